What follows belongs to an exercise in optimizing a design on an open flow for small area, a short achievable clock period and few clock cycles per item; a production flow would make more cautious choices.
In this exercise RTL edits were held to simulation tests only and were not proved equivalent to the original.
Runs are listed by start time; runs that overlapped did not see each other's results, and the first one shown may already differ from the original design.
Some runs may be left out. An edit can pass the tests and still lose a function that they never use.
Power is estimated from default activity; no workload was simulated.

### config.mk
export PLATFORM = sky130hd
export DESIGN_NAME = gan_v3
export DESIGN_NICKNAME = gan_v3
export VERILOG_FILES = /design/flow/design.v
export SDC_FILE = /design/flow/constraint.sdc
export NUM_CORES = 4
export LEC_CHECK = 0
export CAP_MARGIN = 20
export CORE_MARGIN = 2
export CORE_UTILIZATION = 40
export SLEW_MARGIN = 20
### constraint.sdc
create_clock -name core_clock -period 10.0 [get_ports {clk}]
set_input_delay 2.0000 -clock core_clock [delete_from_list [all_inputs] [get_ports {clk}]]
set_output_delay 2.0000 -clock core_clock [all_outputs]
set_load 0.01 [all_outputs]
### design.v
module gan_v3 #(parameter WIDTH=32)
(
    input wire clk,
    input wire rst,
    input wire signed [WIDTH-1:0] data_in,
    input wire [7:0] addr,
    input wire we,
    input wire start,
    output reg signed [WIDTH-1:0] data_out,
    output reg data_valid
);
    reg signed [WIDTH-1:0] X1, X2, X3, X4;
    reg signed [WIDTH-1:0] Y [0:3];
    reg signed [WIDTH-1:0] W1, W2, W3, W4;
    reg signed [WIDTH-1:0] B;
    reg signed [WIDTH-1:0] mult_result [0:3];
    reg [2:0] y_key;
    reg [4:0] neuron_key;
    reg [2:0] output_key;
    reg signed [WIDTH-1:0] temp, temp_add1, temp_add2;
     parameter n_x = 4;
    parameter n_w = 54;
    parameter n_b = 19;
    reg signed [WIDTH-1:0] x [0: n_x-1];
    reg signed [WIDTH-1:0] w [0: n_w-1];
    reg signed [WIDTH-1:0] b [0: n_b-1];
    reg done_loading;
    reg [3:0] STATE;
    parameter LOAD_DATA = 4'b0001, ASSIGN   = 4'b0010,
              MULTIPLY = 4'b0011, ADD_1      = 4'b0111, ADD_2      = 4'b1000,
                ADD_BIAS = 4'b0100, RELU       = 4'b0101, FINISH     = 4'b0110;
    always @(posedge clk ) begin
    if (rst) begin
        X1 <= 0; X2 <= 0; X3 <= 0; X4 <= 0;
        Y[0] <= 0; Y[1] <= 0; Y[2] <= 0; Y[3] <= 0;
        W1 <= 0; W2 <= 0; W3 <= 0; W4 <= 0;
        B <= 0;
        done_loading <= 1'b0;
        data_valid <= 1'b0;
        STATE <= LOAD_DATA;
    end  
    else begin
        case (STATE)
            LOAD_DATA : begin
                if (we) begin
                    if (addr < n_x) begin
                        x[addr] <= data_in;
                    end  
                    else if (addr < n_x + n_w) begin
                        w[addr - n_x] <= data_in;
                    end  
                    else if (addr < n_x + n_w + n_b ) begin
                        b[addr - n_x - n_w] <= data_in;
                    end  
                    if (addr == n_x + n_w + n_b - 1) begin
                        STATE <= ASSIGN;
                        done_loading <= 1'b1;
                        neuron_key <= 0;
                    end
                end  
            end  
            ASSIGN : begin
                case (neuron_key) 
                    0: begin
                        X1 <= x[0];
                        X2 <= x[1];
                        X3 <= x[2];
                        X4 <= x[3];
                        W1 <= w[0];
                        W2 <= w[1];
                        W3 <= w[2];
                        W4 <= w[3];
                        B  <= b[0];
                        y_key <= 0;
                        neuron_key <= neuron_key + 1;
                    end  
                    1: begin
                        W1 <= w[4];
                        W2 <= w[5];
                        W3 <= w[6];
                        W4 <= w[7];
                        B  <= b[1];
                        y_key <= 1;
                        neuron_key <= neuron_key + 1;
                    end  
                    2: begin
                        W1 <= w[8];
                        W2 <= w[9];
                        W3 <= w[10];
                        W4 <= w[11];
                        B  <= b[2];
                        y_key <= 2;
                        neuron_key <= neuron_key + 1;
                    end  
                    3: begin
                        W1 <= w[12];
                        W2 <= w[13];
                        W3 <= w[14];
                        W4 <= w[15];
                        B  <= b[3];
                        y_key <= 3;
                        STATE <= MULTIPLY;
                        neuron_key <= neuron_key + 1;
                    end  
                    4 : begin 
                        X1 <= Y[0];
                        X2 <= Y[1];
                        X3 <= Y[2];
                        X4 <= Y[3];
                        W1 <= w[16];
                        W2 <= w[17];
                        W3 <= w[18];
                        W4 <= w[19];
                        B  <= b[4];
                        y_key <= 0;
                        neuron_key <= neuron_key + 1;
                    end  
                    5 : begin 
                        W1 <= w[20];
                        W2 <= w[21];
                        W3 <= w[22];
                        W4 <= w[23];
                        B  <= b[5];
                        y_key <= 1;
                        neuron_key <= neuron_key + 1;
                    end  
                    6 : begin
                        X1 <= Y[0];
                        X2 <= Y[1];
                        X3 <= 0;
                        X4 <= 0;
                        W1 <= w[24];
                        W2 <= w[25];
                        W3 <= 0;
                        W4 <= 0;
                        B  <= b[6];
                        y_key <= 0;
                        neuron_key <= neuron_key + 1;
                    end  
                    7 : begin
                        X1 <= Y[0];
                        X2 <= 0;
                        X3 <= 0;
                        X4 <= 0;
                        W1 <= w[26];
                        W2 <= 0;
                        W3 <= 0;
                        W4 <= 0;
                        B  <= b[7];
                        y_key <= 0;
                        neuron_key <= neuron_key + 1;
                    end  
                    8 : begin
                        X1 <= Y[0];
                        X2 <= 0;
                        X3 <= 0;
                        X4 <= 0;
                        W1 <= w[27];
                        W2 <= 0;
                        W3 <= 0;
                        W4 <= 0;
                        B  <= b[8];
                        y_key <= 0;
                        neuron_key <= neuron_key + 1;
                    end  
                    9 : begin
                        X1 <= Y[0];
                        X2 <= 0;
                        X3 <= 0;
                        X4 <= 0;
                        W1 <= w[28];
                        W2 <= 0;
                        W3 <= 0;
                        W4 <= 0;
                        B  <= b[9];
                        y_key <= 0;
                        neuron_key <= neuron_key + 1;
                    end  
                    10 : begin
                        W1 <= w[29];
                        W2 <= 0;
                        W3 <= 0;
                        W4 <= 0;
                        B  <= b[10];
                        y_key <= 1;
                        neuron_key <= neuron_key + 1;
                    end  
                    11 : begin
                        X1 <= Y[0];
                        X2 <= Y[1];
                        X3 <= 0;
                        X4 <= 0;
                        W1 <= w[30];
                        W2 <= w[31];
                        W3 <= 0;
                        W4 <= 0;
                        B  <= b[11];
                        y_key <= 0;
                        neuron_key <= neuron_key + 1;
                    end  
                    12 : begin
                        W1 <= w[32];
                        W2 <= w[33];
                        W3 <= 0;
                        W4 <= 0;
                        B  <= b[12];
                        y_key <= 1;
                        neuron_key <= neuron_key + 1;
                    end  
                    13 : begin
                        W1 <= w[34];
                        W2 <= w[35];
                        W3 <= 0;
                        W4 <= 0;
                        B  <= b[13];
                        y_key <= 2;
                        neuron_key <= neuron_key + 1;
                    end  
                    14 : begin
                        W1 <= w[36];
                        W2 <= w[37];
                        W3 <= 0;
                        W4 <= 0;
                        B  <= b[14];
                        y_key <= 3;
                        neuron_key <= neuron_key + 1;
                    end  
                    15 : begin
                        X1 <= Y[0];
                        X2 <= Y[1];
                        X3 <= Y[2];
                        X4 <= Y[3];
                        W1 <= w[38];
                        W2 <= w[39];
                        W3 <= w[40];
                        W4 <= w[41];
                        B  <= b[15];
                        y_key <= 0;
                        neuron_key <= neuron_key + 1;
                    end  
                    16 : begin
                        W1 <= w[42];
                        W2 <= w[43];
                        W3 <= w[44];
                        W4 <= w[45];
                        B  <= b[16];
                        y_key <= 1;
                        neuron_key <= neuron_key + 1;
                    end  
                    17 : begin
                        W1 <= w[46];
                        W2 <= w[47];
                        W3 <= w[48];
                        W4 <= w[49];
                        B  <= b[17];
                        y_key <= 2;
                        neuron_key <= neuron_key + 1;
                    end  
                    18 : begin
                        W1 <= w[50];
                        W2 <= w[51];
                        W3 <= w[52];
                        W4 <= w[53];
                        B  <= b[18];
                        y_key <= 3;
                        neuron_key <= neuron_key + 1;
                    end  
                    default: ;
                endcase  
                STATE <= MULTIPLY;
                end  
            MULTIPLY : begin
                mult_result[0] <= X1*W1;
                mult_result[1] <= X2*W2;
                mult_result[2] <= X3*W3;
                mult_result[3] <= X4*W4;
                STATE <= ADD_1;
            end  
            ADD_1 : begin
                temp_add1 <= mult_result[0] + mult_result[1];
                temp_add2 <= mult_result[2] + mult_result[3];
                STATE <= ADD_2;
            end  
            ADD_2 : begin
                Y[y_key] <= temp_add1 + temp_add2;
                STATE <= ADD_BIAS;
            end  
            ADD_BIAS : begin
                Y[y_key] <= Y[y_key] + B;
                STATE <= RELU;
            end  
            RELU : begin
                temp = Y[y_key];
                if (temp < 0)
                    Y[y_key] <= 0;
                else
                    Y[y_key] <= temp;
                if (neuron_key < 19) begin
                    STATE <= ASSIGN;
                end else begin
                    STATE <= FINISH;
                    output_key <= 0;
                end
            end  
            FINISH : begin
                case (output_key)
                    0: begin
                        data_out <= Y[0];
                        output_key <= output_key + 1;
                    end
                    1: begin
                        data_out <= Y[1];
                        output_key <= output_key + 1;
                    end
                    2: begin
                        data_out <= Y[2];
                        output_key <= output_key + 1;
                    end
                    3: begin
                        data_out <= Y[3];
                        output_key <= output_key + 1;
                        data_valid <= 1'b1;
                    end
                    default: ;
                endcase  
            end  
            default: ;
        endcase  
    end  
    end  
endmodule
### run.sh
#!/bin/bash
# synth_recipe.tcl (not shown) runs the flow's synth.tcl, then flattens the netlist and writes it again
# the make line also repeats each setting of config.mk as NAME=value (left out here)
make -C /OpenROAD-flow-scripts/flow DESIGN_CONFIG=/design/flow/config.mk WORK_HOME=/design/flow/orfs CLKGATE_MAP_FILE= SYNTH_SCRIPT=/design/flow/synth_recipe.tcl finish
==> results of run 1 <==
## how the worst max path moves through the flow
stage / start / slack, ns / depth (start not counted) / endpoint
global route: W3[8] / 1.36 / 24 / mult_result[2][30]
detailed placement: W3[3] / 1.82 / 23 / mult_result[2][30]
finish: X3[12] / 1.95 / 24 / mult_result[2][30]
floorplan: rst / 1.48 / 4 / mult_result[0][0]
global placement: W2[3] / 1.91 / 20 / mult_result[1][30]
CTS: W3[3] / 1.83 / 23 / mult_result[2][30]
## synth_stat cells, drive strengths merged (78+ instances only)
cell type | n | area [um2]
nand3 | 144 | 721
ha | 740 | 9260
clkbuf | 731 | 2740
nand2 | 970 | 3640
xnor2 | 344 | 3010
a21o | 78 | 586
nand4 | 92 | 576
a222oi | 287 | 2870
fa | 1636 | 32800
xor2 | 103 | 902
a21oi | 352 | 1760
buf | 91 | 410
nor2 | 672 | 2520
a22oi | 377 | 2830
inv | 1809 | 6790
o21ai | 167 | 836
edfxtp | 2826 | 84900
nor3 | 285 | 1430
a22o | 167 | 1460
and2 | 1392 | 8710
a221oi | 271 | 2370
dfxtp | 295 | 5910
## worst max-delay path, stage by stage (launching register included)
cell	delay, ns
sky130_fd_sc_hd__dfxtp_1	0.75
sky130_fd_sc_hd__buf_4	0.35
sky130_fd_sc_hd__and2_1	0.18
sky130_fd_sc_hd__fa_1	0.44
sky130_fd_sc_hd__fa_1	0.49
sky130_fd_sc_hd__fa_1	0.51
sky130_fd_sc_hd__inv_1	0.05
sky130_fd_sc_hd__fa_1	0.47
sky130_fd_sc_hd__inv_1	0.05
sky130_fd_sc_hd__fa_1	0.49
sky130_fd_sc_hd__inv_1	0.05
sky130_fd_sc_hd__fa_1	0.53
sky130_fd_sc_hd__inv_1	0.05
sky130_fd_sc_hd__fa_1	0.51
sky130_fd_sc_hd__fa_1	0.42
sky130_fd_sc_hd__ha_1	0.38
sky130_fd_sc_hd__nand4_1	0.18
sky130_fd_sc_hd__or3_1	0.40
sky130_fd_sc_hd__nor3_1	0.33
sky130_fd_sc_hd__o2111ai_1	0.18
sky130_fd_sc_hd__o21ai_0	0.20
sky130_fd_sc_hd__nor4_1	0.12
sky130_fd_sc_hd__o31ai_1	0.38
sky130_fd_sc_hd__o41a_1	0.19
sky130_fd_sc_hd__xor2_1	0.18
## flip-flops by register name (all words and copies together) (netlist names), 128 cells and up, named ones only
signal / flops
w: 1728
b: 608
Y: 128
mult_result: 128
x: 128
## placed cells by master, fill, tap and decap left out, types with 56 or more instances in the layout
master                      instances
sky130_fd_sc_hd__nand3_1          143
sky130_fd_sc_hd__buf_4            334
sky130_fd_sc_hd__a221oi_1         270
sky130_fd_sc_hd__ha_1             738
sky130_fd_sc_hd__inv_1           1809
sky130_fd_sc_hd__clkbuf_16        327
sky130_fd_sc_hd__and2_1          1392
sky130_fd_sc_hd__nand4_1           92
sky130_fd_sc_hd__nor3_1           275
sky130_fd_sc_hd__a21oi_1          352
sky130_fd_sc_hd__fa_1            1636
sky130_fd_sc_hd__a21o_1            78
sky130_fd_sc_hd__clkbuf_1          76
sky130_fd_sc_hd__xor2_1           103
sky130_fd_sc_hd__a222oi_1         287
sky130_fd_sc_hd__xnor2_1          344
sky130_fd_sc_hd__nor2_1           586
sky130_fd_sc_hd__nor2_4            83
sky130_fd_sc_hd__o21ai_0          153
sky130_fd_sc_hd__o211ai_1          56
sky130_fd_sc_hd__a22o_1           167
sky130_fd_sc_hd__dfxtp_1          283
sky130_fd_sc_hd__a22oi_1          377
sky130_fd_sc_hd__a41oi_1           68
sky130_fd_sc_hd__a211oi_1          76
sky130_fd_sc_hd__nand2_1          970
sky130_fd_sc_hd__edfxtp_1        2826
## final cells by class
| class | count | area, um2 |
|---|---|---|
| sequential | 3121 | 90800 |
| fill | 41400 | 254000 |
| timing repair buffer | 397 | 3310 |
| inverter | 1809 | 6790 |
| tap | 6000 | 7510 |
| antenna | 28 | 70.1 |
| multi-input combinational | 8762 | 82800 |
| clock inverter | 162 | 1560 |
| clock buffer | 417 | 8660 |
## through the flow
stage	utilization (%)	hold WS [ns]	instance area [um2]
2_1_floorplan	-	0.445	183000
3_3_place_gp	41.9	0.465	191000
3_5_place_dp	42.0	0.475	191000
4_1_cts	44.2	0.486	201000
5_1_grt	44.2	0.501	201000
6_report	44.2	0.480	202000
## metal layers
layer,wire length (um),global-route usage (%),share of wire [%]
met1,229000,33.6,41
met2,259000,38.4,46
met3,52000,3.79,9.2
met4,23800,8.90,4.2
met5,126,0,0.022
## power breakdown
part           total, mW  switching (mW)  internal [mW]
Sequential          15.0           0.462           14.5
Combinational       4.68            3.44           1.24
Clock               11.8            5.15           6.67
Total               31.5            9.05           22.4
## logic make-up (layout without fill, tap and decap cells)
logic type	after synthesis	count (layout)	synth area share (%)
other	0	28	0
AND/OR/NAND/NOR	3751	3751	10.4
AO/OA/AOI/OAI	2114	2114	8.76
XOR/XNOR	447	447	2.14
buffers and inverters	2631	2785	5.44
adder cells (fa/ha/maj)	2376	2376	23.0
multiplexers	74	74	0.621
flip-flops	3121	3121	49.7
==> out/results.md, run 1 <==
| Parameter | Reported |
|:---|:---|
| Combined global-route utilization of all metal layers | 24.2% |
| Headroom to the max-slew limit | 14.8% |
| Clock tree root driver cell | sky130_fd_sc_hd__clkbuf_16 |
| Top-Level Pins | 77 |
| Core area | 0.456 mm2 |
| Number of H-tree levels | 5 |
| Fraction of final layout cells sized beyond drive strength 1 | 6.76% |
| Worst reg-to-reg setup slack | 1.95 ns |
| Effective utilization at floorplan | 40.1% |
| Crit Path Class | register to register |
| Via count | 118000 |
| Final standard cell count with taps included and fillers excluded | 20700 |
| Overall power of the completed layout | 31.5 mW |
| Nature of the critical path startpoint | register |
| Vias per Instance | 5.70 |
| Maximum buffer depth of the clock tree | 4 |
| Hold Path Origin | W2[30] |
| Arr. time, crit path | 8.81 ns |
| Overall routed net length | 565000 um |
| Leakage dissipation | 77.2 nW |
| Share of the yosys chip area belonging to registers | 49.7% |
| Total count of hold-check failures in the final report | 0 |
| Portion of the clock cycle consumed by the worst path in the final layout | 80.5% |
| Outcome | no timing/DRC/antenna violations |
| PnR worst setup slack | 1.95 ns |
| Number of enable flip-flop cells after synthesis | 2826 |
| Cell count of the worst reg-to-reg path | 24 |
| Type of the most critical hold path | register to register |
| Actual slew at the worst max-slew pin | 1.26 ns |
| Number of warnings printed during yosys synthesis | 2 |
| Cell total after placement | 20100 |
| HPWL reported at the end of detailed placement | 362000 um |
| Post-CTS Setup Bufs | 0 |
| Via count of the first global-routing pass | 118000 |
| Final-report max-slew violation count | 0 |
| Gates resized, CTS repair | 0 |
| Clock latency reported for the late side of the worst-skew pair | 0.96 ns |
| Count of state elements after synthesis | 3121 |
| Die width | 680 um |
| Chip Height | 680 um |
| DP Worst Slack | 1.82 ns |
| Largest fanout on the critical path | 13 |
| Post-detailed-route count of antenna-violating nets | 0 |
| Clock-pin slew of the registers on the worst-case setup and hold paths | 0.06 ns |
| Setup TNS | 0 ns |
| FMAX | 124 MHz |
| Aggregate global routing overflow | 0 |
| Drt drc | 0 |
| Area growth from synthesis to layout | 10.3% |
| Hold bufs inserted after CTS | 0 |
| Kind of capture point of the worst setup path | register |
| Number of sinks driven by the clock tree | 3121 |
| Post-synthesis async set-or-reset flop share | 0% |
| Post-route minimum period | 8.05 ns |
| Cell row count | 248 |
| Worst VDD drop | 0.234 mV |
| Capture instance of the worst register-to-register path | mult_result[2][30] |
| Number of buffer cells added on primary ports | 75 |
| Pin count of the biggest net entering global routing | 161 |
| Mapped Area | 0.183 mm2 |
| Net count reported at finish | 16800 |
| Startpoint of the worst register-to-register path | X3[12] |
| Final routed wire length divided by cell count | 27.3 um |
| Worst Path Required | 10.76 ns |
| Number of clock buffers inserted by TritonCTS | 317 |
| Max-capacitance violation count | 0 |
| RSZ-0062 raised after global routing | no |
| Most used flip-flop cell after synthesis | sky130_fd_sc_hd__edfxtp_1 |
| DRT Pass-1 Iters | 10 |
| Hold worst-path end | W2[30] |
| Distinct cell type count of the synthesized netlist | 74 |
| Global-route wire length before repair | 822000 um |
| Routability-driven placement congestion ratio | 0.934 |
| Mean post-synth cell area | 12.6 um2 |
| Cell count after synthesis | 14500 |
| Overall die area | 0.462 mm2 |
| Worst setup skew after layout | 0.0680 ns |
| Instance count along the most critical hold path | 2 |
| Total nets after synthesis | 16900 |
| Number of antenna violations at the first check in global routing | 56 |
| Clock tree from TritonCTS | done |
| Final number of setup-violating endpoints | 0 |
| Power density over cell area | 156 mW/mm2 |
| DRC violation total after the first TritonRoute iteration | 14300 |
Testbench counts, summed over its fixed seeds: cycles 18,816, inferences 96.
==> inputs of run 2 (changes only) <==
==> design.v (replaced) <==
module gan_v3 #(parameter WIDTH=32)
(
    input wire clk,
    input wire rst,
    input wire signed [WIDTH-1:0] data_in,
    input wire [7:0] addr,
    input wire we,
    input wire start,
    output reg signed [WIDTH-1:0] data_out,
    output reg data_valid
);
    reg        r_we;
    reg [7:0]  r_addr;
    reg [31:0] r_data;
    reg        r_rst;
    reg        loading;       
    reg        running;       
    reg [6:0]  step;
    reg [31:0] x [0:3];
    reg [31:0] w [0:53];
    reg [31:0] b [0:18];      
    reg        c0_v, c0_first, c0_last, c0_f0; reg [53:0] c0_wsel; reg [4:0] c0_src; reg [4:0] c0_b; reg [2:0] c0_oc;
    reg        c1_v, c1_first, c1_last; reg [4:0] c1_b; reg [2:0] c1_oc;
    reg        c2_first, c2_last; reg [4:0] c2_b; reg [2:0] c2_oc;
    reg        c3_last; reg [4:0] c3_b; reg [2:0] c3_oc;
    reg [31:0] opa;
    reg [31:0] br1;
    reg [31:0] acc_s, acc_c;
    wire [31:0] acc = acc_s + acc_c;
    wire [31:0] yfwd = acc[31] ? 32'd0 : acc;
    reg        m_v, m_first, m_last, m_f0; reg [5:0] m_w; reg [4:0] m_src; reg [4:0] m_b; reg [2:0] m_oc;
    always @(*) begin
        {m_v, m_w, m_src, m_f0, m_first, m_last, m_b, m_oc} = 0;
        case (step)
            7'd0: {m_v, m_w, m_src, m_f0, m_first, m_last, m_b, m_oc} = {1'b1, 6'd0, 5'd12, 1'b0, 1'b1, 1'b0, 5'd0, 3'd0};
            7'd1: {m_v, m_w, m_src, m_f0, m_first, m_last, m_b, m_oc} = {1'b1, 6'd1, 5'd13, 1'b0, 1'b0, 1'b0, 5'd0, 3'd0};
            7'd2: {m_v, m_w, m_src, m_f0, m_first, m_last, m_b, m_oc} = {1'b1, 6'd2, 5'd14, 1'b0, 1'b0, 1'b0, 5'd0, 3'd0};
            7'd3: {m_v, m_w, m_src, m_f0, m_first, m_last, m_b, m_oc} = {1'b1, 6'd3, 5'd15, 1'b0, 1'b0, 1'b1, 5'd0, 3'd0};
            7'd4: {m_v, m_w, m_src, m_f0, m_first, m_last, m_b, m_oc} = {1'b1, 6'd4, 5'd12, 1'b0, 1'b1, 1'b0, 5'd1, 3'd0};
            7'd5: {m_v, m_w, m_src, m_f0, m_first, m_last, m_b, m_oc} = {1'b1, 6'd5, 5'd13, 1'b0, 1'b0, 1'b0, 5'd1, 3'd0};
            7'd6: {m_v, m_w, m_src, m_f0, m_first, m_last, m_b, m_oc} = {1'b1, 6'd6, 5'd14, 1'b0, 1'b0, 1'b0, 5'd1, 3'd0};
            7'd7: {m_v, m_w, m_src, m_f0, m_first, m_last, m_b, m_oc} = {1'b1, 6'd7, 5'd15, 1'b0, 1'b0, 1'b1, 5'd1, 3'd0};
            7'd8: {m_v, m_w, m_src, m_f0, m_first, m_last, m_b, m_oc} = {1'b1, 6'd8, 5'd12, 1'b0, 1'b1, 1'b0, 5'd2, 3'd0};
            7'd9: {m_v, m_w, m_src, m_f0, m_first, m_last, m_b, m_oc} = {1'b1, 6'd9, 5'd13, 1'b0, 1'b0, 1'b0, 5'd2, 3'd0};
            7'd10: {m_v, m_w, m_src, m_f0, m_first, m_last, m_b, m_oc} = {1'b1, 6'd10, 5'd14, 1'b0, 1'b0, 1'b0, 5'd2, 3'd0};
            7'd11: {m_v, m_w, m_src, m_f0, m_first, m_last, m_b, m_oc} = {1'b1, 6'd11, 5'd15, 1'b0, 1'b0, 1'b1, 5'd2, 3'd0};
            7'd12: {m_v, m_w, m_src, m_f0, m_first, m_last, m_b, m_oc} = {1'b1, 6'd12, 5'd12, 1'b0, 1'b1, 1'b0, 5'd3, 3'd0};
            7'd13: {m_v, m_w, m_src, m_f0, m_first, m_last, m_b, m_oc} = {1'b1, 6'd13, 5'd13, 1'b0, 1'b0, 1'b0, 5'd3, 3'd0};
            7'd14: {m_v, m_w, m_src, m_f0, m_first, m_last, m_b, m_oc} = {1'b1, 6'd14, 5'd14, 1'b0, 1'b0, 1'b0, 5'd3, 3'd0};
            7'd15: {m_v, m_w, m_src, m_f0, m_first, m_last, m_b, m_oc} = {1'b1, 6'd15, 5'd15, 1'b0, 1'b0, 1'b1, 5'd3, 3'd0};
            7'd16: {m_v, m_w, m_src, m_f0, m_first, m_last, m_b, m_oc} = {1'b1, 6'd16, 5'd0, 1'b0, 1'b1, 1'b0, 5'd4, 3'd0};
            7'd17: {m_v, m_w, m_src, m_f0, m_first, m_last, m_b, m_oc} = {1'b1, 6'd17, 5'd1, 1'b0, 1'b0, 1'b0, 5'd4, 3'd0};
            7'd18: {m_v, m_w, m_src, m_f0, m_first, m_last, m_b, m_oc} = {1'b1, 6'd18, 5'd2, 1'b0, 1'b0, 1'b0, 5'd4, 3'd0};
            7'd19: {m_v, m_w, m_src, m_f0, m_first, m_last, m_b, m_oc} = {1'b1, 6'd19, 5'd11, 1'b0, 1'b0, 1'b1, 5'd4, 3'd0};
            7'd20: {m_v, m_w, m_src, m_f0, m_first, m_last, m_b, m_oc} = {1'b1, 6'd20, 5'd0, 1'b0, 1'b1, 1'b0, 5'd5, 3'd0};
            7'd21: {m_v, m_w, m_src, m_f0, m_first, m_last, m_b, m_oc} = {1'b1, 6'd21, 5'd1, 1'b0, 1'b0, 1'b0, 5'd5, 3'd0};
            7'd22: {m_v, m_w, m_src, m_f0, m_first, m_last, m_b, m_oc} = {1'b1, 6'd22, 5'd2, 1'b0, 1'b0, 1'b0, 5'd5, 3'd0};
            7'd23: {m_v, m_w, m_src, m_f0, m_first, m_last, m_b, m_oc} = {1'b1, 6'd23, 5'd3, 1'b0, 1'b0, 1'b1, 5'd5, 3'd0};
            7'd24: {m_v, m_w, m_src, m_f0, m_first, m_last, m_b, m_oc} = {1'b1, 6'd24, 5'd4, 1'b0, 1'b1, 1'b0, 5'd6, 3'd0};
            7'd26: {m_v, m_w, m_src, m_f0, m_first, m_last, m_b, m_oc} = {1'b1, 6'd25, 5'd0, 1'b1, 1'b0, 1'b1, 5'd6, 3'd0};
            7'd29: {m_v, m_w, m_src, m_f0, m_first, m_last, m_b, m_oc} = {1'b1, 6'd26, 5'd0, 1'b1, 1'b1, 1'b1, 5'd7, 3'd0};
            7'd32: {m_v, m_w, m_src, m_f0, m_first, m_last, m_b, m_oc} = {1'b1, 6'd27, 5'd0, 1'b1, 1'b1, 1'b1, 5'd8, 3'd0};
            7'd35: {m_v, m_w, m_src, m_f0, m_first, m_last, m_b, m_oc} = {1'b1, 6'd28, 5'd0, 1'b1, 1'b1, 1'b1, 5'd9, 3'd0};
            7'd36: {m_v, m_w, m_src, m_f0, m_first, m_last, m_b, m_oc} = {1'b1, 6'd29, 5'd11, 1'b0, 1'b1, 1'b1, 5'd10, 3'd0};
            7'd38: {m_v, m_w, m_src, m_f0, m_first, m_last, m_b, m_oc} = {1'b1, 6'd30, 5'd0, 1'b1, 1'b1, 1'b0, 5'd11, 3'd0};
            7'd39: {m_v, m_w, m_src, m_f0, m_first, m_last, m_b, m_oc} = {1'b1, 6'd31, 5'd0, 1'b1, 1'b0, 1'b1, 5'd11, 3'd0};
            7'd40: {m_v, m_w, m_src, m_f0, m_first, m_last, m_b, m_oc} = {1'b1, 6'd32, 5'd5, 1'b0, 1'b1, 1'b0, 5'd12, 3'd0};
            7'd41: {m_v, m_w, m_src, m_f0, m_first, m_last, m_b, m_oc} = {1'b1, 6'd33, 5'd6, 1'b0, 1'b0, 1'b1, 5'd12, 3'd0};
            7'd42: {m_v, m_w, m_src, m_f0, m_first, m_last, m_b, m_oc} = {1'b1, 6'd34, 5'd5, 1'b0, 1'b1, 1'b0, 5'd13, 3'd0};
            7'd43: {m_v, m_w, m_src, m_f0, m_first, m_last, m_b, m_oc} = {1'b1, 6'd35, 5'd6, 1'b0, 1'b0, 1'b1, 5'd13, 3'd0};
            7'd44: {m_v, m_w, m_src, m_f0, m_first, m_last, m_b, m_oc} = {1'b1, 6'd36, 5'd5, 1'b0, 1'b1, 1'b0, 5'd14, 3'd0};
            7'd45: {m_v, m_w, m_src, m_f0, m_first, m_last, m_b, m_oc} = {1'b1, 6'd37, 5'd6, 1'b0, 1'b0, 1'b1, 5'd14, 3'd0};
            7'd46: {m_v, m_w, m_src, m_f0, m_first, m_last, m_b, m_oc} = {1'b1, 6'd38, 5'd7, 1'b0, 1'b1, 1'b0, 5'd15, 3'd0};
            7'd47: {m_v, m_w, m_src, m_f0, m_first, m_last, m_b, m_oc} = {1'b1, 6'd39, 5'd8, 1'b0, 1'b0, 1'b0, 5'd15, 3'd0};
            7'd48: {m_v, m_w, m_src, m_f0, m_first, m_last, m_b, m_oc} = {1'b1, 6'd40, 5'd9, 1'b0, 1'b0, 1'b0, 5'd15, 3'd0};
            7'd49: {m_v, m_w, m_src, m_f0, m_first, m_last, m_b, m_oc} = {1'b1, 6'd41, 5'd11, 1'b0, 1'b0, 1'b1, 5'd15, 3'd0};
            7'd50: {m_v, m_w, m_src, m_f0, m_first, m_last, m_b, m_oc} = {1'b1, 6'd42, 5'd7, 1'b0, 1'b1, 1'b0, 5'd16, 3'd0};
            7'd51: {m_v, m_w, m_src, m_f0, m_first, m_last, m_b, m_oc} = {1'b1, 6'd43, 5'd8, 1'b0, 1'b0, 1'b0, 5'd16, 3'd0};
            7'd52: {m_v, m_w, m_src, m_f0, m_first, m_last, m_b, m_oc} = {1'b1, 6'd44, 5'd9, 1'b0, 1'b0, 1'b0, 5'd16, 3'd0};
            7'd53: {m_v, m_w, m_src, m_f0, m_first, m_last, m_b, m_oc} = {1'b1, 6'd45, 5'd10, 1'b0, 1'b0, 1'b1, 5'd16, 3'd0};
            7'd54: {m_v, m_w, m_src, m_f0, m_first, m_last, m_b, m_oc} = {1'b1, 6'd46, 5'd7, 1'b0, 1'b1, 1'b0, 5'd17, 3'd0};
            7'd55: {m_v, m_w, m_src, m_f0, m_first, m_last, m_b, m_oc} = {1'b1, 6'd47, 5'd8, 1'b0, 1'b0, 1'b0, 5'd17, 3'd0};
            7'd56: {m_v, m_w, m_src, m_f0, m_first, m_last, m_b, m_oc} = {1'b1, 6'd48, 5'd9, 1'b0, 1'b0, 1'b0, 5'd17, 3'd0};
            7'd57: {m_v, m_w, m_src, m_f0, m_first, m_last, m_b, m_oc} = {1'b1, 6'd49, 5'd10, 1'b0, 1'b0, 1'b1, 5'd17, 3'd0};
            7'd58: {m_v, m_w, m_src, m_f0, m_first, m_last, m_b, m_oc} = {1'b1, 6'd50, 5'd7, 1'b0, 1'b1, 1'b0, 5'd18, 3'd1};
            7'd59: {m_v, m_w, m_src, m_f0, m_first, m_last, m_b, m_oc} = {1'b1, 6'd51, 5'd8, 1'b0, 1'b0, 1'b0, 5'd18, 3'd2};
            7'd60: {m_v, m_w, m_src, m_f0, m_first, m_last, m_b, m_oc} = {1'b1, 6'd52, 5'd9, 1'b0, 1'b0, 1'b0, 5'd18, 3'd3};
            7'd61: {m_v, m_w, m_src, m_f0, m_first, m_last, m_b, m_oc} = {1'b1, 6'd53, 5'd10, 1'b0, 1'b0, 1'b1, 5'd18, 3'd4};
            7'd62: {m_v, m_w, m_src, m_f0, m_first, m_last, m_b, m_oc} = {1'b0, 6'd0, 5'd0, 1'b0, 1'b0, 1'b0, 5'd0, 3'd5};
            default: ;
        endcase
    end
    wire ld = loading | r_rst;
    wire trig = we & ~rst & ld & (addr == 8'd76);
    always @(posedge clk) begin
        r_rst <= rst;
        if (ld) begin
            r_data <= data_in;
            r_addr <= addr;
            r_we <= we & ~rst;
        end else begin
            r_data <= yfwd;
            r_addr <= {3'd0, c3_b} + 8'd58;
            r_we <= c3_last;
        end
        if (rst | r_rst) data_valid <= 1'b0;
        else if (c3_oc == 3'd4) data_valid <= 1'b1;
        {c0_src, c0_f0, c0_first, c0_b} <= {m_src, m_f0, m_first, m_b};
        c0_wsel <= m_v ? (54'd1 << m_w) : 54'd0;    
        {c1_first, c1_b} <= {c0_first, c0_b};
        {c2_first, c2_b} <= {c1_first, c1_b};
        c3_b <= c2_b;
        if (trig) step <= 7'd1;
        else if (rst | r_rst) step <= 7'd0;
        else if (running) step <= step + 7'd1;
        if (trig) begin
            loading <= 1'b0;
            running <= 1'b1;
        end else if (r_rst) begin
            loading <= 1'b1;
            running <= 1'b0;
        end else if (step == 7'd63) begin
            running <= 1'b0;
        end
        if ((running & ~r_rst) | trig) {c0_v, c0_last, c0_oc} <= {m_v, m_last, m_oc};
        else {c0_v, c0_last, c0_oc} <= 5'd0;
        if (r_rst) begin
            c1_v <= 1'b0; c1_last <= 1'b0; c1_oc <= 3'd0;
            c2_last <= 1'b0; c2_oc <= 3'd0;
            c3_last <= 1'b0; c3_oc <= 3'd0;
        end else begin
            {c1_v, c1_last, c1_oc} <= {c0_v, c0_last, c0_oc};
            {c2_last, c2_oc} <= {c1_last, c1_oc};
            {c3_last, c3_oc} <= {c2_last, c2_oc};
        end
    end
    integer i;
    always @(posedge clk) begin
        if (r_we) begin
            for (i = 0; i < 4; i = i + 1) if (r_addr == i) x[i] <= r_data;
            for (i = 0; i < 54; i = i + 1) if (r_addr == i + 4) w[i] <= r_data;
            for (i = 0; i < 19; i = i + 1) if (r_addr == i + 58) b[i] <= r_data;
        end
    end
    reg [31:0] asel, wsel;
    always @(*) begin
        case (c0_src)
            5'd0: asel = b[0];
            5'd1: asel = b[1];
            5'd2: asel = b[2];
            5'd3: asel = b[3];
            5'd4: asel = b[4];
            5'd5: asel = b[9];
            5'd6: asel = b[10];
            5'd7: asel = b[11];
            5'd8: asel = b[12];
            5'd9: asel = b[13];
            5'd10: asel = b[14];
            5'd11: asel = r_data;
            5'd12: asel = x[0];
            5'd13: asel = x[1];
            5'd14: asel = x[2];
            default: asel = x[3];
        endcase
        wsel = 32'd0;
        for (i = 0; i < 54; i = i + 1) wsel = wsel | (w[i] & {32{c0_wsel[i]}});
    end
    reg [15:0] bone, btwo, bneg;
    reg [2:0] dg;
    integer j;
    always @(*) begin
        for (j = 0; j < 16; j = j + 1) begin
            dg = {wsel[2*j+1], wsel[2*j], (j == 0) ? 1'b0 : wsel[2*j-1]};
            bone[j] = dg[1] ^ dg[0];
            btwo[j] = (dg == 3'b011) | (dg == 3'b100);
            bneg[j] = dg[2];
        end
    end
    reg [15:0] op_one, op_two, op_neg;
    always @(posedge clk) begin
        opa <= c0_f0 ? yfwd : asel;
        op_one <= bone;
        op_two <= btwo;
        op_neg <= bneg;
    end
    function [63:0] csa;   
        input [31:0] a, b2, c;
        begin
            csa[31:0]  = a ^ b2 ^ c;
            csa[63:32] = {((a & b2) | (a & c) | (b2 & c)), 1'b0};
        end
    endfunction
    function [63:0] red8to2;   
        input [255:0] r;
        reg [63:0] t0, t1, t2, t3, t4;
        begin
            t0 = csa(r[31:0], r[63:32], r[95:64]);
            t1 = csa(r[127:96], r[159:128], r[191:160]);
            t2 = csa(t0[31:0], t0[63:32], t1[31:0]);
            t3 = csa(t1[63:32], r[223:192], r[255:224]);
            t4 = csa(t2[31:0], t2[63:32], t3[31:0]);
            red8to2 = csa(t4[31:0], t4[63:32], t3[63:32]);
        end
    endfunction
    function [63:0] red8;   
        input [255:0] r;
        reg [63:0] t0, t1, t2, t3, t4;
        begin
            t0 = csa(r[95:64], r[127:96], r[159:128]);
            t1 = csa(r[191:160], r[223:192], r[255:224]);
            t2 = csa(t0[31:0], t0[63:32], t1[31:0]);
            t3 = csa(t1[63:32], r[31:0], r[63:32]);
            t4 = csa(t2[31:0], t2[63:32], t3[31:0]);
            red8 = csa(t4[31:0], t4[63:32], t3[63:32]);
        end
    endfunction
    reg [511:0] brow;
    reg [31:0] a2;
    reg [31:0] sel;
    always @(*) begin
        a2 = opa << 1;
        for (j = 0; j < 16; j = j + 1) begin
            sel = ({32{op_one[j]}} & opa) | ({32{op_two[j]}} & a2);
            if (op_neg[j]) sel = ~sel;
            brow[j*32 +: 32] = sel << (2*j);
        end
    end
    wire [63:0] g0 = red8to2(brow[255:0]);
    wire [63:0] g1 = red8to2(brow[511:256]);
    reg [63:0] s1a;           
    reg [31:0] s1b;           
    reg [15:0] s1n;           
    always @(posedge clk) begin
        s1a <= g0;
        s1b <= {g1[63:48], g1[31:16]};
        s1n <= op_neg;
        br1 <= c1_first ? b[c1_b] : 32'd0;
    end
    reg [31:0] nrow;
    always @(*) begin
        nrow = 32'd0;
        for (j = 0; j < 16; j = j + 1) nrow[2*j] = s1n[j];
    end
    wire [31:0] base_s = c2_first ? 32'd0 : acc_s;
    wire [31:0] base_c = c2_first ? 32'd0 : acc_c;
    wire [63:0] g2 = red8({br1, nrow, {s1b[31:16], 16'd0}, {s1b[15:0], 16'd0}, s1a[63:32], s1a[31:0],
                           base_c, base_s});
    always @(posedge clk) begin
        acc_s <= g2[31:0];
        acc_c <= g2[63:32];
    end
    always @(posedge clk) begin
        case (c3_oc)
            3'd1: data_out <= b[15];
            3'd2: data_out <= b[16];
            3'd3: data_out <= b[17];
            3'd4: data_out <= yfwd;
            3'd5: data_out <= r_data;
            default: data_out <= b[18];
        endcase
    end
endmodule
==> flow/run.sh (new file) <==
#!/bin/bash
set -euo pipefail
bash standard.sh SETUP_SLACK_MARGIN=6.6 finish > standard_flow.log 2>&1
==> standard.sh (new file) <==
#!/bin/bash
# synth_recipe.tcl (not shown) runs the flow's synth.tcl, then flattens the netlist and writes it again
# the make line also repeats each setting of config.mk as NAME=value (left out here)
make -C /OpenROAD-flow-scripts/flow DESIGN_CONFIG=/design/flow/config.mk WORK_HOME=/design/flow/orfs CLKGATE_MAP_FILE= SYNTH_SCRIPT=/design/flow/synth_recipe.tcl "${@:-finish}"
--- a/config.mk
+++ b/config.mk
@@ -7,5 +7,7 @@
 export LEC_CHECK = 0
+export ABC_CLOCK_PERIOD_IN_PS = 3000
 export CAP_MARGIN = 20
 export CORE_MARGIN = 2
-export CORE_UTILIZATION = 40
+export CORE_UTILIZATION = 45
+export SETUP_SLACK_MARGIN = 5
 export SLEW_MARGIN = 20
removed: run.sh
==> run 2 against run 1 <==
Compared with the run above: still clean; worst setup slack better by 4.6 ns; register-to-register slack better by 4.6 ns; sequential share of layout area increased by 16 points; die area down 42%; sequential power decreased by 11%; via count is 31% lower; largest cell class unchanged.
==> out/results.md, run 2 <==
| Parameter | Reported | Change |
|:---|:---|:---|
| Worst setup skew after layout | 0.0804 ns | was 0.0680 ns |
| Top-Level Pins | 77 | unchanged |
| Cell with the most instances after synthesis | sky130_fd_sc_hd__edfxtp_1 | unchanged |
| Outcome | no timing/DRC/antenna violations | unchanged |
| Final number of setup-violating endpoints | 0 | unchanged |
| Overall die area | 0.267 mm2 | was 0.462 mm2 |
| Post-route minimum period | 3.48 ns | was 8.05 ns |
| Number of fillers in the final layout | 21600 | was 41400 |
| Instance count along the most critical hold path | 0 | was 2 |
| Vias per Instance | 6.88 | was 5.70 |
| Worst Path Required | 10.71 ns | was 10.76 ns |
| Core area | 0.262 mm2 | was 0.456 mm2 |
| Largest fanout on the critical path | 5 | was 13 |
| Max-capacitance violation count | 0 | unchanged |
| Hold bufs inserted after CTS | 0 | unchanged |
| Number of antenna violations at the first check in global routing | 28 | was 56 |
| Worst VDD drop | 0.165 mV | was 0.234 mV |
| Share of the yosys chip area belonging to registers | 70.2% | was 49.7% |
| Net count reported at finish | 8515 | was 16800 |
| Area growth from synthesis to layout | 15.1% | was 10.3% |
| Startpoint of the worst register-to-register path | acc_c[9] | was X3[12] |
| Aggregate global routing overflow | 0 | unchanged |
| Hold Path Origin | c2_b[3] | was W2[30] |
| Most area-hungry cell type in the Yosys netlist | sky130_fd_sc_hd__edfxtp_1 | unchanged |
| Type of the most critical hold path | register to register | unchanged |
| Most flop-heavy register | w | unchanged |
| Mean post-synth cell area | 15.1 um2 | was 12.6 um2 |
| Post-synthesis async set-or-reset flop share | 0% | unchanged |
| Post-detailed-route count of antenna-violating nets | 0 | unchanged |
| Leading cell type in the layout, fill and taps excluded | sky130_fd_sc_hd__edfxtp_1 | unchanged |
| Combined global-route utilization of all metal layers | 34.2% | was 24.2% |
| Arr. time, crit path | 4.19 ns | was 8.81 ns |
| Total nets after synthesis | 8287 | was 16900 |
| Maximum buffer depth of the clock tree | 4 | unchanged |
| Cell row count | 188 | was 248 |
| HPWL reported at the end of detailed placement | 243000 um | was 362000 um |
| Number of H-tree levels | 5 | unchanged |
| Number of sinks driven by the clock tree | 2920 | was 3121 |
| Most used flip-flop cell after synthesis | sky130_fd_sc_hd__edfxtp_1 | unchanged |
| Number of buffer cells added on primary ports | 75 | unchanged |
| Share of the synthesized area in the top cell type | 62.5% | was 46.4% |
| Pin count of the biggest net entering global routing | 80 | was 161 |
| Worst reg-to-reg setup slack | 6.52 ns | was 1.95 ns |
| Mapped Area | 0.118 mm2 | was 0.183 mm2 |
| Clock tree root driver cell | sky130_fd_sc_hd__clkbuf_16 | unchanged |
| Power density over cell area | 199 mW/mm2 | was 156 mW/mm2 |
| Portion of the clock cycle consumed by the worst path in the final layout | 34.8% | was 80.5% |
| DRC violation total after the first TritonRoute iteration | 15800 | was 14300 |
| Die width | 517 um | was 680 um |
| Chip Height | 517 um | was 680 um |
| Routability-driven placement congestion ratio | 0.875 | was 0.934 |
| Kind of capture point of the worst setup path | register | unchanged |
| Effective utilization at floorplan | 45.2% | was 40.1% |
| DP Worst Slack | 5.05 ns | was 1.82 ns |
| Fraction of final layout cells sized beyond drive strength 1 | 14.6% | was 6.76% |
| Drt drc | 0 | unchanged |
| Count of state elements after synthesis | 2920 | was 3121 |
| Clock latency reported for the late side of the worst-skew pair | 0.90 ns | was 0.96 ns |
| Cells taking the most area after synthesis | sky130_fd_sc_hd__edfxtp_1 (63%), sky130_fd_sc_hd__a22oi_1 (8.7%), sky130_fd_sc_hd__dfxtp_1 (7.7%) | was sky130_fd_sc_hd__edfxtp_1 (46%), sky130_fd_sc_hd__fa_1 (18%), sky130_fd_sc_hd__ha_1 (5.1%) |
| Hold worst-path end | c3_b[3] | was W2[30] |
| DRT Pass-1 Iters | 8 | was 10 |
| Actual slew at the worst max-slew pin | 1.28 ns | was 1.26 ns |
| Most common library cells after synthesis | sky130_fd_sc_hd__edfxtp_1 (2464), sky130_fd_sc_hd__a22oi_1 (1377), sky130_fd_sc_hd__dfxtp_1 (456) | was sky130_fd_sc_hd__edfxtp_1 (2826), sky130_fd_sc_hd__inv_1 (1809), sky130_fd_sc_hd__fa_1 (1636) |
| RSZ-0062 raised after global routing | yes | was no |
| Final-report max-slew violation count | 0 | unchanged |
| Flip-flop count of the largest register after layout | 1728 | unchanged |
| Number of clock buffers inserted by TritonCTS | 306 | was 317 |
| Distinct cell type count of the synthesized netlist | 69 | was 74 |
| Registers with the most flip-flops | w: 1728 flops, b: 608 flops, x: 128 flops | was w: 1728 flops, b: 608 flops |
| Crit Path Class | register to register | unchanged |
| Clock-pin slew of the registers on the worst-case setup and hold paths | 0.06 ns | about the same |
| Global-route wire length before repair | 629000 um | was 822000 um |
| Setup TNS | 0 ns | unchanged |
| Capture instance of the worst register-to-register path | data_out[20] | was mult_result[2][30] |
| Total count of hold-check failures in the final report | 0 | unchanged |
| FMAX | 287 MHz | was 124 MHz |
| Cell count after synthesis | 7822 | was 14500 |
| Cell count of the worst reg-to-reg path | 14 | was 24 |
| Via count of the first global-routing pass | 77600 | was 118000 |
| Via count | 81400 | was 118000 |
| Number of enable flip-flop cells after synthesis | 2464 | was 2826 |
| Leakage dissipation | 44.7 nW | was 77.2 nW |
| Clock tree from TritonCTS | done | unchanged |
| Headroom to the max-slew limit | 14.8% | about the same |
| Overall routed net length | 468000 um | was 565000 um |
| Number of warnings printed during yosys synthesis | 4 | was 2 |
| PnR worst setup slack | 6.52 ns | was 1.95 ns |
| Nature of the critical path startpoint | register | unchanged |
| Most frequent cells in the layout | sky130_fd_sc_hd__edfxtp_1 (2464), sky130_fd_sc_hd__a22oi_1 (1364), sky130_fd_sc_hd__clkbuf_16 (322), sky130_fd_sc_hd__dfxtp_1 (304), sky130_fd_sc_hd__buf_4 (295) | was sky130_fd_sc_hd__edfxtp_1 (2826), sky130_fd_sc_hd__inv_1 (1809), sky130_fd_sc_hd__fa_1 (1636), sky130_fd_sc_hd__and2_1 (1392), sky130_fd_sc_hd__nand2_1 (970) |
| Final routed wire length divided by cell count | 39.6 um | was 27.3 um |
==> run 2: cell count changes after synthesis, moves of 176 or more <==
cell,before,now
sky130_fd_sc_hd__a22oi_1,377,1377
sky130_fd_sc_hd__and2_1,1392,9
sky130_fd_sc_hd__edfxtp_1,2826,2464
sky130_fd_sc_hd__a222oi_1,287,32
sky130_fd_sc_hd__nand2_1,970,251
sky130_fd_sc_hd__ha_1,740,135
sky130_fd_sc_hd__nor3_1,285,67
sky130_fd_sc_hd__inv_1,1809,269
sky130_fd_sc_hd__xnor2_1,344,168
sky130_fd_sc_hd__a21oi_1,352,159
sky130_fd_sc_hd__fa_1,1636,286
sky130_fd_sc_hd__clkbuf_1,731,431
sky130_fd_sc_hd__nor2_1,672,319
==> run 2: logic make-up (layout without fill, tap and decap cells) <==
kind of cell / Yosys count / after routing / synth area share [%]
mux: 12 / 12 / 0.136
other cells: 0 / 24 / 0
compound gates: 2079 / 2079 / 12.9
xor+xnor: 355 / 355 / 2.63
buf+inv: 777 / 1249 / 2.49
fa+ha+maj: 421 / 421 / 6.27
simple gates: 1258 / 1259 / 5.28
flops: 2920 / 2920 / 70.2
==> run 2: area by class of cell <==
class / count / area [um2] / share of cell area (%)
Sequential cell: 2920 / 83400 / 61.2
Multi-Input combinational cell: 4126 / 33900 / 24.9
Clock buffer: 405 / 8370 / 6.15
Tap cell: 3515 / 4400 / 3.23
Timing Repair Buffer: 425 / 3870 / 2.84
Clock inverter: 148 / 1200 / 0.883
Inverter: 271 / 1020 / 0.747
Antenna cell: 24 / 60.1 / 0.0441
==> run 2: worst max-delay path: stages (launching register included) <==
cell and delay, ns:
sky130_fd_sc_hd__dfxtp_2 0.33, sky130_fd_sc_hd__ha_4 0.25, sky130_fd_sc_hd__a21o_1 0.20, sky130_fd_sc_hd__a221oi_4 0.32, sky130_fd_sc_hd__nor2_2 0.08, sky130_fd_sc_hd__buf_4 0.15
sky130_fd_sc_hd__o31ai_4 0.24, sky130_fd_sc_hd__buf_6 0.17, sky130_fd_sc_hd__o21ai_4 0.06, sky130_fd_sc_hd__nor3b_4 0.29, sky130_fd_sc_hd__xnor2_4 0.18, sky130_fd_sc_hd__buf_6 0.19
sky130_fd_sc_hd__buf_8 0.14, sky130_fd_sc_hd__or3_4 0.40, sky130_fd_sc_hd__a31oi_4 0.36
==> run 2: metrics by stage <==
stage | std cells | hold WS [ns] | instance area (um2) | utilization, % | total power [mW]
2_1_floorplan | 7822 | 0.310 | 118000 | - | 14.8
3_3_place_gp | 11200 | 0.312 | 125000 | 47.6 | 15.6
3_5_place_dp | 11200 | 0.313 | 125000 | 47.6 | 15.6
4_1_cts | 11800 | 0.328 | 135000 | 51.6 | 26.9
5_1_grt | 11800 | 0.330 | 136000 | 52.0 | 27.7
6_report | 11800 | 0.327 | 136000 | 52.0 | 27.1
==> run 2: worst max-delay path by stage <==
stage | startpoint | endpoint | slack [ns]
after detailed placement | acc_s[9] | opa[0] | 5.05
after global placement | acc_s[3] | opa[0] | 5.02
after global routing | acc_c[9] | data_out[30] | 6.43
after CTS | acc_c[9] | opa[8] | 6.48
after floorplan | op_neg[1] | s1a[15] | 6.63
final | acc_c[9] | data_out[20] | 6.52
==> run 2: repair_timing <==
action	4_1_cts	5_1_grt
resized for setup	284	141
setup endpoints to repair	249	155
pin swaps	28	36
cloned	4	6
buffers inserted	28	27
==> run 2: where the power goes <==
group | internal, mW | switching (mW)
Sequential | 13.3 | 0.0999
Combinational | 0.941 | 1.64
Clock | 6.30 | 4.82
==> run 2: per-layer routing <==
metal  track usage (%)  up-vias  wire [um]
li1                  -    31200          -
met1              43.7    40900     157000
met2              51.5     7471     203000
met3              9.53     1852      70200
met4              21.9       12      37700
met5            0.0901        -         82
Testbench counts for the RTL of run 2, summed over its fixed seeds: cycles 13,728, inferences 96.
==> inputs of run 3 (changes only) <==
--- a/design.v
+++ b/design.v
@@ -13,3 +13,5 @@
     reg [7:0]  r_addr;
-    reg [31:0] r_data;
+    reg [31:0] r_data;        
+    reg        r_neg;         
+    wire [31:0] r_val = r_neg ? 32'd0 : r_data;
     reg        r_rst;
@@ -98,2 +100,3 @@
             r_data <= data_in;
+            r_neg <= 1'b0;
             r_addr <= addr;
@@ -101,3 +104,4 @@
         end else begin
-            r_data <= yfwd;
+            r_data <= acc;
+            r_neg <= acc[31];
             r_addr <= {3'd0, c3_b} + 8'd58;
@@ -139,5 +143,5 @@
         if (r_we) begin
-            for (i = 0; i < 4; i = i + 1) if (r_addr == i) x[i] <= r_data;
-            for (i = 0; i < 54; i = i + 1) if (r_addr == i + 4) w[i] <= r_data;
-            for (i = 0; i < 19; i = i + 1) if (r_addr == i + 58) b[i] <= r_data;
+            for (i = 0; i < 4; i = i + 1) if (r_addr == i) x[i] <= r_val;
+            for (i = 0; i < 54; i = i + 1) if (r_addr == i + 4) w[i] <= r_val;
+            for (i = 0; i < 19; i = i + 1) if (r_addr == i + 58) b[i] <= r_val;
         end
@@ -158,3 +162,3 @@
             5'd10: asel = b[14];
-            5'd11: asel = r_data;
+            5'd11: asel = r_val;
             5'd12: asel = x[0];
@@ -251,12 +255,15 @@
     end
-    always @(posedge clk) begin
+    reg [31:0] dsel;
+    always @(*) begin
         case (c3_oc)
-            3'd1: data_out <= b[15];
-            3'd2: data_out <= b[16];
-            3'd3: data_out <= b[17];
-            3'd4: data_out <= yfwd;
-            3'd5: data_out <= r_data;
-            default: data_out <= b[18];
+            3'd1: dsel = b[15];
+            3'd2: dsel = b[16];
+            3'd3: dsel = b[17];
+            3'd5: dsel = r_val;
+            default: dsel = b[18];
         endcase
     end
+    always @(posedge clk) begin
+        data_out <= (c3_oc == 3'd4) ? yfwd : dsel;
+    end
 endmodule
--- a/config.mk
+++ b/config.mk
@@ -10,3 +10,3 @@
 export CORE_MARGIN = 2
-export CORE_UTILIZATION = 45
+export CORE_UTILIZATION = 50
 export SETUP_SLACK_MARGIN = 5
==> run 3 against run 2 <==
Compared with the run above: core utilization rose by 5.4 points; worst setup slack improved by 0.017 ns; synthesized cell count fell by 0.88%; count of clock-buffer cells in the layout rose by 5; register-to-register slack improved by 0.02 ns; highest routed layer unchanged; critical path type unchanged; critical path depth fell by 8; still clean; clock power barely moved.
==> out/results.md, run 3 <==
| Parameter | Reported | Change |
|:---|:---|:---|
| Worst reg-to-reg setup slack | 6.54 ns | was 6.52 ns |
| Most area-hungry cell type in the Yosys netlist | sky130_fd_sc_hd__edfxtp_1 | unchanged |
| Peak-usage layer in the global routing report | met2 | unchanged |
| Fraction of met2 tracks used by global routing | 57.2% | was 51.5% |
| Count of state elements after synthesis | 2921 | was 2920 |
| Max-capacitance violation count | 0 | unchanged |
| Largest fanout on the critical path | 13 | was 5 |
| Cell with the most instances after synthesis | sky130_fd_sc_hd__edfxtp_1 | unchanged |
| Number of sinks driven by the clock tree | 2921 | was 2920 |
| Number of buffer cells added on primary ports | 75 | unchanged |
| Crit Path Class | register to register | unchanged |
| Die width | 491 um | was 517 um |
| Number of H-tree levels | 5 | unchanged |
| Routability-driven placement congestion ratio | 0.882 | was 0.875 |
| Final-report max-slew violation count | 0 | unchanged |
| Number of enable flip-flop cells after synthesis | 2464 | unchanged |
| Leading cell type in the layout, fill and taps excluded | sky130_fd_sc_hd__edfxtp_1 | unchanged |
| Effective utilization at floorplan | 50.3% | was 45.2% |
| Most used flip-flop cell after synthesis | sky130_fd_sc_hd__edfxtp_1 | unchanged |
| Cell count of the worst reg-to-reg path | 6 | was 14 |
| Share of the synthesized area in the top cell type | 62.5% | about the same |
| Final std cell area, no fill | 0.135 mm2 | was 0.136 mm2 |
| Post-detailed-route count of antenna-violating nets | 0 | unchanged |
| Leakage dissipation | 44.5 nW | was 44.7 nW |
| Global-route track usage on met1 | 49.4% | was 43.7% |
| Aggregate global routing overflow | 0 | unchanged |
| Via count | 80900 | was 81400 |
| Total nets after synthesis | 8218 | was 8287 |
| Combined global-route utilization of all metal layers | 38.2% | was 34.2% |
| Setup TNS | 0 ns | unchanged |
| Clock tree root driver cell | sky130_fd_sc_hd__clkbuf_16 | unchanged |
| Capture instance of the worst register-to-register path | data_out[28] | was data_out[20] |
| Mapped Area | 0.118 mm2 | about the same |
| Distinct cell type count of the synthesized netlist | 78 | was 69 |
| Top-Level Pins | 77 | unchanged |
| DRT Pass-1 Iters | 7 | was 8 |
| Startpoint of the worst register-to-register path | c3_oc[0] | was acc_c[9] |
| Worst VDD drop | 0.178 mV | was 0.165 mV |
| DP Worst Slack | 5.80 ns | was 5.05 ns |
| Pin count of the biggest net entering global routing | 80 | unchanged |
| FMAX | 289 MHz | was 287 MHz |
| Overall die area | 0.241 mm2 | was 0.267 mm2 |
| Portion of the clock cycle consumed by the worst path in the final layout | 34.6% | was 34.8% |
| Most frequent cells in the layout | sky130_fd_sc_hd__edfxtp_1 (2464), sky130_fd_sc_hd__a22oi_1 (1400), sky130_fd_sc_hd__dfxtp_1 (352), sky130_fd_sc_hd__clkbuf_16 (320), sky130_fd_sc_hd__fa_1 (285) | was sky130_fd_sc_hd__edfxtp_1 (2464), sky130_fd_sc_hd__a22oi_1 (1364), sky130_fd_sc_hd__clkbuf_16 (322), sky130_fd_sc_hd__dfxtp_1 (304), sky130_fd_sc_hd__buf_4 (295) |
| Clock latency reported for the late side of the worst-skew pair | 0.98 ns | was 0.90 ns |
| Power density over cell area | 198 mW/mm2 | was 199 mW/mm2 |
| Cell row count | 178 | was 188 |
| Vias per Instance | 7.12 | was 6.88 |
| RSZ-0062 raised after global routing | yes | unchanged |
| Core area | 0.235 mm2 | was 0.262 mm2 |
| Hold Path Origin | c2_b[1] | was c2_b[3] |
| Overall power of the completed layout | 26.8 mW | was 27.1 mW |
| Most common library cells after synthesis | sky130_fd_sc_hd__edfxtp_1 (2464), sky130_fd_sc_hd__a22oi_1 (1407), sky130_fd_sc_hd__dfxtp_1 (457) | was sky130_fd_sc_hd__edfxtp_1 (2464), sky130_fd_sc_hd__a22oi_1 (1377), sky130_fd_sc_hd__dfxtp_1 (456) |
| Met3 GRT Util | 9.02% | was 9.53% |
| Fraction of the core area covered by cells at the end of the flow | 57.4% | was 52.0% |
| Kind of capture point of the worst setup path | register | unchanged |
| Outcome | no timing/DRC/antenna violations | unchanged |
| HPWL reported at the end of detailed placement | 242000 um | was 243000 um |
| Most flop-heavy register | w | unchanged |
| Arr. time, crit path | 4.31 ns | was 4.19 ns |
| Mean post-synth cell area | 15.3 um2 | was 15.1 um2 |
| Clock-pin slew of the registers on the worst-case setup and hold paths | 0.06 ns | about the same |
| Maximum buffer depth of the clock tree | 4 | unchanged |
| Net count reported at finish | 8406 | was 8515 |
| Worst Path Required | 10.85 ns | was 10.71 ns |
| Number of clock buffers inserted by TritonCTS | 315 | was 306 |
| Instance count along the most critical hold path | 0 | unchanged |
| Post-synthesis async set-or-reset flop share | 0% | unchanged |
| Worst setup skew after layout | 0.0787 ns | was 0.0804 ns |
| Drt drc | 0 | unchanged |
| Global-route wire length before repair | 633000 um | was 629000 um |
| Registers with the most flip-flops | w: 1728 flops, b: 608 flops, x: 128 flops | unchanged |
| DRC violation total after the first TritonRoute iteration | 16300 | was 15800 |
| Chip Height | 491 um | was 517 um |
| Clock tree from TritonCTS | done | unchanged |
| Instance area after placement | 0.125 mm2 | about the same |
| Final routed wire length divided by cell count | 41.3 um | was 39.6 um |
| PnR worst setup slack | 6.54 ns | was 6.52 ns |
| Overall routed net length | 469000 um | was 468000 um |
| Headroom to the max-slew limit | 19.5% | was 14.8% |
| Cells taking the most area after synthesis | sky130_fd_sc_hd__edfxtp_1 (62%), sky130_fd_sc_hd__a22oi_1 (8.9%), sky130_fd_sc_hd__dfxtp_1 (7.7%) | was sky130_fd_sc_hd__edfxtp_1 (63%), sky130_fd_sc_hd__a22oi_1 (8.7%), sky130_fd_sc_hd__dfxtp_1 (7.7%) |
| Hold worst-path end | c3_b[1] | was c3_b[3] |
| Number of warnings printed during yosys synthesis | 4 | unchanged |
| Type of the most critical hold path | register to register | unchanged |
| Via count of the first global-routing pass | 76700 | was 77600 |
| Final number of setup-violating endpoints | 0 | unchanged |
| Share of the yosys chip area belonging to registers | 70.2% | about the same |
| Post-route minimum period | 3.46 ns | was 3.48 ns |
| Total count of hold-check failures in the final report | 0 | unchanged |
| Number of antenna violations at the first check in global routing | 27 | was 28 |
| Cell count after synthesis | 7753 | was 7822 |
| Actual slew at the worst max-slew pin | 1.21 ns | was 1.28 ns |
| Flip-flop count of the largest register after layout | 1728 | unchanged |
| Nature of the critical path startpoint | register | unchanged |
| Fraction of final layout cells sized beyond drive strength 1 | 13.6% | was 14.6% |
| Area growth from synthesis to layout | 14.1% | was 15.1% |
[run 3: worst max path at each step]
| stage | startpoint | cells past startpoint | slack (ns) | endpoint |
|---|---|---|---|---|
| after global routing | data_out[27] | 1 | 6.52 | data_out[27] |
| final | c3_oc[0] | 6 | 6.54 | data_out[28] |
| after global placement | acc_s[3] | 12 | 5.82 | data_out[22] |
| after floorplan | op_neg[1] | 10 | 6.60 | s1a[17] |
| after CTS | data_out[11] | 1 | 6.53 | data_out[11] |
| after detailed placement | acc_s[20] | 11 | 5.80 | data_out[25] |
[run 3: cell families (layout without fill, tap and decap cells)]
logic type               after synthesis  after routing  synth area share (%)
AO/OA/AOI/OAI                       2075           2075                  12.9
buffers and inverters                747           1171                  2.39
adder cells (fa/ha/maj)              421            421                  6.26
other                                  0             27                     0
flip-flops                          2921           2921                  70.2
XOR/XNOR                             347            347                  2.57
multiplexers                          48             48                 0.628
AND/OR/NAND/NOR                     1194           1194                  5.05
[run 3: area by class of cell]
| cell class | instances | area (um2) |
|---|---|---|
| Fill cell | 18400 | 100000 |
| Sequential cell | 2921 | 83300 |
| Multi-Input combinational cell | 4085 | 33900 |
| Clock buffer | 410 | 8470 |
| Tap cell | 3150 | 3940 |
| Timing Repair Buffer | 368 | 3170 |
| Clock inverter | 143 | 1320 |
| Inverter | 250 | 938 |
| Antenna cell | 27 | 67.6 |
[run 3: stage by stage]
| step | hold WS (ns) | instances |
|---|---|---|
| after global routing | 0.328 | 11300 |
| after detailed placement | 0.313 | 10800 |
| after CTS | 0.327 | 11300 |
| final | 0.322 | 11400 |
| after floorplan | 0.310 | 7753 |
| after global placement | 0.310 | 10800 |
[run 3: timing repair]
item | 4_1_cts | 5_1_grt
buffers inserted | 12 | 6
hold buffers | 0 | 0
resized for setup | 248 | 79
gates cloned | 0 | 0
pin swaps | 7 | 11
endpoints found under the setup margin | 234 | 179
[run 3: worst max-delay path, cell delays in order, from the launching register on]
cell and delay (ns):
sky130_fd_sc_hd__dfxtp_2 0.67, sky130_fd_sc_hd__inv_1 0.40, sky130_fd_sc_hd__nor2_2 0.92, sky130_fd_sc_hd__buf_4 0.52, sky130_fd_sc_hd__a21oi_1 0.14, sky130_fd_sc_hd__o221ai_1 0.39, sky130_fd_sc_hd__a31o_2 0.29
[run 3: power by group]
| part | total (mW) | switching [mW] | internal, mW |
|---|---|---|---|
| sequential | 13.4 | 0.0854 | 13.3 |
| clock | 11.3 | 4.75 | 6.57 |
| combinational | 2.03 | 1.36 | 0.670 |
| total | 26.8 | 6.20 | 20.6 |
[run 3: routing by layer]
layer,vias up,wire length (um)
li1,30900,-
met1,40900,160000
met2,7280,207000
met3,1806,63800
met4,6,38700
met5,-,33
Testbench counts for the RTL of run 3, summed over its fixed seeds: cycles 13,728, inferences 96.
==> inputs of run 4 (changes only) <==
--- a/config.mk
+++ b/config.mk
@@ -10,3 +10,5 @@
 export CORE_MARGIN = 2
-export CORE_UTILIZATION = 50
+export CORE_UTILIZATION = 55
+export CTS_CLUSTER_DIAMETER = 60
+export CTS_CLUSTER_SIZE = 20
 export SETUP_SLACK_MARGIN = 5
==> run 4 against run 3 <==
Compared with the run above: final area down 2.6%; first-iteration DRC count down 4.7%; sequential power about the same; area after synthesis unchanged; critical path type unchanged; register-to-register slack about the same; highest routed layer unchanged.
==> out/results.md, run 4 <==
| Parameter | Reported | Change |
|:---|:---|:---|
| Switching fraction of total power | 24.6% | was 23.1% |
| Top-Level Pins | 77 | unchanged |
| Max-capacitance violation count | 0 | unchanged |
| Crit Path Class | register to register | unchanged |
| DRC violation total after the first TritonRoute iteration | 15500 | was 16300 |
| Worst VDD drop | 0.215 mV | was 0.178 mV |
| DRT Pass-1 Iters | 7 | unchanged |
| Count of state elements after synthesis | 2921 | unchanged |
| Fraction of the core area covered by cells at the end of the flow | 61.4% | was 57.4% |
| Mapped Area | 0.118 mm2 | unchanged |
| Number of H-tree levels | 4 | was 5 |
| Drt drc | 0 | unchanged |
| Mux contribution to synthesized area | 0.628% | unchanged |
| Vias per Instance | 7.38 | was 7.12 |
| Setup TNS | 0 ns | unchanged |
| Worst setup skew after layout | 0.0547 ns | was 0.0787 ns |
| Most area-hungry cell type in the Yosys netlist | sky130_fd_sc_hd__edfxtp_1 | unchanged |
| RSZ-0062 raised after global routing | yes | unchanged |
| Number of sinks driven by the clock tree | 2921 | unchanged |
| Worst reg-to-reg setup slack | 6.54 ns | about the same |
| Number of enable flip-flop cells after synthesis | 2464 | unchanged |
| Cell row count | 170 | was 178 |
| Final standard cell count with taps included and fillers excluded | 10800 | was 11400 |
| Clock tree from TritonCTS | done | unchanged |
| Most used flip-flop cell after synthesis | sky130_fd_sc_hd__edfxtp_1 | unchanged |
| Clock latency reported for the late side of the worst-skew pair | 0.89 ns | was 0.98 ns |
| Arr. time, crit path | 4.13 ns | was 4.31 ns |
| Fraction of final layout cells sized beyond drive strength 1 | 12.6% | was 13.6% |
| Number of buffer cells added on primary ports | 75 | unchanged |
| Final-report max-slew violation count | 0 | unchanged |
| Cell with the most instances after synthesis | sky130_fd_sc_hd__edfxtp_1 | unchanged |
| Combinational family with the most area after synthesis | compound AO/OA/AOI/OAI gates | unchanged |
| Most common library cells after synthesis | sky130_fd_sc_hd__edfxtp_1 (2464), sky130_fd_sc_hd__a22oi_1 (1407), sky130_fd_sc_hd__dfxtp_1 (457) | unchanged |
| Number of fillers in the final layout | 15900 | was 18400 |
| Clock network fraction of total power | 34.7% | was 42.3% |
| Outcome | no timing/DRC/antenna violations | unchanged |
| Via count of the first global-routing pass | 75100 | was 76700 |
| Sequential cell fraction of total power | 56.1% | was 50.1% |
| Final routed wire length divided by cell count | 43.3 um | was 41.3 um |
| Clock tree root driver cell | sky130_fd_sc_hd__clkbuf_16 | unchanged |
| Portion of the clock cycle consumed by the worst path in the final layout | 34.6% | about the same |
| Final number of setup-violating endpoints | 0 | unchanged |
| Most frequent cells in the layout | sky130_fd_sc_hd__edfxtp_1 (2464), sky130_fd_sc_hd__a22oi_1 (1395), sky130_fd_sc_hd__dfxtp_1 (340), sky130_fd_sc_hd__fa_1 (284), sky130_fd_sc_hd__nand4_1 (268) | was sky130_fd_sc_hd__edfxtp_1 (2464), sky130_fd_sc_hd__a22oi_1 (1400), sky130_fd_sc_hd__dfxtp_1 (352), sky130_fd_sc_hd__clkbuf_16 (320), sky130_fd_sc_hd__fa_1 (285) |
| Type of the most critical hold path | register to register | unchanged |
| Kind of capture point of the worst setup path | register | unchanged |
| P_sw | 5.88 mW | was 6.20 mW |
| Total nets after synthesis | 8218 | unchanged |
| Die width | 468 um | was 491 um |
| Cell total after placement | 10400 | was 10800 |
| Total count of hold-check failures in the final report | 0 | unchanged |
| Combined global-route utilization of all metal layers | 42.2% | was 38.2% |
| Share of the synthesized area in compound gates (AO/OA/AOI/OAI) | 12.9% | unchanged |
| Number of antenna violations at the first check in global routing | 19 | was 27 |
| Overall die area | 0.219 mm2 | was 0.241 mm2 |
| Worst hold slack | 0.330 ns | was 0.322 ns |
| Maximum buffer depth of the clock tree | 3 | was 4 |
| Net count reported at finish | 8295 | was 8406 |
| Post-route minimum period | 3.46 ns | about the same |
| Sequential standard cell area | 0.0834 mm2 | was 0.0833 mm2 |
| Area growth from synthesis to layout | 11.2% | was 14.1% |
| Number of clock buffers inserted by TritonCTS | 191 | was 315 |
| HPWL reported at the end of detailed placement | 243000 um | was 242000 um |
| Largest fanout on the critical path | 25 | was 13 |
| Cells taking the most area after synthesis | sky130_fd_sc_hd__edfxtp_1 (62%), sky130_fd_sc_hd__a22oi_1 (8.9%), sky130_fd_sc_hd__dfxtp_1 (7.7%) | unchanged |
| Worst Path Required | 10.66 ns | was 10.85 ns |
| Distinct cell type count of the synthesized netlist | 78 | unchanged |
| Via count | 80000 | was 80900 |
| Share of the yosys chip area belonging to registers | 70.2% | unchanged |
| Headroom to the max-slew limit | 20.3% | was 19.5% |
| Power density over cell area | 181 mW/mm2 | was 198 mW/mm2 |
| Routability-driven placement congestion ratio | 0.897 | was 0.882 |
| Internal power | 18.0 mW | was 20.6 mW |
| Registers with the most flip-flops | w: 1728 flops, b: 608 flops, x: 128 flops | unchanged |
| Mean post-synth cell area | 15.3 um2 | unchanged |
| Post-detailed-route count of antenna-violating nets | 0 | unchanged |
| Most flop-heavy register | w | unchanged |
| Aggregate global routing overflow | 0 | unchanged |
| Arithmetic-cell share of the synthesized area counting full adders, half adders and majority gates | 6.26% | unchanged |
| Synthesized-area fraction occupied by xor and xnor cells | 2.57% | unchanged |
| Actual slew at the worst max-slew pin | 1.20 ns | was 1.21 ns |
| Effective utilization at floorplan | 55.2% | was 50.3% |
| Number of warnings printed during yosys synthesis | 4 | unchanged |
| Chip Height | 468 um | was 491 um |
| FMAX | 289 MHz | about the same |
| Cell count after synthesis | 7753 | unchanged |
| Pin count of the biggest net entering global routing | 80 | unchanged |
| Flip-flop count of the largest register after layout | 1728 | unchanged |
| Share of the synthesized area in the top cell type | 62.5% | unchanged |
| Leading cell type in the layout, fill and taps excluded | sky130_fd_sc_hd__edfxtp_1 | unchanged |
| Overall power of the completed layout | 23.9 mW | was 26.8 mW |
| Clock-pin slew of the registers on the worst-case setup and hold paths | 0.08 ns | was 0.06 ns |
| Leakage dissipation | 42.9 nW | was 44.5 nW |
| Global-route wire length before repair | 627000 um | was 633000 um |
| Nature of the critical path startpoint | register | unchanged |
| Footprint of the multi-input gates | 0.0340 mm2 | was 0.0339 mm2 |
| Core area | 0.214 mm2 | was 0.235 mm2 |
| Portion of total power attributed to combinational logic | 9.2% | was 7.6% |
| Post-synthesis async set-or-reset flop share | 0% | unchanged |
| Overall routed net length | 469000 um | about the same |
| Basic-gate share of the synthesized area counting and, or, nand and nor cells | 5.05% | unchanged |
==> run 4: cells by family after synthesis <==
logic type / after synthesis
DFF: 2921
AOI/OAI and AO/OA: 2075
and+or+nand+nor: 1194
buffers and inverters: 747
adders and majority gates: 421
xor gates and xnor gates: 347
muxes: 48
==> run 4: layout make-up <==
class	instances	area share (%)
Antenna cell	45	0.0855
Inverter	250	0.713
Sequential cell	2921	63.3
Multi-Input combinational cell	4086	25.8
Timing Repair Buffer	380	2.70
Clock inverter	89	0.806
Clock buffer	231	3.86
Tap cell	2838	2.70
==> run 4: what timing repair did <==
action / CTS / global route
setup endpoints to repair: 319 / 235
hold buffers: 0 / 0
gates cloned: 2 / 8
pin swaps: 20 / 23
setup buffers: 22 / 14
gates resized for setup: 285 / 98
==> run 4: final timing paths <==
check,startpoint,to,cells after the start
max reg2reg,c1_b[4],br1[22],7
min reg2reg,c2_b[1],c3_b[1],0
max,c1_b[4],br1[22],7
min,c2_b[1],c3_b[1],0
==> run 4: critical path, stage by stage (launching register included) <==
cell and delay [ns]:
sky130_fd_sc_hd__dfxtp_1 0.50, sky130_fd_sc_hd__or3b_2 0.67, sky130_fd_sc_hd__nor2_4 0.41, sky130_fd_sc_hd__buf_6 0.49, sky130_fd_sc_hd__a221oi_1 0.21, sky130_fd_sc_hd__nand4_1 0.15, sky130_fd_sc_hd__nor2_1 0.06, sky130_fd_sc_hd__a21oi_1 0.73
==> run 4: power by group through the flow <==
stage / logic (mW) / clock network (mW) / registers, mW
2_1_floorplan: 1.13 / 0 / 13.7
3_3_place_gp: 1.85 / 0 / 13.7
3_5_place_dp: 1.89 / 0 / 13.7
4_1_cts: 2.02 / 8.27 / 13.4
5_1_grt: 2.34 / 8.70 / 13.4
6_report: 2.20 / 8.30 / 13.4
==> run 4: metal layers <==
layer  vias to the layer above  global-route usage (%)  share of wire [%]
met5                         -                       0             0.0041
met4                         4                    26.2                8.0
met3                      1645                    11.1                 14
met2                      7124                    63.1                 44
met1                     40600                    55.4                 34
li1                      30600                       -                  -
==> run 4: stage by stage <==
stage               worst slack, ns  area (um2)
floorplan                      6.60      118000
global placement               5.89      124000
detailed placement             5.86      124000
CTS                            6.51      131000
global route                   6.54      132000
finish                         6.54      132000
==> inputs of run 5 (changes only) <==
==> flow/run.sh (replaced) <==
#!/bin/bash
set -euo pipefail
bash standard.sh SETUP_SLACK_MARGIN=6.7 finish > standard_flow.log 2>&1
--- a/config.mk
+++ b/config.mk
@@ -10,5 +10,5 @@
 export CORE_MARGIN = 2
-export CORE_UTILIZATION = 55
+export CORE_UTILIZATION = 60
 export CTS_CLUSTER_DIAMETER = 60
-export CTS_CLUSTER_SIZE = 20
+export CTS_CLUSTER_SIZE = 26
 export SETUP_SLACK_MARGIN = 5
==> run 5 against run 4 <==
Compared with the run above: first-iteration DRC count increased by 2.1%; via count up 0.38%; highest routed layer unchanged; final area shrank 0.30%; critical path depth up 1; critical path type unchanged; core utilization rose by 5.3 points; clock skew up 0.0072 ns.
==> out/results.md, run 5 <==
| Parameter | Reported | Change |
|:---|:---|:---|
| Flip-flop count of the largest register after layout | 1728 | unchanged |
| Final standard cell count with taps included and fillers excluded | 10600 | was 10800 |
| Total count of hold-check failures in the final report | 0 | unchanged |
| Final routed wire length divided by cell count | 43.4 um | was 43.3 um |
| Number of buffer cells added on primary ports | 75 | unchanged |
| Outcome | no timing/DRC/antenna violations | unchanged |
| Max-capacitance violation count | 0 | unchanged |
| Share of the yosys chip area belonging to registers | 70.2% | unchanged |
| Met3 routed wirelength | 69900 um | was 66200 um |
| Clock tree from TritonCTS | done | unchanged |
| Total nets after synthesis | 8218 | unchanged |
| Fraction of the core area covered by cells at the end of the flow | 66.7% | was 61.4% |
| Cell row count | 163 | was 170 |
| Clock tree root driver cell | sky130_fd_sc_hd__clkbuf_16 | unchanged |
| Arr. time, crit path | 4.18 ns | was 4.13 ns |
| Nature of the critical path startpoint | register | unchanged |
| Area growth from synthesis to layout | 10.8% | was 11.2% |
| Leading cell type in the layout, fill and taps excluded | sky130_fd_sc_hd__edfxtp_1 | unchanged |
| Most common library cells after synthesis | sky130_fd_sc_hd__edfxtp_1 (2464), sky130_fd_sc_hd__a22oi_1 (1407), sky130_fd_sc_hd__dfxtp_1 (457) | unchanged |
| Aggregate global routing overflow | 0 | unchanged |
| Mean post-synth cell area | 15.3 um2 | unchanged |
| RSZ-0062 raised after global routing | yes | unchanged |
| Portion of the clock cycle consumed by the worst path in the final layout | 35.2% | was 34.6% |
| Post-synthesis async set-or-reset flop share | 0% | unchanged |
| Uppermost signal routing layer after detailed routing | met5 | unchanged |
| Most used flip-flop cell after synthesis | sky130_fd_sc_hd__edfxtp_1 | unchanged |
| Metal1 wirelength | 150000 um | was 160000 um |
| Headroom to the max-slew limit | 16.0% | was 20.3% |
| FMAX | 284 MHz | was 289 MHz |
| Maximum buffer depth of the clock tree | 3 | unchanged |
| Worst Path Required | 10.66 ns | about the same |
| Count of state elements after synthesis | 2921 | unchanged |
| Setup TNS | 0 ns | unchanged |
| Net count reported at finish | 8285 | was 8295 |
| Global-route wire length before repair | 616000 um | was 627000 um |
| Post-route minimum period | 3.52 ns | was 3.46 ns |
| Die width | 448 um | was 468 um |
| Number of clock buffers inserted by TritonCTS | 177 | was 191 |
| Number of warnings printed during yosys synthesis | 4 | unchanged |
| Drt drc | 0 | unchanged |
| Clock-pin slew of the registers on the worst-case setup and hold paths | 0.09 ns | was 0.08 ns |
| Leakage dissipation | 42.9 nW | about the same |
| Routability-driven placement congestion ratio | 0.894 | was 0.897 |
| Most flop-heavy register | w | unchanged |
| Hold bufs inserted after CTS | 0 | unchanged |
| Power density over cell area | 180 mW/mm2 | was 181 mW/mm2 |
| Detailed-routed wire length on met2 | 202000 um | was 205000 um |
| Cell count after synthesis | 7753 | unchanged |
| Clock latency reported for the late side of the worst-skew pair | 0.90 ns | was 0.89 ns |
| Post-detailed-route count of antenna-violating nets | 0 | unchanged |
| Overall routed net length | 461000 um | was 469000 um |
| Cell total after placement | 10200 | was 10400 |
| Effective utilization at floorplan | 60.2% | was 55.2% |
| Worst setup skew after layout | 0.0619 ns | was 0.0547 ns |
| DRC violation total after the first TritonRoute iteration | 15900 | was 15500 |
| Chip Height | 448 um | was 468 um |
| Via count | 80300 | was 80000 |
| Number of H-tree levels | 4 | unchanged |
| Cell with the most instances after synthesis | sky130_fd_sc_hd__edfxtp_1 | unchanged |
| Mapped Area | 0.118 mm2 | unchanged |
| Final-report max-slew violation count | 0 | unchanged |
| Kind of capture point of the worst setup path | register | unchanged |
| Number of fillers in the final layout | 13900 | was 15900 |
| HPWL reported at the end of detailed placement | 241000 um | was 243000 um |
| Fraction of final layout cells sized beyond drive strength 1 | 13.0% | was 12.6% |
| Number of antenna violations at the first check in global routing | 30 | was 19 |
| Final number of setup-violating endpoints | 0 | unchanged |
| Most area-hungry cell type in the Yosys netlist | sky130_fd_sc_hd__edfxtp_1 | unchanged |
| Number of enable flip-flop cells after synthesis | 2464 | unchanged |
| Actual slew at the worst max-slew pin | 1.26 ns | was 1.20 ns |
| Footprint of the multi-input gates | 0.0339 mm2 | was 0.0340 mm2 |
| Number of sinks driven by the clock tree | 2921 | unchanged |
| Core area | 0.197 mm2 | was 0.214 mm2 |
| Type of the most critical hold path | register to register | unchanged |
| Worst VDD drop | 0.222 mV | was 0.215 mV |
| Via count of the first global-routing pass | 75100 | about the same |
| Crit Path Class | register to register | unchanged |
| Cells taking the most area after synthesis | sky130_fd_sc_hd__edfxtp_1 (62%), sky130_fd_sc_hd__a22oi_1 (8.9%), sky130_fd_sc_hd__dfxtp_1 (7.7%) | unchanged |
| Sequential standard cell area | 0.0834 mm2 | about the same |
| Top-Level Pins | 77 | unchanged |
| Largest fanout on the critical path | 32 | was 25 |
| Pin count of the biggest net entering global routing | 80 | unchanged |
| Combined global-route utilization of all metal layers | 45.4% | was 42.2% |
| Most frequent cells in the layout | sky130_fd_sc_hd__edfxtp_1 (2464), sky130_fd_sc_hd__a22oi_1 (1396), sky130_fd_sc_hd__dfxtp_1 (333), sky130_fd_sc_hd__fa_1 (283), sky130_fd_sc_hd__nand4_1 (268) | was sky130_fd_sc_hd__edfxtp_1 (2464), sky130_fd_sc_hd__a22oi_1 (1395), sky130_fd_sc_hd__dfxtp_1 (340), sky130_fd_sc_hd__fa_1 (284), sky130_fd_sc_hd__nand4_1 (268) |
| Overall die area | 0.201 mm2 | was 0.219 mm2 |
| Vias per Instance | 7.55 | was 7.38 |
| Distinct cell type count of the synthesized netlist | 78 | unchanged |
| Share of the synthesized area in the top cell type | 62.5% | unchanged |
| DRT Pass-1 Iters | 6 | was 7 |
| Registers with the most flip-flops | w: 1728 flops, b: 608 flops, x: 128 flops | unchanged |
run 5: what timing repair did:
action | in CTS | in global routing
pin swaps | 9 | 20
gates cloned | 1 | 8
hold endpoints to repair | 0 | 0
setup endpoints to repair | 255 | 203
resized for setup | 282 | 117
buffers inserted | 8 | 15
run 5: critical path: stages, from the launching register on:
cell and delay (ns):
sky130_fd_sc_hd__dfxtp_1 0.59, sky130_fd_sc_hd__nand2b_1 0.39, sky130_fd_sc_hd__nor2_4 0.19, sky130_fd_sc_hd__buf_4 0.68, sky130_fd_sc_hd__a22o_1 0.23, sky130_fd_sc_hd__a221oi_1 0.05
sky130_fd_sc_hd__nand4_1 0.14, sky130_fd_sc_hd__nor2_1 0.06, sky130_fd_sc_hd__a21oi_1 0.94
run 5: power breakdown:
group | leakage (nW) | internal [mW] | switching (mW) | total [mW]
sequential | 26.0 | 13.3 | 0.0975 | 13.4
combinational | 14.0 | 0.668 | 1.38 | 2.04
clock | 2.93 | 3.65 | 4.50 | 8.15
run 5: per-layer routing:
layer / global-route usage, % / up-vias
met4: 31.9 / 8
met2: 67.1 / 7683
met5: 0 / -
met1: 58.5 / 40100
met3: 12.7 / 1825
li1: - / 30600
run 5: worst paths after layout:
kind         cells past startpoint  endpoint     from  slack [ns]
max reg2reg                      8   br1[18]  c1_b[0]        6.48
min                              0   c1_b[4]  c0_b[4]        0.32
min reg2reg                      0   c1_b[4]  c0_b[4]        0.32
max                              8   br1[18]  c1_b[0]        6.48
run 5: cell families (layout without fill, tap and decap cells):
group                    after synthesis  in the layout  synth area share, %
flip-flops                          2921           2921                 70.2
AO/OA/AOI/OAI                       2075           2075                 12.9
AND/OR/NAND/NOR                     1194           1194                 5.05
buffers and inverters                747            958                 2.39
adder cells (fa/ha/maj)              421            421                 6.26
XOR/XNOR                             347            347                 2.57
multiplexers                          48             48                0.628
other                                  0             35                    0
run 5: per-stage QoR:
stage	setup WS (ns)	hold WS (ns)	power, mW	area [um2]
2_1_floorplan	6.70	0.310	14.8	118000
3_3_place_gp	6.12	0.312	15.5	124000
3_5_place_dp	6.11	0.312	15.5	124000
4_1_cts	6.48	0.316	23.4	130000
5_1_grt	6.51	0.316	24.1	131000
6_report	6.48	0.323	23.6	131000
run 5: area by class of cell:
| class | instances | share of cell area (%) |
|---|---|---|
| multi-input combinational | 4085 | 25.9 |
| antenna | 35 | 0.0667 |
| timing repair buffer | 385 | 2.71 |
| tap | 2640 | 2.52 |
| clock buffer | 191 | 3.51 |
| clock inverter | 132 | 1.10 |
| inverter | 250 | 0.715 |
| sequential | 2921 | 63.5 |

-- afterwards: timing with drivers on the ports --
The results above use ideal ports. As a check the final layouts listed here were re-extracted and re-timed, cells and wires unchanged. Step 1 sets driving cells, clkbuf_16 on the clock port and buf_2 on the other inputs (assumed; they add their load-dependent delay and slew). Step 2 adds t to the input delays and takes it off the output delays; t is the mean of the earliest and latest rising clock arrival at the registers after step 1. Input paths then give back, and output paths get back, about the clock's delay inside the block. Slacks: no drivers / after step 1 / after step 2; pairs: no drivers / after step 1.
run	shift t [ns]	setup slack, ns	hold WS [ns]	worst setup path at the end	cell pins on the clock port's net
run 1	1.018	1.948 / 1.948 / 1.948	0.480 / 0.480 / 0.480	register to register	1
run 2	0.962	6.520 / 6.488 / 6.050	0.327 / 0.327 / 0.327	input to register	1
run 3	1.040	6.537 / 6.450 / 5.958	0.322 / 0.322 / 0.322	input to register	1
run 4	0.960	6.538 / 6.457 / 6.055	0.330 / 0.330 / 0.330	input to register	1
run 5	0.967	6.479 / 6.436 / 6.082	0.323 / 0.323 / 0.323	input to register	1
After both steps every run listed still meets setup and hold. The setup slack of run 3, which loses most, moves by -0.087 ns with the drivers and by -0.579 ns with both steps.
